This design comes from an exercise in tuning for small area on the open sky130 flow, not from production work. Where RTL was checked, it was by simulation tests only, not by an equivalence proof against the original. Runs are listed by start time; runs that overlapped did not see each other's results, and the first one shown may already differ from the original design. Some runs may be left out. An edit can pass the tests and still lose a function that they never use. Function not checked in runs 1 to 4: the RTL went through the layout flow alone. The flow treats the clock pin as an ideal source, which a real chip does not have.

--- flow/config.mk ---
export PLATFORM = sky130hd
export DESIGN_NAME = processor
export DESIGN_NICKNAME = processor
export VERILOG_FILES = /design/flow/design.v
export SDC_FILE = /design/flow/constraint.sdc
export NUM_CORES = 8
export LEC_CHECK = 0
export CAP_MARGIN = 20
export CORE_MARGIN = 2
export CORE_UTILIZATION = 35
export SETUP_SLACK_MARGIN = 0.4
export SLEW_MARGIN = 20
--- flow/constraint.sdc ---
create_clock -name core_clock -period 12.0 [get_ports {clk}]
set_input_delay 2.4000 -clock core_clock [delete_from_list [all_inputs] [get_ports {clk}]]
set_output_delay 2.4000 -clock core_clock [all_outputs]
set_load 0.01 [all_outputs]
--- flow/design.v ---
module processor(
    input clk, reset,
    output [31:0] pc,
    input [31:0] instruction,
    output write_enable,
    output [31:0] address_to_mem, data_to_mem,
    input [31:0] data_from_mem
);
    wire branch_blt, branch_beq, branch_jal, branch_jalr, reg_write, mem_to_reg, mem_write, alu_src;
    wire [2:0] alu_control;
    wire [2:0] imm_control;
    wire [31:0] PCPLus4, ALUOut;
    wire BranchJalx = branch_jal | branch_jalr;
    wire [31:0] BranchTarget;
    wire lt, Zero;
    wire MuxPCSelect = (branch_blt & lt) | (branch_beq & Zero) | BranchJalx;
    wire [31:0] WD3;
    wire [31:0] PCNext;
    wire [31:0] SrcA, rd2;
    wire [31:0] ImmOp;
    wire [31:0] SrcB;
    control_unit ctrl(
        instruction, 
        branch_blt, branch_beq, branch_jal, branch_jalr, 
        reg_write, mem_to_reg, mem_write, alu_src, 
        alu_control, imm_control
    );
    ALU AlUModule(alu_control, SrcA, SrcB, lt, Zero, ALUOut);
    registers Regs(
        instruction[19:15], instruction[24:20], instruction[11:7],
        WD3, reg_write, reset, clk, SrcA, rd2
    );
    ImmDecoder immdec(instruction[31:7], imm_control, ImmOp);
    PC MyPC(PCNext, pc, clk, reset); 
    Plus4 alu4(pc, PCPLus4);
    assign SrcB = (alu_src) ? ImmOp : rd2;
    assign address_to_mem = ALUOut;
    assign data_to_mem = rd2;
    assign write_enable = mem_write;
    assign WD3 = (mem_to_reg) ? data_from_mem 
                            : (BranchJalx ? PCPLus4 : ALUOut);
    assign BranchTarget = (branch_jalr) ? ALUOut : (pc + ImmOp);
    assign PCNext = (MuxPCSelect) ? BranchTarget : reset ? 0 : PCPLus4;
endmodule
module Plus4(input [31:0] pcin, output [31:0] out);
    assign out = pcin + 4;
endmodule    
module control_unit(
        input [31:0] inst,
        output reg branch_blt, branch_beq, branch_jal, branch_jalr,
        output reg reg_write, mem_to_reg, mem_write, alu_src,
        output reg [2:0] alu_control,
        output reg [2:0] imm_control
    );
    localparam OPCODE_RTYPE   = 7'b0110011;
    localparam OPCODE_ITYPE   = 7'b0010011;
    localparam OPCODE_LOAD    = 7'b0000011;
    localparam OPCODE_STORE   = 7'b0100011;
    localparam OPCODE_BRANCH  = 7'b1100011;
    localparam OPCODE_LUI     = 7'b0110111;
    localparam OPCODE_JAL     = 7'b1101111;
    localparam OPCODE_JALR    = 7'b1100111;
    localparam OPCODE_EXP     = 7'b0001011; 
    localparam ALU_AND       = 3'b000;
    localparam ALU_SRL       = 3'b001;
    localparam ALU_ADD       = 3'b010;
    localparam ALU_SUB       = 3'b011;
    localparam ALU_EXPONENT  = 3'b100;
    localparam ALU_LUI       = 3'b101;
    localparam ALU_ETD       = 3'b111;
    always @(*) begin
        branch_blt   = 0;
        branch_beq   = 0;
        branch_jal   = 0;
        branch_jalr  = 0;
        reg_write    = 0;
        mem_to_reg   = 0;
        mem_write    = 0;
        alu_src      = 0;
        alu_control  = ALU_ADD;  
        imm_control  = 3'b000;   
        case (inst[6:0])
            OPCODE_RTYPE: begin  
                reg_write = 1;
                case ({inst[31:25], inst[14:12]})
                    {7'b0000000, 3'b000}: alu_control = ALU_ADD;  
                    {7'b0100000, 3'b000}: alu_control = ALU_SUB;  
                    {7'b0000000, 3'b111}: alu_control = ALU_AND;  
                    {7'b0000000, 3'b101}: alu_control = ALU_SRL;  
                    {7'b0000000, 3'b110}: alu_control = ALU_ETD;  
                endcase
            end
            OPCODE_ITYPE: begin  
                reg_write   = 1;
                alu_src     = 1;
                imm_control = 3'b001;  
                case (inst[14:12])
                    3'b000: alu_control = ALU_ADD;  
                endcase
            end
            OPCODE_LOAD: begin  
                if (inst[14:12] == 3'b010) begin  
                    reg_write   = 1;
                    mem_to_reg  = 1;
                    alu_src     = 1;
                    imm_control = 3'b001;  
                end
            end
            OPCODE_STORE: begin  
                if (inst[14:12] == 3'b010) begin  
                    mem_write   = 1;
                    alu_src     = 1;
                    imm_control = 3'b010;  
                end
            end
            OPCODE_BRANCH: begin  
                imm_control = 3'b011;  
                alu_control = ALU_SUB;  
                case (inst[14:12])
                    3'b000: branch_beq = 1;  
                    3'b100: branch_blt = 1;  
                    default: ;
                endcase
            end
            OPCODE_LUI: begin  
                reg_write   = 1;
                alu_src     = 1;
                imm_control = 3'b100;  
                alu_control = ALU_LUI;  
            end
            OPCODE_JAL: begin  
                branch_jal  = 1;
                reg_write   = 1;
                imm_control = 3'b101;  
            end
            OPCODE_JALR: begin  
                branch_jalr = 1;
                reg_write   = 1;
                alu_src     = 1;
                imm_control = 3'b001;  
            end
            OPCODE_EXP: begin  
                if (inst[14:12] == 3'b000 && inst[31:25] == 7'b0000000) begin
                    reg_write   = 1;
                    alu_control = ALU_EXPONENT;  
                end
            end
        endcase
    end
endmodule
module registers(
        input [4:0] a1, a2, a3,
        input [31:0] wd3,
        input we, reset, clk,
        output reg [31:0] rd1, rd2
    );
    integer i;
    reg [31:0] data [31:0];
    always @(*) begin
        rd1 = data[a1];
        rd2 = data[a2];
    end
    always @(posedge clk or posedge reset) begin
        if (reset) begin
            for(i = 0; i < 32; i = i + 1)
                data[i] <= 0;
        end else begin
            if (we == 1 && a3 != 0) begin
                data[a3] <= wd3;
            end
        end
    end
endmodule
module ALU (
        input [2:0] ALUControl,  
        input [31:0] SrcA, SrcB,
        output reg lt, Zero,
        output reg [31:0] ALUOut
    );
    integer i;
    always @(*) begin
        Zero = 0;
        lt = 0;
        case (ALUControl)
            3'b000: ALUOut = SrcA & SrcB;             
            3'b001: ALUOut = SrcA >> SrcB;            
            3'b010: ALUOut = SrcA + SrcB;             
            3'b011: ALUOut = SrcA - SrcB;             
            3'b100: ALUOut = $signed (SrcA[30:23]) - 127;
            default: ALUOut = SrcB;  
        endcase
        Zero = (ALUOut == 0);
        lt = ($signed(SrcA) < $signed(SrcB));
    end
endmodule
module ImmDecoder(
        input [31:7] inst,
        input [2:0] imm_control,
        output reg [31:0] ImmOp
    );
    always @(*) begin
        ImmOp = 0;
        case (imm_control)
            3'b000: ImmOp = 0; 
            3'b001: begin  
                ImmOp[11:0] = inst[31:20];
                ImmOp[31:12] = {20{inst[31]}};
            end
            3'b010: begin  
                ImmOp[11:5] = inst[31:25];
                ImmOp[4:0] = inst[11:7];
                ImmOp[31:12] = {20{inst[31]}};
            end
            3'b011: begin  
                ImmOp[31:13] = {19{inst[31]}};
                ImmOp[12]    = inst[31];
                ImmOp[11]    = inst[7];
                ImmOp[10:5]  = inst[30:25];
                ImmOp[4:1]   = inst[11:8];
                ImmOp[0]     = 0; 
            end
            3'b100: begin  
                ImmOp[31:12] = inst[31:12];
                ImmOp[11:0] = 12'b0;
            end
            3'b101: begin  
                ImmOp[31:21] = {11{inst[31]}};
                ImmOp[20]    = inst[31];
                ImmOp[19:12] = inst[19:12];
                ImmOp[11]    = inst[20];
                ImmOp[10:1]  = inst[30:21];
                ImmOp[0]     = 0; 
            end
            default: ImmOp = 0;
        endcase
    end
endmodule
module PC(input [31:0] PCnext, output [31:0] out, input clk, reset );
    reg [31:0] data;
    assign out = data;
    always @(posedge clk or posedge reset) begin
        if (reset)
            data <= 0;
        else
            data <= PCnext;
    end
endmodule
--- flow/run.sh ---
#!/bin/bash
# synth_recipe.tcl (not shown) runs the flow's synth.tcl, then flattens the netlist and writes it again
# the make line also repeats each setting of config.mk as NAME=value (left out here)
make -C /OpenROAD-flow-scripts/flow DESIGN_CONFIG=/design/flow/config.mk WORK_HOME=/design/flow/orfs CLKGATE_MAP_FILE= SYNTH_SCRIPT=/design/flow/synth_recipe.tcl finish
==> impl_metrics.toml, run 1 <==
[run]
drv_cap = 0

[place]
hpwl_um = 292000
io_buffer_count = 162
gp_congestion = 1.087

[floorplanning]
die_area_um2 = 185200
initial_core_util = 0.3520
core-area_um2 = 180700
ioPinCount = 163
die_height_um = 430.3
num_rows = 156
fp.dieW_um = 430.3

[global_routing]
antenna_found_initial = 44
grt_remaining_overflow = 0
grt_max_degree = 172
grt_pass1_vias = 65990
track_usage = 0.4381
grt_pass1_wl_um = 564000

[timing]
worst_slew_pin_slew_ns = 1.297
fin_crit_ns = 11.68
hold_viol_final = 0
clock_skew_ns = 0.09186
max_freq_mhz = 85.60
finalSetupTns_ns = 0
final_max_slew_viol_count = 0
setup_viol_count_final = 0
finalCritPeriodShare = 0.9735
grt_setup_unrepaired = "true"
slew-limit-headroom = 0.1350

[final_layout]
register_area_um2 = 26430
final_nets = 8064
filler_cell_count = 18130
multiInputGateArea_um2 = 34450
layout-drive-gt1-share = 0.1415
syn_to_final_growth_pct = 18.65

[logic_synthesis]
ys_top_cells_by_area = "dfrtp_1, o21ai_0, nand2_1"
post-synth-top-area-fraction = 0.4154
yosysWarnings = 6
synth_cell_types = 108
synth-seq-cells = 1056
yosysSeqAreaShare = 0.4154
ys.flop_type = "dfrtp_1"
synth-async-reset-ratio = 1.000
syn_area_um2 = 63620
synth_cells = 7740
synth_top_cell_by_area = "dfrtp_1"
avgSynthCellArea_um2 = 8.219
synth_commonest_cells = "nand2_1, o21ai_0, dfrtp_1"
synth_edf_count = 0
synthMostInstantiatedCell = "nand2_1"
synth_nets = 7906

[drt]
firstDrtPassIters = 9
dr.first_iter.drc_count = 12600
drc = 0
num_vias = 70990
wl_per_cell_um = 40.11
routed_wl_um = 417100
final_antenna_net_count = 0
via_per_inst = 6.826

[critical_path]
end_kind = "output port"
worst_path_max_delay_cell = "nor3_1"
crit_type = "in2out"
critPathMostFrequentCell = "buf_4"
cp_top_family = "compound AO/OA/AOI/OAI gates"
max_stage_delay_ns = 0.98
start_kind = "primary input"
crit_fanout = 19
critical_path_arrival_ns = 9.28
crit_buf_inv = 4
crit_required_ns = 9.60
path_cells = "buf_2, buf_4, nor3_1, o21ai_1, buf_4, nand4_1, or4_1, o32a_1, ha_1, or3_1, o211ai_1, o221ai_1, a31o_2, o2111ai_2, a31oi_2, or2_2, a31oi_1, nand3_1, a32oi_4, clkdlybuf4s50_1"

[clock_network]
clk_latency_ns = 0.85
root_buffer = "clkbuf_16"
clkSlewWorstSetupHoldPaths_ns = 0.07
htree_levels = 3
clock_path_buffers = 3
cts_tree = "built"
cts_buffers = 118
hold_buffers = 0
clock-sinks = 1056

[hold_path]
hold_class = "reg2reg"

[status]
outcome = "no timing/DRC/antenna violations"
## through the flow
step	instances	setup WS [ns]	cell area, µm²	hold slack, ns	utilization
2_1_floorplan	7740	-5.972	63620	0.4387	-
3_3_place_gp	10140	-0.05121	70760	0.3908	0.3915
3_5_place_dp	10140	-0.08421	70830	0.3890	0.3919
4_1_cts	10370	0.3265	75190	0.4044	0.4160
5_1_grt	10380	0.4007	75420	0.4135	0.4173
6_report	10400	0.3176	75480	0.4051	0.4176
## routing by layer
metal | part of all wire | vias to the layer above | global-route usage | routed length, µm
li1 | - | 28560 | - | -
met3 | 0.14 | 1899 | 0.1742 | 57920
met1 | 0.36 | 34350 | 0.5341 | 151700
met2 | 0.40 | 6156 | 0.6101 | 165100
met5 | 0.00041 | - | 0 | 173
met4 | 0.10 | 26 | 0.3499 | 42240
## sequential cells by signal, summed over array words and instances, names as in the netlist
signal	flops
Regs.data	1024
MyPC.data	32
## placed cells by master (no fill, tap or decap), types with 22 or more instances in the layout
cell	instances
clkdlybuf4s50_1	150
and3_1	345
nor3_1	67
buf_4	596
diode_2	31
and2_1	30
nor2_2	35
or4_1	27
nand2_1	1186
a21oi_1	137
a211oi_1	44
nor2_1	291
nand3_1	731
nor4_1	39
inv_1	93
mux2_4	26
a21o_1	43
o21ai_0	1113
xnor2_1	51
nor2b_1	33
a221o_1	22
o211ai_1	32
ha_1	97
nand2b_1	37
mux2i_1	67
or3_1	27
a221oi_1	31
xor2_1	44
and4_1	31
nand4_1	236
a22o_1	52
clkbuf_16	118
a22oi_1	310
a31oi_1	45
a2111oi_0	89
dfrtp_1	1056
a21oi_2	27
buf_12	32
## cells by family after synthesis
logic type / Yosys count / share of synthesized area
DFF: 1056 / 0.4154
buffers and inverters: 865 / 0.05772
AOI/OAI and AO/OA: 2222 / 0.2206
adders and majority gates: 100 / 0.02002
xor gates and xnor gates: 95 / 0.01308
muxes: 113 / 0.02038
and+or+nand+nor: 3289 / 0.2528
## worst reg2reg max path: cells and delay by family (launching register included)
kind            cells  cell delay, ns
flops               1            0.54
compound gates      9            2.09
fa+ha+maj           1            0.26
xor+xnor            1            0.09
simple gates       10            3.24
buf+inv             8            1.54
mux                 1            0.35
## what timing repair did
action | in CTS | in global routing
gates resized for setup | 12 | 48
pin swaps | 0 | 3
setup buffers | 3 | 1
setup endpoints to repair | 9 | 12
## final timing paths
path	slack, ns	endpoint	cells past startpoint	startpoint
worst max register to register	3.78	MyPC.data[2]$_DFF_PP0_	30	Regs.data[6][9]$_DFFE_PP0P_
worst max-delay path	0.32	address_to_mem[27]	20	instruction[15]
max in group asynchronous	7.04	Regs.data[1][10]$_DFFE_PP0P_	6	reset
worst min register to register	0.41	Regs.data[0][19]$_DFFE_PP0P_	0	Regs.data[0][19]$_DFFE_PP0P_
min in group asynchronous	2.17	Regs.data[29][24]$_DFFE_PP0P_	3	reset
worst min-delay path	0.41	Regs.data[0][19]$_DFFE_PP0P_	0	Regs.data[0][19]$_DFFE_PP0P_
## layout make-up
type                    instances  share of cell area
well taps                    2370             0.03928
inverters                     100            0.005022
flip-flops and latches       1056              0.3501
clock buffers                 155             0.04348
repair buffers                803             0.09135
multi-input cells            5819              0.4564
diodes                         31            0.001028
clock inverters                66             0.01333
Power of run 1 is not shown: the default activity estimate is doubtful for this run.
==> inputs of run 2 (changes only) <==
==> flow/design.v (replaced) <==
module processor(
    input clk, reset,
    output [31:0] pc,
    input [31:0] instruction,
    output write_enable,
    output [31:0] address_to_mem, data_to_mem,
    input [31:0] data_from_mem
);
    wire [31:0] I = instruction;
    integer i;
    genvar b, r;
    wire [6:0] op = I[6:0];
    wire [2:0] f3 = I[14:12];
    wire [6:0] f7 = I[31:25];
    wire [4:0] rd = I[11:7];
    wire [4:0] ra = I[19:15];
    wire [4:0] rb = I[24:20];
    wire is_r    = op == 7'b0110011;
    wire is_i    = op == 7'b0010011;
    wire is_ld   = op == 7'b0000011;
    wire is_st   = op == 7'b0100011;
    wire is_br   = op == 7'b1100011;
    wire is_lui  = op == 7'b0110111;
    wire is_jal  = op == 7'b1101111;
    wire is_jalr = op == 7'b1100111;
    wire is_cu   = op == 7'b0001011;
    wire lw    = is_ld & (f3 == 3'b010);
    wire sw    = is_st & (f3 == 3'b010);
    wire beq   = is_br & (f3 == 3'b000);
    wire blt   = is_br & (f3 == 3'b100);
    wire f7z   = f7 == 7'b0000000;
    wire expo  = is_cu & f7z & (f3 == 3'b000);
    wire r_sub = is_r & (f7 == 7'b0100000) & (f3 == 3'b000);
    wire r_and = is_r & f7z & (f3 == 3'b111);
    wire r_srl = is_r & f7z & (f3 == 3'b101);
    wire r_etd = is_r & f7z & (f3 == 3'b110);
    wire link  = is_jal | is_jalr;
    wire reg_write = is_r | is_i | lw | is_lui | link | expo;
    wire use_b = is_r | is_br;       
    wire sub   = r_sub | is_br;
    reg  [31:0] pc_r;
    reg  [31:0] rf [1:31];
    reg  [31:1] valid;               
    assign pc = pc_r;
    reg [31:0] sa, sb, wr, nwr;
    always @(*) begin
        sa = 32'd0; sb = 32'd0; wr = 32'd0; nwr = 32'd0;
        for (i = 1; i < 32; i = i + 1) begin
            sa[i]  = (ra == i) & valid[i] & ~r_etd;    
            sb[i]  = (rb == i) & valid[i];
            wr[i]  = reg_write & (rd == i);
            nwr[i] = ~(reg_write & (rd == i));
        end
    end
    wire [31:0] A, B;                
    generate for (b = 0; b < 32; b = b + 1) begin : rd_g
        wire [31:0] col;
        assign col[0] = 1'b0;
        for (r = 1; r < 32; r = r + 1) begin : c
            assign col[r] = rf[r][b];
        end
        rdmux ma(.s(sa), .d(col), .y(A[b]));
        rdmux mb(.s(sb), .d(col), .y(B[b]));
    end endgenerate
    wire [31:0] wd;
    reg  [31:0] nxt [1:31];
    generate for (r = 1; r < 32; r = r + 1) begin : wr_g
        for (b = 0; b < 32; b = b + 1) begin : c
            wire y;
            c_ao22 m(.a(wr[r]), .b(wd[b]), .c(nwr[r]), .d(rf[r][b]), .y(y));
            always @(*) nxt[r][b] = y;
        end
    end endgenerate
    reg [31:0] imm, k0, k1;
    always @(*) begin
        for (i = 0; i < 32; i = i + 1) begin
            if (i < 5)       imm[i] = is_st ? I[7 + i] : I[20 + i];
            else if (i < 11) imm[i] = I[20 + i];
            else             imm[i] = I[31];
            k0[i] = use_b ? sub : imm[i];
            k1[i] = use_b ? ~sub : imm[i];
        end
    end
    wire [31:0] xv;                  
    generate for (b = 0; b < 32; b = b + 1) begin : x_g
        if (b % 2 == 0) begin : e
            c_mux2i m(.s(B[b]), .a(~k0[b]), .b(~k1[b]), .y(xv[b]));
        end else begin : o
            c_mux2i m(.s(B[b]), .a(k0[b]), .b(k1[b]), .y(xv[b]));
        end
    end endgenerate
    localparam SPL = 18;
    wire [32:0] c1, cz, co;         
    wire [31:0] p1, S;
    assign c1[0] = sub;
    generate for (b = 0; b < 32; b = b + 1) begin : a1_g
        if (b % 2 == 0) begin : e
            c_xor2  x(.a(A[b]), .b(xv[b]), .y(p1[b]));
        end else begin : o
            c_xnor2 x(.a(A[b]), .b(xv[b]), .y(p1[b]));
        end
        if (b < SPL) begin : lo
            c_mux2i k(.s(p1[b]), .a(xv[b]), .b(c1[b]), .y(c1[b+1]));
        end else if (b == SPL) begin : first
            c_nand2 k0(.a(A[b]), .b(xv[b]), .y(cz[b+1]));
            c_nor2  k1(.a(A[b]), .b(xv[b]), .y(co[b+1]));
        end else if (b < 31) begin : hi
            c_mux2i k0(.s(p1[b]), .a(xv[b]), .b(cz[b]), .y(cz[b+1]));
            c_mux2i k1(.s(p1[b]), .a(xv[b]), .b(co[b]), .y(co[b+1]));
        end
        if (b <= SPL) begin : sl
            if (b % 2 == 0) begin : e
                c_xor2  s(.a(p1[b]), .b(c1[b]), .y(S[b]));
            end else begin : o
                c_xnor2 s(.a(p1[b]), .b(c1[b]), .y(S[b]));
            end
        end else begin : sh
            wire cs;
            c_mux2i m(.s(c1[SPL]), .a(cz[b]), .b(co[b]), .y(cs));
            if (b % 2 == 0) begin : e
                c_xnor2 s(.a(p1[b]), .b(cs), .y(S[b]));
            end else begin : o
                c_xor2  s(.a(p1[b]), .b(cs), .y(S[b]));
            end
        end
    end endgenerate
    wire eq = &p1;                                   
    wire lt = (A[31] ^ B[31]) ? A[31] : S[31];
    wire big = |B[31:5];
    wire [31:0] l0n, l1, l2n, l3;
    wire e0 = r_srl & ~big & ~B[4];
    wire e1 = r_srl & ~big & B[4];
    generate for (b = 0; b < 32; b = b + 1) begin : sh_g
        if (b < 31) begin : s0
            c_mux2i m(.s(B[0]), .a(A[b]), .b(A[b+1]), .y(l0n[b]));
        end else begin : z0
            c_nand2 m(.a(~B[0]), .b(A[b]), .y(l0n[b]));
        end
        if (b < 30) begin : s1
            c_mux2i m(.s(B[1]), .a(l0n[b]), .b(l0n[b+2]), .y(l1[b]));
        end else begin : z1
            c_nor2 m(.a(B[1]), .b(l0n[b]), .y(l1[b]));
        end
        if (b < 28) begin : s2
            c_mux2i m(.s(B[2]), .a(l1[b]), .b(l1[b+4]), .y(l2n[b]));
        end else begin : z2
            c_nand2 m(.a(~B[2]), .b(l1[b]), .y(l2n[b]));
        end
        if (b < 24) begin : s3
            c_mux2i m(.s(B[3]), .a(l2n[b]), .b(l2n[b+8]), .y(l3[b]));
        end else begin : z3
            c_nor2 m(.a(B[3]), .b(l2n[b]), .y(l3[b]));
        end
    end endgenerate
    wire [7:0] ex = A[30:23];
    wire [7:0] exr = (ex + 8'd1) ^ 8'h80;
    wire exhi = expo & (ex != 8'd127);       
    wire [31:0] pc4;
    wire [32:0] ci;
    assign pc4[1:0] = pc_r[1:0];
    assign pc4[2] = ~pc_r[2];
    assign ci[3] = pc_r[2];
    generate for (b = 3; b < 32; b = b + 1) begin : inc_g
        c_ha h(.a(pc_r[b]), .b(ci[b]), .s(pc4[b]), .c(ci[b+1]));
    end endgenerate
    reg [31:0] im2;
    always @(*) begin
        im2 = 32'd0;
        for (i = 1; i < 32; i = i + 1) begin
            if (i < 5)       im2[i] = is_jal ? I[20 + i] : I[7 + i];
            else if (i < 11) im2[i] = I[20 + i];
            else if (i == 11) im2[i] = is_jal ? I[20] : I[7];
            else if (i < 20) im2[i] = is_jal ? I[i] : I[31];
            else             im2[i] = I[31];
        end
    end
    wire [31:0] tgt;
    wire [32:0] c2;
    wire [31:0] p2;
    assign tgt[0] = pc_r[0];
    assign c2[2] = pc_r[1] & im2[1];
    assign tgt[1] = pc_r[1] ^ im2[1];
    generate for (b = 2; b < 32; b = b + 1) begin : a2_g
        if (b % 2 == 0) begin : e
            c_xor2  x(.a(pc_r[b]), .b(im2[b]), .y(p2[b]));
            c_mux2i k(.s(p2[b]), .a(im2[b]), .b(c2[b]), .y(c2[b+1]));
            c_xor2  s(.a(p2[b]), .b(c2[b]), .y(tgt[b]));
        end else begin : o
            c_xor2  x(.a(pc_r[b]), .b(im2[b]), .y(p2[b]));
            c_mux2i k(.s(p2[b]), .a(~im2[b]), .b(c2[b]), .y(c2[b+1]));
            c_xnor2 s(.a(p2[b]), .b(c2[b]), .y(tgt[b]));
        end
    end endgenerate
    wire taken = is_jal | (beq & eq) | (blt & lt);
    wire nS = ~reset & is_jalr;
    wire nT = ~reset & ~is_jalr & taken;
    wire n4 = ~reset & ~is_jalr & ~taken;
    wire [31:0] npcn;
    generate for (b = 0; b < 32; b = b + 1) begin : np_g
        c_aoi222 m(.a(nS), .b(S[b]), .c(nT), .d(tgt[b]), .e(n4), .f(pc4[b]), .y(npcn[b]));
    end endgenerate
    wire selM = lw;
    wire selL = link;
    wire selS = ~(lw | link | r_and | r_srl | expo | is_lui);
    generate for (b = 0; b < 32; b = b + 1) begin : wd_g
        wdbit #(.K(b < 8 ? 0 : b < 12 ? 1 : b < 16 ? 2 : 3)) m(
            .selS(selS), .S(S[b]), .selM(selM), .M(data_from_mem[b]), .selL(selL), .L(pc4[b]),
            .selA(r_and), .a(A[b]), .b(B[b]),
            .e0(e0), .e1(e1), .h0(l3[b]), .h1(b < 16 ? l3[(b + 16) % 32] : 1'b0),
            .selE(expo), .x(b < 8 ? exr[b % 8] : 1'b0), .selU(is_lui), .u(I[b]), .exhi(exhi),
            .y(wd[b]));
    end endgenerate
    wire [31:1] vnext = {31{~reset}} & (valid | wr[31:1]);
    always @(posedge clk) begin
        pc_r  <= ~npcn;
        valid <= vnext;
        for (i = 1; i < 32; i = i + 1)
            rf[i] <= nxt[i];
    end
    assign write_enable   = sw;
    assign address_to_mem = S;
    assign data_to_mem    = B;
endmodule
module rdmux(input [31:0] s, input [31:0] d, output y);
    wire [10:0] t;
    wire [2:0] u;
    genvar k;
    generate for (k = 0; k < 10; k = k + 1) begin : a
        c_aoi222 m(.a(s[3*k+1]), .b(d[3*k+1]), .c(s[3*k+2]), .d(d[3*k+2]),
                   .e(s[3*k+3]), .f(d[3*k+3]), .y(t[k]));
    end endgenerate
    c_nand2 m31(.a(s[31]), .b(d[31]), .y(t[10]));
    c_nand4 n0(.a(t[0]), .b(t[1]), .c(t[2]), .d(t[3]), .y(u[0]));
    c_nand4 n1(.a(t[4]), .b(t[5]), .c(t[6]), .d(t[7]), .y(u[1]));
    c_nand3 n2(.a(t[8]), .b(t[9]), .c(t[10]), .y(u[2]));
    c_or3   o(.a(u[0]), .b(u[1]), .c(u[2]), .y(y));
endmodule
module wdbit #(parameter K = 0) (
    input selS, S, selM, M, selL, L, selA, a, b, e0, e1, h0, h1,
    input selE, x, selU, u, exhi,
    output y
);
    wire t1 = ~((selS & S) | (selM & M) | (selL & L));
    wire t2 = ~(selA & a & b);
    wire t3 = K < 3 ? ~((e0 & h0) | (e1 & h1)) : ~(e0 & h0);
    wire t4 = K == 0 ? ~(selE & x) : K == 1 ? ~exhi : ~((selU & u) | exhi);
    assign y = ~(t1 & t2 & t3 & t4);
endmodule
module c_nand2(input a, b, output y); assign y = ~(a & b); endmodule
module c_nand3(input a, b, c, output y); assign y = ~(a & b & c); endmodule
module c_nand4(input a, b, c, d, output y); assign y = ~(a & b & c & d); endmodule
module c_nor2(input a, b, output y); assign y = ~(a | b); endmodule
module c_or3(input a, b, c, output y); assign y = a | b | c; endmodule
module c_xor2(input a, b, output y); assign y = a ^ b; endmodule
module c_xnor2(input a, b, output y); assign y = ~(a ^ b); endmodule
module c_ao22(input a, b, c, d, output y); assign y = (a & b) | (c & d); endmodule
module c_aoi21(input a, b, c, output y); assign y = ~((a & b) | c); endmodule
module c_aoi22(input a, b, c, d, output y); assign y = ~((a & b) | (c & d)); endmodule
module c_aoi222(input a, b, c, d, e, f, output y); assign y = ~((a & b) | (c & d) | (e & f)); endmodule
module c_mux2i(input s, a, b, output y); assign y = ~(s ? b : a); endmodule
module c_ha(input a, b, output s, c); assign s = a ^ b; assign c = a & b; endmodule
--- a/flow/config.mk
+++ b/flow/config.mk
@@ -7,6 +7,8 @@
 export LEC_CHECK = 0
 export CAP_MARGIN = 20
 export CORE_MARGIN = 2
-export CORE_UTILIZATION = 35
-export SETUP_SLACK_MARGIN = 0.4
+export CORE_UTILIZATION = 60
+export SETUP_SLACK_MARGIN = 0.1
 export SLEW_MARGIN = 20
+export SYNTH_HIERARCHICAL = 1
+export SYNTH_MINIMUM_KEEP_SIZE = 0
==> run 2 against run 1 <==
Final cell count fell by 42%. First-iteration DRC count rose by 27%. Global-route usage rose by 14 points. Synthesized area fell by 27%. The layout now fails its checks (setup timing). Worst setup slack got worse by 0.53 ns. Critical path type unchanged. Sequential share of layout area rose by 1.4 points.
==> impl_metrics.toml, run 2 <==
[drt]
final_antenna_net_count = 0
routed_wl_um = 238100
wl_per_cell_um = 39.43
num_vias = 51940
via_per_inst = 8.603
dr.first_iter.drc_count = 15950
firstDrtPassIters = 23
drc = 0

[global_routing]
grt_remaining_overflow = 0
grt_pass1_wl_um = 337000
grt_pass1_vias = 48360
track_usage = 0.5772
antenna_found_initial = 19
grt_max_degree = 39

[clock_network]
clock-sinks = 1055
clk_latency_ns = 0.73
clkSlewWorstSetupHoldPaths_ns = 0.07
htree_levels = 3
root_buffer = "clkbuf_16"
cts_buffers = 103
clock_path_buffers = 3
cts_tree = "built"

[logic_synthesis]
synth_nets = 4229
synth_cells = 4132
avgSynthCellArea_um2 = 11.17
yosysWarnings = 11
syn_area_um2 = 46160

[critical_path]
worst_path_max_delay_cell = "nand4_1"
r2r_end = "pc_r[20]$_DFF_P_"
crit_required_ns = 9.60
max_stage_delay_ns = 0.76
critPathMostFrequentCell = "mux2i_1"
crit_fanout = 17
r2r_slack_ns = 3.56
critical_path_arrival_ns = 9.81
crit_type = "in2out"
end_kind = "output port"
r2r_cells = 34
r2r-start = "valid[10]$_DFF_P_"
start_kind = "primary input"

[timing]
grt_setup_unrepaired = "true"
final_max_slew_viol_count = 0
fin_crit_ns = 12.21
finalCritPeriodShare = 1.018
setup_ws_ns = -0.2142
slew-limit-headroom = 0.1401
clock_skew_ns = 0.06691
setup_viol_count_final = 13
fin_hold_ws_ns = 0.4994
hold_viol_final = 0
worst_slew_pin_slew_ns = 1.287
max_freq_mhz = 81.87

[hold_path]
hold_class = "reg2reg"
worstHoldPathCells = 1
holdPathEnd = "rf[17][26]$_DFF_P_"
hp-start = "rf[17][26]$_DFF_P_"

[final_layout]
layout-drive-gt1-share = 0.1843
regMostFlops = "rf"
reg_top3 = "rf: 992 flops, pc_r: 32 flops, valid: 31 flops"
syn_to_final_growth_pct = 25.81
largest_reg_flops = 992
final_cell_mix = "dfxtp_1, a22o_1, a222oi_1, buf_4, mux2i_1"
final_nets = 5011
final_common_cell = "dfxtp_1"
filler_cell_count = 5117

[floorplanning]
initial_core_util = 0.6067
die_height_um = 281.4
fp.dieW_um = 281.4
core-area_um2 = 76080
die_area_um2 = 79160
num_rows = 101
ioPinCount = 163

[status]
failed_checks = "setup timing"
outcome = "failed layout checks"

[place]
hpwl_um = 152400
io_buffer_count = 162
gp_congestion = 1.091

[run]
drv_cap = 0
run 2: metal layers:
metal / up-vias / GRT usage / share of wire
li1: 20000 / - / -
met5: - / 0.02015 / 0.0020
met3: 1761 / 0.2790 / 0.18
met4: 26 / 0.4742 / 0.11
met2: 5934 / 0.7899 / 0.38
met1: 24210 / 0.6778 / 0.32
run 2: what timing repair did:
item | CTS | global route
setup buffers | 45 | 16
gates resized for setup | 118 | 42
setup endpoints to repair | 18 | 19
hold buffers | 0 | 0
pin swaps | 24 | 32
gates cloned | 3 | 0
run 2: per-stage QoR:
step           setup WS (ns)  setup TNS (ns)  cells    util  instance area [µm²]
5_1_grt              -0.3609          -4.039   6028  0.7631                58050
3_5_place_dp          -1.018          -14.71   5771  0.7023                53430
6_report             -0.2142          -1.418   6037  0.7633                58070
2_1_floorplan         0.2289               0   4132       -                46470
4_1_cts              0.01873               0   6007  0.7577                57650
3_3_place_gp         -0.8046          -11.36   5770  0.7020                53410
run 2: worst max path at each step:
stage,start,to,slack (ns),cells past startpoint
after floorplan,instruction[26],address_to_mem[31],0.23,30
final,instruction[20],address_to_mem[31],-0.21,27
after global routing,instruction[25],address_to_mem[27],-0.36,38
after detailed placement,instruction[26],address_to_mem[29],-1.02,34
after CTS,instruction[28],address_to_mem[19],0.02,38
after global placement,instruction[26],address_to_mem[29],-0.80,35
run 2: layout make-up:
type                            instances  area (µm²)  area share
Clock inverter                         46       684.4     0.01179
Timing Repair Buffer                  711        6017      0.1036
Tap cell                             1030        1289     0.02219
Clock buffer                          142        2935     0.05055
Multi-Input combinational cell       2964       25700      0.4426
Inverter                               79       296.5    0.005106
Sequential cell                      1055       21120      0.3637
Antenna cell                           10       25.02   0.0004309
run 2: worst max-delay path, delay by kind of cell:
kind / cells / cell delay (ns)
buf+inv: 8 / 1.78
simple gates: 5 / 2.05
xor+xnor: 2 / 0.38
compound gates: 1 / 0.35
mux: 11 / 2.82
Power of run 2 is not shown: the default activity estimate is doubtful for this run.
==> inputs of run 3 (changes only) <==
--- a/flow/design.v
+++ b/flow/design.v
@@ -40,16 +40,15 @@
     wire sub   = r_sub | is_br;
     reg  [31:0] pc_r;
     reg  [31:0] rf [1:31];
-    reg  [31:1] valid;               
     assign pc = pc_r;
     reg [31:0] sa, sb, wr, nwr;
     always @(*) begin
         sa = 32'd0; sb = 32'd0; wr = 32'd0; nwr = 32'd0;
         for (i = 1; i < 32; i = i + 1) begin
-            sa[i]  = (ra == i) & valid[i] & ~r_etd;    
-            sb[i]  = (rb == i) & valid[i];
-            wr[i]  = reg_write & (rd == i);
-            nwr[i] = ~(reg_write & (rd == i));
+            sa[i]  = (ra == i);
+            sb[i]  = (rb == i);
+            wr[i]  = reset | (reg_write & (rd == i));
+            nwr[i] = ~(reset | (reg_write & (rd == i)));
         end
     end
     wire [31:0] A, B;                
@@ -89,9 +88,10 @@
             c_mux2i m(.s(B[b]), .a(k0[b]), .b(k1[b]), .y(xv[b]));
         end
     end endgenerate
-    localparam SPL = 18;
+    localparam B1 = 10, B2 = 22;
     wire [32:0] c1, cz, co;         
     wire [31:0] p1, S;
+    wire c22n;                      
     assign c1[0] = sub;
     generate for (b = 0; b < 32; b = b + 1) begin : a1_g
         if (b % 2 == 0) begin : e
@@ -99,37 +99,48 @@
         end else begin : o
             c_xnor2 x(.a(A[b]), .b(xv[b]), .y(p1[b]));
         end
-        if (b < SPL) begin : lo
+        if (b < B1) begin : lo
             c_mux2i k(.s(p1[b]), .a(xv[b]), .b(c1[b]), .y(c1[b+1]));
-        end else if (b == SPL) begin : first
+        end else if (b == B1 || b == B2) begin : first
             c_nand2 k0(.a(A[b]), .b(xv[b]), .y(cz[b+1]));
             c_nor2  k1(.a(A[b]), .b(xv[b]), .y(co[b+1]));
         end else if (b < 31) begin : hi
             c_mux2i k0(.s(p1[b]), .a(xv[b]), .b(cz[b]), .y(cz[b+1]));
             c_mux2i k1(.s(p1[b]), .a(xv[b]), .b(co[b]), .y(co[b+1]));
         end
-        if (b <= SPL) begin : sl
+        if (b <= B1) begin : s0
             if (b % 2 == 0) begin : e
                 c_xor2  s(.a(p1[b]), .b(c1[b]), .y(S[b]));
             end else begin : o
                 c_xnor2 s(.a(p1[b]), .b(c1[b]), .y(S[b]));
             end
-        end else begin : sh
+        end else if (b < B2) begin : s1
             wire cs;
-            c_mux2i m(.s(c1[SPL]), .a(cz[b]), .b(co[b]), .y(cs));
+            c_mux2i m(.s(c1[B1]), .a(cz[b]), .b(co[b]), .y(cs));
             if (b % 2 == 0) begin : e
                 c_xnor2 s(.a(p1[b]), .b(cs), .y(S[b]));
             end else begin : o
                 c_xor2  s(.a(p1[b]), .b(cs), .y(S[b]));
             end
+        end else if (b == B2) begin : s2
+            c_mux2i m(.s(c1[B1]), .a(cz[b]), .b(co[b]), .y(c22n));
+            c_xnor2 s(.a(p1[b]), .b(c22n), .y(S[b]));
+        end else begin : s3
+            wire cs;
+            c_mux2i m(.s(c22n), .a(co[b]), .b(cz[b]), .y(cs));
+            if (b % 2 == 0) begin : e
+                c_xnor2 s(.a(p1[b]), .b(cs), .y(S[b]));
+            end else begin : o
+                c_xor2  s(.a(p1[b]), .b(cs), .y(S[b]));
+            end
         end
     end endgenerate
     wire eq = &p1;                                   
     wire lt = (A[31] ^ B[31]) ? A[31] : S[31];
     wire big = |B[31:5];
     wire [31:0] l0n, l1, l2n, l3;
-    wire e0 = r_srl & ~big & ~B[4];
-    wire e1 = r_srl & ~big & B[4];
+    wire e0 = ~reset & r_srl & ~big & ~B[4];
+    wire e1 = ~reset & r_srl & ~big & B[4];
     generate for (b = 0; b < 32; b = b + 1) begin : sh_g
         if (b < 31) begin : s0
             c_mux2i m(.s(B[0]), .a(A[b]), .b(A[b+1]), .y(l0n[b]));
@@ -154,7 +165,7 @@
     end endgenerate
     wire [7:0] ex = A[30:23];
     wire [7:0] exr = (ex + 8'd1) ^ 8'h80;
-    wire exhi = expo & (ex != 8'd127);       
+    wire exhi = ~reset & expo & (ex != 8'd127);       
     wire [31:0] pc4;
     wire [32:0] ci;
     assign pc4[1:0] = pc_r[1:0];
@@ -199,21 +210,24 @@
     generate for (b = 0; b < 32; b = b + 1) begin : np_g
         c_aoi222 m(.a(nS), .b(S[b]), .c(nT), .d(tgt[b]), .e(n4), .f(pc4[b]), .y(npcn[b]));
     end endgenerate
-    wire selM = lw;
-    wire selL = link;
-    wire selS = ~(lw | link | r_and | r_srl | expo | is_lui);
+    wire nrst = ~reset;
+    wire selM = nrst & lw;
+    wire selL = nrst & link;
+    wire selS = nrst & ~(lw | link | r_and | r_srl | expo | is_lui | r_etd);
+    wire selB = nrst & r_etd;
+    wire selA = nrst & r_and;
+    wire selE = nrst & expo;
+    wire selU = nrst & is_lui;
     generate for (b = 0; b < 32; b = b + 1) begin : wd_g
         wdbit #(.K(b < 8 ? 0 : b < 12 ? 1 : b < 16 ? 2 : 3)) m(
             .selS(selS), .S(S[b]), .selM(selM), .M(data_from_mem[b]), .selL(selL), .L(pc4[b]),
-            .selA(r_and), .a(A[b]), .b(B[b]),
+            .selA(selA), .a(A[b]), .selB(selB), .b(B[b]),
             .e0(e0), .e1(e1), .h0(l3[b]), .h1(b < 16 ? l3[(b + 16) % 32] : 1'b0),
-            .selE(expo), .x(b < 8 ? exr[b % 8] : 1'b0), .selU(is_lui), .u(I[b]), .exhi(exhi),
+            .selE(selE), .x(b < 8 ? exr[b % 8] : 1'b0), .selU(selU), .u(I[b]), .exhi(exhi),
             .y(wd[b]));
     end endgenerate
-    wire [31:1] vnext = {31{~reset}} & (valid | wr[31:1]);
     always @(posedge clk) begin
         pc_r  <= ~npcn;
-        valid <= vnext;
         for (i = 1; i < 32; i = i + 1)
             rf[i] <= nxt[i];
     end
@@ -236,12 +250,12 @@
     c_or3   o(.a(u[0]), .b(u[1]), .c(u[2]), .y(y));
 endmodule
 module wdbit #(parameter K = 0) (
-    input selS, S, selM, M, selL, L, selA, a, b, e0, e1, h0, h1,
+    input selS, S, selM, M, selL, L, selA, a, selB, b, e0, e1, h0, h1,
     input selE, x, selU, u, exhi,
     output y
 );
     wire t1 = ~((selS & S) | (selM & M) | (selL & L));
-    wire t2 = ~(selA & a & b);
+    wire t2 = ~(b & (selB | (selA & a)));
     wire t3 = K < 3 ? ~((e0 & h0) | (e1 & h1)) : ~(e0 & h0);
     wire t4 = K == 0 ? ~(selE & x) : K == 1 ? ~exhi : ~((selU & u) | exhi);
     assign y = ~(t1 & t2 & t3 & t4);
==> flow/flow/run.sh (new file) <==
#!/bin/bash
# Layout flow: the standard ORFS steps, with buf_1 port buffers and a
# clock tree built from small clock buffers without dummy loads.
# Each tool's output goes to a log in this folder.
set -e
export BUFFER_PORTS_ARGS="-buffer_cell sky130_fd_sc_hd__buf_1"
export CTS_ARGS="-sink_clustering_enable -repair_clock_nets -dont_use_dummy_load -buf_list {sky130_fd_sc_hd__clkbuf_4 sky130_fd_sc_hd__clkbuf_8}"
bash standard.sh > standard.log 2>&1
==> flow/standard.sh (new file) <==
#!/bin/bash
# synth_recipe.tcl (not shown) runs the flow's synth.tcl, then flattens the netlist and writes it again
# the make line also repeats each setting of config.mk as NAME=value (left out here)
make -C /OpenROAD-flow-scripts/flow DESIGN_CONFIG=/design/flow/config.mk WORK_HOME=/design/flow/orfs CLKGATE_MAP_FILE= SYNTH_SCRIPT=/design/flow/synth_recipe.tcl "${@:-finish}"
--- a/flow/config.mk
+++ b/flow/config.mk
@@ -7,8 +7,8 @@
 export LEC_CHECK = 0
 export CAP_MARGIN = 20
 export CORE_MARGIN = 2
-export CORE_UTILIZATION = 60
-export SETUP_SLACK_MARGIN = 0.1
+export CORE_UTILIZATION = 45
+export SETUP_SLACK_MARGIN = 0.3
 export SLEW_MARGIN = 20
 export SYNTH_HIERARCHICAL = 1
 export SYNTH_MINIMUM_KEEP_SIZE = 0
removed: flow/run.sh
==> run 3 against run 2 <==
Fmax grew 4.7%. Sequential cell count shrank 31. Synthesized area shrank 1.8%. Critical endpoint is now address_to_mem[25]. Utilization fell by 23 points. Wire length rose by 1.3%. Register-to-register slack improved by 0.25 ns. Non-clock buffer count shrank 313. Now clean on timing, DRC and antenna. Synthesized cell count is 2.0% lower.
==> impl_metrics.toml, run 3 <==
[drt]
dr.first_iter.drc_count = 13460
drc = 0
routed_wl_um = 241000
firstDrtPassIters = 16
final_antenna_net_count = 0
num_vias = 48490
via_per_inst = 8.245
wl_per_cell_um = 40.99

[logic_synthesis]
yosysWarnings = 11
synth_nets = 4145
syn_area_um2 = 45340
synth_cells = 4048
avgSynthCellArea_um2 = 11.20

[critical_path]
critPathMostFrequentCell = "mux2i_1"
r2r_cells = 33
r2r_end = "pc_r[31]$_DFF_P_"
crit_type = "in2out"
max_stage_delay_ns = 1.09
path_cells = "buf_1, nand2b_1, nor2_4, buf_4, a222oi_1, nand4_1, or3_1, xor2_1, mux2i_1, mux2i_1, mux2i_1, mux2i_2, mux2i_2, buf_4, mux2i_1, xor2_1, buf_1"
crit_fanout = 18
r2r-start = "pc_r[2]$_DFF_P_"
start_kind = "primary input"
crit_required_ns = 9.60
worst_path_max_delay_cell = "nand4_1"
critical_path_arrival_ns = 9.27
r2r_slack_ns = 3.81
end_kind = "output port"

[final_layout]
layout-drive-gt1-share = 0.1278
regMostFlops = "rf"
largest_reg_flops = 992
reg_top3 = "rf: 992 flops, pc_r: 32 flops"
final_nets = 4667
final_common_cell = "dfxtp_1"
final_cell_mix = "dfxtp_1, a22o_1, a222oi_1, mux2i_1, buf_4"
syn_to_final_growth_pct = 16.86

[clock_network]
clkSlewWorstSetupHoldPaths_ns = 0.05
clk_latency_ns = 0.88
htree_levels = 4
cts_buffers = 171
clock-sinks = 1024
cts_tree = "built"
clock_path_buffers = 3
root_buffer = "clkbuf_8"
hold_buffers = 0

[global_routing]
grt_pass1_vias = 43420
grt_remaining_overflow = 0
grt_max_degree = 49
antenna_found_initial = 35
grt_pass1_wl_um = 334900
track_usage = 0.4448

[timing]
worst_slew_pin_slew_ns = 1.262
setup_viol_count_final = 0
max_freq_mhz = 85.71
clock_skew_ns = 0.09114
fin_crit_ns = 11.67
finalCritPeriodShare = 0.9722
finalSetupTns_ns = 0
hold_viol_final = 0
grt_setup_unrepaired = "false"
final_max_slew_viol_count = 0
slew-limit-headroom = 0.1562

[hold_path]
hold_class = "reg2reg"
hp-start = "rf[27][9]$_DFF_P_"
worstHoldPathCells = 1
holdPathEnd = "rf[27][9]$_DFF_P_"

[floorplanning]
ioPinCount = 163
fp.dieW_um = 321.4
core-area_um2 = 100000
num_rows = 116
die_height_um = 321.4
die_area_um2 = 103300
initial_core_util = 0.4534

[status]
outcome = "no timing/DRC/antenna violations"

[run]
drv_cap = 0

[place]
io_buffer_count = 162
hpwl_um = 154800
gp_congestion = 1.125
[run 3: worst max-delay path by stage]
stage	startpoint	endpoint	slack (ns)
6_report	instruction[18]	address_to_mem[25]	0.33
3_3_place_gp	instruction[21]	address_to_mem[25]	0.39
3_5_place_dp	instruction[21]	address_to_mem[25]	0.32
5_1_grt	instruction[22]	address_to_mem[25]	0.29
2_1_floorplan	instruction[20]	address_to_mem[31]	0.44
4_1_cts	instruction[21]	address_to_mem[25]	0.34
[run 3: layer usage]
metal,global-route usage,share of wire,vias to the layer above
li1,-,-,19170
met1,0.5585,0.36,23470
met2,0.6182,0.40,4755
met3,0.1884,0.16,1068
met4,0.2916,0.084,28
met5,0.0004728,0.00071,-
[run 3: worst max-delay path, delay by kind of cell]
| family | cells | cell delay (ns) |
|---|---|---|
| AOI/OAI and AO/OA | 1 | 0.50 |
| xor gates and xnor gates | 2 | 0.73 |
| buffers and inverters | 4 | 1.22 |
| muxes | 6 | 1.42 |
| and+or+nand+nor | 4 | 2.93 |
[run 3: what timing repair did]
| action | CTS | global route |
|---|---|---|
| gates resized for setup | 0 | 9 |
| cloned | 0 | 5 |
| endpoints found under the setup margin | 1 | 22 |
| pin swaps | 1 | 9 |
| buffers inserted | 0 | 10 |
[run 3: cell type report]
| class | count | area, µm² |
|---|---|---|
| inverters | 68 | 255.2 |
| well taps | 1298 | 1624 |
| repair buffers | 398 | 2572 |
| fillers | 8861 | 47010 |
| clock buffers | 171 | 2354 |
| multi-input cells | 2907 | 25650 |
| flip-flops and latches | 1024 | 20500 |
| diodes | 15 | 37.54 |
[run 3: stage by stage]
step	instances	hold slack, ns	worst slack, ns	utilization	area, µm²
final	5881	0.4987	0.3333	0.5299	52990
after global routing	5870	0.5028	0.2909	0.5296	52960
after CTS	5844	0.4945	0.3358	0.5264	52640
after detailed placement	5673	0.4766	0.3237	0.5028	50280
after global placement	5668	0.4728	0.3941	0.5018	50180
after floorplan	4048	0.4599	0.4351	-	45420
Power of run 3 is not shown: the default activity estimate is doubtful for this run.
==> inputs of run 4 (changes only) <==
--- a/flow/config.mk
+++ b/flow/config.mk
@@ -7,7 +7,7 @@
 export LEC_CHECK = 0
 export CAP_MARGIN = 20
 export CORE_MARGIN = 2
-export CORE_UTILIZATION = 45
+export CORE_UTILIZATION = 55
 export SETUP_SLACK_MARGIN = 0.3
 export SLEW_MARGIN = 20
 export SYNTH_HIERARCHICAL = 1
==> run 4 against run 3 <==
Still clean on timing, DRC and antenna. Critical path depth up 2. First-iteration DRC count up 3.7%. Synthesized area unchanged. Sequential cell count unchanged. Via count down 0.31%. Utilization up 11 points. Final cell count down 4.1%. Global-route usage up 6.8 points.
==> impl_metrics.toml, run 4 <==
[status]
outcome = "no timing/DRC/antenna violations"

[timing]
finalSetupTns_ns = 0
max_freq_mhz = 87.45
slew-limit-headroom = 0.1709
clock_skew_ns = 0.07969
hold_viol_final = 0
grt_setup_unrepaired = "false"
fin_crit_ns = 11.43
worst_slew_pin_slew_ns = 1.241
setup_viol_count_final = 0
final_max_slew_viol_count = 0
finalCritPeriodShare = 0.9529

[final_layout]
multiInputGateArea_um2 = 25630
register_area_um2 = 20500
filler_cell_count = 6725
final_nets = 4658
final_cell_mix = "dfxtp_1, a22o_1, a222oi_1, mux2i_1, buf_4"
syn_to_final_growth_pct = 15.77
layout-drive-gt1-share = 0.1244
largest_reg_flops = 992
regMostFlops = "rf"
final_common_cell = "dfxtp_1"
reg_top3 = "rf: 992 flops, pc_r: 32 flops"

[critical_path]
critical_path_arrival_ns = 9.03
crit_start = "instruction[21]"
start_kind = "primary input"
cp_top_family = "simple AND/OR/NAND/NOR gates"
crit_buf_inv = 3
cp.depth = 19
crit_required_ns = 9.60
crit_type = "in2out"
crit_fanout = 22
r2r-start = "pc_r[2]$_DFF_P_"
end_kind = "output port"
r2r_cells = 33
worst_path_max_delay_cell = "a222oi_1"
path_cells = "buf_1, nand2b_2, nor2_4, buf_4, a222oi_1, nand4_1, or3_1, mux2i_1, xnor2_1, mux2i_1, mux2i_1, mux2i_1, mux2i_1, mux2i_1, mux2i_1, mux2i_1, mux2i_1, xnor2_1, buf_1"
critPathMostFrequentCell = "mux2i_1"
r2r_slack_ns = 4.12
endpoint = "address_to_mem[30]"
max_stage_delay_ns = 1.00
r2r_end = "pc_r[31]$_DFF_P_"

[global_routing]
grt_max_degree = 50
track_usage = 0.5123
antenna_found_initial = 16
grt_pass1_vias = 43750
grt_remaining_overflow = 0
grt_pass1_wl_um = 320900

[floorplanning]
core-area_um2 = 81850
initial_core_util = 0.5540
ioPinCount = 163
die_area_um2 = 84760
die_height_um = 291.1
num_rows = 105
fp.dieW_um = 291.1

[place]
io_buffer_count = 162
gp_congestion = 1.113
hpwl_um = 149600

[clock_network]
root_buffer = "clkbuf_8"
htree_levels = 4
clk_latency_ns = 0.87
cts_tree = "built"
cts_buffers = 166
hold_buffers = 0
clkSlewWorstSetupHoldPaths_ns = 0.05
clock_path_buffers = 3
clock-sinks = 1024

[logic_synthesis]
syn_area_um2 = 45340
yosysWarnings = 11
synth_nets = 4145
avgSynthCellArea_um2 = 11.20
synth_cells = 4048

[drt]
m1WireLength_um = 81380
firstDrtPassIters = 17
dr.first_iter.drc_count = 13960
drc = 0
num_vias = 48340
routed_wl_um = 229100
final_antenna_net_count = 0
met3WireLength_um = 40250
topRoutingLayerUsed = "met5"
routed-wl-met2_um = 88300
via_per_inst = 8.571
wl_per_cell_um = 40.62

[run]
drv_cap = 0

[hold_path]
hold_class = "reg2reg"
-- run 4: worst min-delay path by stage --
stage / startpoint / end / cells after the start
CTS: rf[29][18]$_DFF_P_ / rf[29][18]$_DFF_P_ / 1
detailed placement: rf[31][19]$_DFF_P_ / rf[31][19]$_DFF_P_ / 1
global placement: rf[25][31]$_DFF_P_ / rf[25][31]$_DFF_P_ / 1
floorplan: rf[10][0]$_DFF_P_ / rf[10][0]$_DFF_P_ / 1
finish: rf[2][24]$_DFF_P_ / rf[2][24]$_DFF_P_ / 1
global route: rf[22][20]$_DFF_P_ / rf[22][20]$_DFF_P_ / 1
-- run 4: layout make-up --
class / instances / share of cell area
Sequential cell: 1024 / 0.3905
Antenna cell: 11 / 0.0005243
Timing Repair Buffer: 399 / 0.04693
Clock buffer: 166 / 0.04352
Tap cell: 1070 / 0.02550
Inverter: 68 / 0.004862
Multi-Input combinational cell: 2902 / 0.4882
-- run 4: timing repair --
action                                  in CTS  in global routing
endpoints found under the setup margin       0                 10
setup buffers                                0                  3
resized for setup                            0                  6
-- run 4: per-stage QoR --
stage	area (µm²)	hold slack (ns)	util	instances	worst slack, ns
after detailed placement	50130	0.4755	0.6125	5460	0.4212
after global placement	50060	0.4731	0.6116	5457	0.4718
after floorplan	45420	0.4599	-	4048	0.4351
after CTS	52410	0.4942	0.6404	5626	0.3960
after global routing	52480	0.5053	0.6412	5632	0.4141
final	52500	0.4973	0.6414	5640	0.5655
-- run 4: layer usage --
layer,vias up,global-route usage
met5,-,0
met4,12,0.3485
met3,1011,0.2175
met2,4962,0.6905
met1,23220,0.6581
li1,19140,-
Power of run 4 is not shown: the default activity estimate is doubtful for this run.
==> inputs of run 5 (changes only) <==
--- a/flow/design.v
+++ b/flow/design.v
@@ -41,16 +41,36 @@
     reg  [31:0] pc_r;
     reg  [31:0] rf [1:31];
     assign pc = pc_r;
-    reg [31:0] sa, sb, wr, nwr;
-    always @(*) begin
-        sa = 32'd0; sb = 32'd0; wr = 32'd0; nwr = 32'd0;
-        for (i = 1; i < 32; i = i + 1) begin
-            sa[i]  = (ra == i);
-            sb[i]  = (rb == i);
-            wr[i]  = reset | (reg_write & (rd == i));
-            nwr[i] = ~(reset | (reg_write & (rd == i)));
-        end
-    end
+    wire [3:0] ahi, bhi, whi;
+    wire [7:0] alo, blo, wlo;
+    genvar h;
+    generate for (h = 0; h < 4; h = h + 1) begin : pdh
+        assign ahi[h] = ra[4:3] == h;
+        assign bhi[h] = rb[4:3] == h;
+        assign whi[h] = reset | (reg_write & (rd[4:3] == h));    
+    end endgenerate
+    generate for (h = 0; h < 8; h = h + 1) begin : pdl
+        assign alo[h] = ra[2:0] == h;
+        assign blo[h] = rb[2:0] == h;
+        assign wlo[h] = reset | (rd[2:0] == h);
+    end endgenerate
+    wire [31:0] sa [0:1];
+    wire [31:0] sb [0:1];
+    wire [31:0] wr, nwr;
+    assign wr[0] = 1'b0;
+    assign nwr[0] = 1'b1;
+    generate for (r = 1; r < 32; r = r + 1) begin : dw
+        c_and2  uw(.a(whi[r/8]), .b(wlo[r%8]), .y(wr[r]));
+        c_nand2 un(.a(whi[r/8]), .b(wlo[r%8]), .y(nwr[r]));
+    end endgenerate
+    generate for (h = 0; h < 2; h = h + 1) begin : dec
+        assign sa[h][0] = 1'b0;
+        assign sb[h][0] = 1'b0;
+        for (r = 1; r < 32; r = r + 1) begin : d
+            c_and2 ua(.a(ahi[r/8]), .b(alo[r%8]), .y(sa[h][r]));
+            c_and2 ub(.a(bhi[r/8]), .b(blo[r%8]), .y(sb[h][r]));
+        end
+    end endgenerate
     wire [31:0] A, B;                
     generate for (b = 0; b < 32; b = b + 1) begin : rd_g
         wire [31:0] col;
@@ -58,8 +78,8 @@
         for (r = 1; r < 32; r = r + 1) begin : c
             assign col[r] = rf[r][b];
         end
-        rdmux ma(.s(sa), .d(col), .y(A[b]));
-        rdmux mb(.s(sb), .d(col), .y(B[b]));
+        rdmux ma(.s(sa[b/16]), .d(col), .y(A[b]));
+        rdmux mb(.s(sb[b/16]), .d(col), .y(B[b]));
     end endgenerate
     wire [31:0] wd;
     reg  [31:0] nxt [1:31];
@@ -260,6 +280,7 @@
     wire t4 = K == 0 ? ~(selE & x) : K == 1 ? ~exhi : ~((selU & u) | exhi);
     assign y = ~(t1 & t2 & t3 & t4);
 endmodule
+module c_and2(input a, b, output y); assign y = a & b; endmodule
 module c_nand2(input a, b, output y); assign y = ~(a & b); endmodule
 module c_nand3(input a, b, c, output y); assign y = ~(a & b & c); endmodule
 module c_nand4(input a, b, c, d, output y); assign y = ~(a & b & c & d); endmodule
==> flow/flow/run.sh (replaced) <==
#!/bin/bash
# Layout flow: the standard ORFS steps (standard.sh) with
#  - buf_1 port buffers,
#  - a clock tree of clkbuf_4 cells without dummy loads,
#  - high-fanout drivers upsized before placement-time repair (pre_gpl.tcl),
#  - slack-based downsizing after clock tree synthesis (post_cts.tcl).
# Each tool's output goes to a log file in this folder.
set -e
here=$(pwd)
export BUFFER_PORTS_ARGS="-buffer_cell sky130_fd_sc_hd__buf_1"
export CTS_ARGS="-sink_clustering_enable -dont_use_dummy_load -buf_list {sky130_fd_sc_hd__clkbuf_4} -sink_clustering_size 8 -sink_clustering_max_diameter 50"
export PRE_GLOBAL_PLACE_TCL=$here/flow/pre_gpl.tcl
export POST_CTS_TCL=$here/flow/post_cts.tcl
bash standard.sh > standard.log 2>&1
==> flow/flow/post_cts.tcl (new file) <==
# After clock tree synthesis: downsize gates whose paths have slack to spare.
estimate_parasitics -placement
puts "post_cts: area before recovery [rsz::design_area]"
repair_timing -recover_power 100 -setup_margin 0.15 -verbose
puts "post_cts: area after recovery [rsz::design_area]"
==> flow/flow/pre_gpl.tcl (new file) <==
# Before placement-time repair: give each gate that drives 12 or more pins the
# next drive strength, so one stronger gate replaces a buffer tree.
set n_up 0
foreach inst [[ord::get_db_block] getInsts] {
  set m [[$inst getMaster] getName]
  if {![regexp {^(sky130_fd_sc_hd__[a-z0-9]+)_1$} $m -> base]} continue
  if {[string match "*df*" $m]} continue
  foreach it [$inst getITerms] {
    if {![$it isOutputSignal]} continue
    set net [$it getNet]
    if {$net == "NULL" || $net == ""} continue
    set fo [expr {[llength [$net getITerms]] - 1}]
    if {$fo >= 12} {
      set new "${base}_2"
      if {[[ord::get_db] findMaster $new] != "NULL"} {
        replace_cell [$inst getName] $new
        incr n_up
      }
    }
  }
}
puts "pre_gpl: upsized $n_up high-fanout drivers"
--- a/flow/config.mk
+++ b/flow/config.mk
@@ -8,7 +8,7 @@
 export CAP_MARGIN = 20
 export CORE_MARGIN = 2
 export CORE_UTILIZATION = 55
-export SETUP_SLACK_MARGIN = 0.3
+export SETUP_SLACK_MARGIN = 0.1
 export SLEW_MARGIN = 20
 export SYNTH_HIERARCHICAL = 1
 export SYNTH_MINIMUM_KEEP_SIZE = 0
==> run 5 against run 4 <==
Still clean on timing, DRC and antenna. Utilization is 2.9 points lower. Final cell count shrank 1.3%. Count of clock-buffer cells in the layout down 16. Clock skew grew 0.0025 ns. Final area shrank 4.3%. Largest cell class unchanged. Highest routed layer unchanged. Critical path depth grew 6. Critical endpoint is now address_to_mem[23]. First-iteration DRC count is 2.3% lower.
==> impl_metrics.toml, run 5 <==
[status]
outcome = "no timing/DRC/antenna violations"

[drt]
final_antenna_net_count = 0
dr.first_iter.drc_count = 13640
via_per_inst = 8.516
drc = 0
routed_wl_um = 221000
num_vias = 47380
wl_per_cell_um = 39.72
firstDrtPassIters = 22

[logic_synthesis]
syn_area_um2 = 45590
synth_cells = 4068
yosysWarnings = 11
avgSynthCellArea_um2 = 11.21
synth_nets = 4165

[timing]
setup_ws_ns = 0.2717
setup_viol_count_final = 0
slew-limit-headroom = 0.1701
fin_hold_ws_ns = 0.5055
finalSetupTns_ns = 0
hold_viol_final = 0
final_max_slew_viol_count = 0
clock_skew_ns = 0.08215
fin_crit_ns = 11.73
finalCritPeriodShare = 0.9774
max_freq_mhz = 85.26
grt_setup_unrepaired = "false"
worst_slew_pin_slew_ns = 1.245

[floorplanning]
core-area_um2 = 82110
ioPinCount = 163
num_rows = 105
die_area_um2 = 85210
initial_core_util = 0.5553
die_height_um = 291.9
fp.dieW_um = 291.9

[place]
hpwl_um = 140500
gp_congestion = 1.055
place_ws_ns = 0.5652
io_buffer_count = 162

[critical_path]
crit_type = "in2out"
max_stage_delay_ns = 0.60
crit_fanout = 12
crit_required_ns = 9.60
critical_path_arrival_ns = 9.33
worst_path_max_delay_cell = "or3_1"
critPathMostFrequentCell = "mux2i_1"
crit_buf_inv = 4
cp_top_family = "multiplexers"
end_kind = "output port"
start_kind = "primary input"

[hold_path]
hold_class = "reg2reg"

[clock_network]
cts_tree = "built"
clk_latency_ns = 1.19
clock-sinks = 1024
clkSlewWorstSetupHoldPaths_ns = 0.09

[final_layout]
filler_cell_count = 6967
layout-drive-gt1-share = 0.1165
reg_top3 = "rf: 992 flops, pc_r: 32 flops"
final_nets = 4573
syn_to_final_growth_pct = 10.23
regMostFlops = "rf"
multiInputGateArea_um2 = 25340
final_common_cell = "dfxtp_1"
largest_reg_flops = 992
final_cell_mix = "dfxtp_1, a22o_1, a222oi_1, mux2i_1, and2_2"
register_area_um2 = 20500

[global_routing]
track_usage = 0.4911
grt_remaining_overflow = 0
antenna_found_initial = 11
grt_pass1_wl_um = 307800
grt_max_degree = 35
grt_pass1_vias = 42360

[run]
drv_cap = 0
==> run 5: stage by stage <==
stage | utilization | instances | area, µm²
6_report | 0.6121 | 5564 | 50260
5_1_grt | 0.6117 | 5551 | 50230
3_5_place_dp | 0.5937 | 5363 | 48750
3_3_place_gp | 0.5933 | 5362 | 48710
2_1_floorplan | - | 4068 | 45610
==> run 5: worst reg2reg max path: cells and delay by family, from the launching register on <==
| family | cells | cell delay, ns |
|---|---|---|
| and+or+nand+nor | 3 | 1.12 |
| AOI/OAI and AO/OA | 5 | 2.04 |
| xor gates and xnor gates | 2 | 0.66 |
| DFF | 1 | 0.34 |
| buffers and inverters | 4 | 1.04 |
| muxes | 14 | 2.92 |
==> run 5: final timing paths <==
check / from / end / slack (ns) / cells past startpoint
worst min-delay path: rf[17][9]$_DFF_P_ / rf[17][9]$_DFF_P_ / 0.51 / 1
worst max-delay path: instruction[22] / address_to_mem[23] / 0.27 / 25
worst max register to register: rf[16][11]$_DFF_P_ / pc_r[9]$_DFF_P_ / 3.78 / 28
worst min register to register: rf[17][9]$_DFF_P_ / rf[17][9]$_DFF_P_ / 0.51 / 1
==> run 5: final cells by class <==
type,count,area share
multi-input combinational,2955,0.5042
timing repair buffer,274,0.03254
tap,1070,0.02664
inverter,71,0.005303
antenna,20,0.0009958
sequential,1024,0.4079
clock buffer,150,0.02241
==> run 5: layer usage <==
metal,up-vias,track usage,share of wire
met4,6,0.3347,0.086
met5,-,0.003971,0.00018
met2,4928,0.6711,0.39
met3,972,0.1684,0.16
met1,22550,0.6483,0.36
li1,18930,-,-
Power of run 5 is not shown: the default activity estimate is doubtful for this run.
==> inputs of run 6 (changes only) <==
--- a/flow/design.v
+++ b/flow/design.v
@@ -108,50 +108,59 @@
             c_mux2i m(.s(B[b]), .a(k0[b]), .b(k1[b]), .y(xv[b]));
         end
     end endgenerate
-    localparam B1 = 10, B2 = 22;
     wire [32:0] c1, cz, co;         
     wire [31:0] p1, S;
-    wire c22n;                      
+    wire [3:1] bsel;                
     assign c1[0] = sub;
+    assign bsel[1] = c1[8];
     generate for (b = 0; b < 32; b = b + 1) begin : a1_g
         if (b % 2 == 0) begin : e
             c_xor2  x(.a(A[b]), .b(xv[b]), .y(p1[b]));
         end else begin : o
             c_xnor2 x(.a(A[b]), .b(xv[b]), .y(p1[b]));
         end
-        if (b < B1) begin : lo
+        if (b < 8) begin : rip
             c_mux2i k(.s(p1[b]), .a(xv[b]), .b(c1[b]), .y(c1[b+1]));
-        end else if (b == B1 || b == B2) begin : first
-            c_nand2 k0(.a(A[b]), .b(xv[b]), .y(cz[b+1]));
-            c_nor2  k1(.a(A[b]), .b(xv[b]), .y(co[b+1]));
-        end else if (b < 31) begin : hi
-            c_mux2i k0(.s(p1[b]), .a(xv[b]), .b(cz[b]), .y(cz[b+1]));
-            c_mux2i k1(.s(p1[b]), .a(xv[b]), .b(co[b]), .y(co[b+1]));
-        end
-        if (b <= B1) begin : s0
             if (b % 2 == 0) begin : e
                 c_xor2  s(.a(p1[b]), .b(c1[b]), .y(S[b]));
             end else begin : o
                 c_xnor2 s(.a(p1[b]), .b(c1[b]), .y(S[b]));
             end
-        end else if (b < B2) begin : s1
-            wire cs;
-            c_mux2i m(.s(c1[B1]), .a(cz[b]), .b(co[b]), .y(cs));
-            if (b % 2 == 0) begin : e
-                c_xnor2 s(.a(p1[b]), .b(cs), .y(S[b]));
-            end else begin : o
-                c_xor2  s(.a(p1[b]), .b(cs), .y(S[b]));
+        end else begin : blk
+            localparam K = b / 8;           
+            localparam POS = (K == 1);      
+            if (b % 8 == 0) begin : first
+                c_nand2 k0(.a(A[b]), .b(xv[b]), .y(cz[b+1]));
+                c_nor2  k1(.a(A[b]), .b(xv[b]), .y(co[b+1]));
+            end else if (b < 31) begin : chain
+                c_mux2i k0(.s(p1[b]), .a(xv[b]), .b(cz[b]), .y(cz[b+1]));
+                c_mux2i k1(.s(p1[b]), .a(xv[b]), .b(co[b]), .y(co[b+1]));
             end
-        end else if (b == B2) begin : s2
-            c_mux2i m(.s(c1[B1]), .a(cz[b]), .b(co[b]), .y(c22n));
-            c_xnor2 s(.a(p1[b]), .b(c22n), .y(S[b]));
-        end else begin : s3
-            wire cs;
-            c_mux2i m(.s(c22n), .a(co[b]), .b(cz[b]), .y(cs));
-            if (b % 2 == 0) begin : e
-                c_xnor2 s(.a(p1[b]), .b(cs), .y(S[b]));
-            end else begin : o
-                c_xor2  s(.a(p1[b]), .b(cs), .y(S[b]));
+            if (b % 8 == 0) begin : s0
+                if (POS) begin : p
+                    c_xor2  s(.a(p1[b]), .b(bsel[K]), .y(S[b]));
+                end else begin : n
+                    c_xnor2 s(.a(p1[b]), .b(bsel[K]), .y(S[b]));
+                end
+            end else begin : sn
+                wire cs;
+                if (POS) begin : p
+                    c_mux2i m(.s(bsel[K]), .a(cz[b]), .b(co[b]), .y(cs));
+                end else begin : n
+                    c_mux2i m(.s(bsel[K]), .a(co[b]), .b(cz[b]), .y(cs));
+                end
+                if (b % 2 == 0) begin : e
+                    c_xnor2 s(.a(p1[b]), .b(cs), .y(S[b]));
+                end else begin : o
+                    c_xor2  s(.a(p1[b]), .b(cs), .y(S[b]));
+                end
+            end
+            if (b % 8 == 7 && K < 3) begin : cout
+                if (POS) begin : p
+                    c_mux2i m(.s(bsel[K]), .a(cz[b+1]), .b(co[b+1]), .y(bsel[K+1]));
+                end else begin : n
+                    c_mux2i m(.s(bsel[K]), .a(co[b+1]), .b(cz[b+1]), .y(bsel[K+1]));
+                end
             end
         end
     end endgenerate
==> flow/flow/run.sh (replaced) <==
#!/bin/bash
# Layout flow: the standard ORFS steps (standard.sh) with
#  - buf_1 port buffers,
#  - a clock tree of clkbuf_4 cells without dummy loads,
#  - high-fanout drivers upsized before placement-time repair (pre_gpl.tcl).
# Each tool's output goes to a log file in this folder.
set -e
here=$(pwd)
export BUFFER_PORTS_ARGS="-buffer_cell sky130_fd_sc_hd__buf_1"
export CTS_ARGS="-sink_clustering_enable -dont_use_dummy_load -buf_list {sky130_fd_sc_hd__clkbuf_4} -sink_clustering_size 8 -sink_clustering_max_diameter 50"
export PRE_GLOBAL_PLACE_TCL=$here/flow/pre_gpl.tcl
bash standard.sh > standard.log 2>&1
--- a/flow/config.mk
+++ b/flow/config.mk
@@ -7,8 +7,8 @@
 export LEC_CHECK = 0
 export CAP_MARGIN = 20
 export CORE_MARGIN = 2
-export CORE_UTILIZATION = 55
-export SETUP_SLACK_MARGIN = 0.1
+export CORE_UTILIZATION = 58
+export SETUP_SLACK_MARGIN = 0.2
 export SLEW_MARGIN = 20
 export SYNTH_HIERARCHICAL = 1
 export SYNTH_MINIMUM_KEEP_SIZE = 0
removed: flow/flow/post_cts.tcl
==> run 6 against run 5 <==
Register-to-register slack improved by 0.09 ns. Synthesized cell count barely moved. Final area fell by 0.40%. Clock skew increased by 0.050 ns. Global-route usage increased by 2.7 points. Still clean on timing, DRC and antenna. Non-clock buffer count decreased by 26. Count of clock-buffer cells in the layout stayed put. Highest routed layer unchanged. Wire length rose by 0.52%. Critical endpoint is now address_to_mem[31]. Hold slack got worse by 0.0033 ns. Via count up 1.9%. Largest cell class unchanged. Utilization is 3.2 points higher.
==> impl_metrics.toml, run 6 <==
[status]
outcome = "no timing/DRC/antenna violations"

[final_layout]
multiInputGateArea_um2 = 25440
reg_top3 = "rf: 992 flops, pc_r: 32 flops"
register_area_um2 = 20500
layout-drive-gt1-share = 0.1166
final_cell_mix = "dfxtp_1, a22o_1, a222oi_1, mux2i_1, buf_1"
final_common_cell = "dfxtp_1"
filler_cell_count = 6437
syn_to_final_growth_pct = 9.723
largest_reg_flops = 992
regMostFlops = "rf"
final_nets = 4551

[critical_path]
worst_path_max_delay_cell = "or3_1"
start_kind = "primary input"
crit_buf_inv = 6
crit_fanout = 16
max_stage_delay_ns = 0.55
path_cells = "buf_1, and3b_1, and2_2, a222oi_1, nand4_1, or3_1, xor2_1, mux2i_1, mux2i_1, mux2i_1, mux2i_1, mux2i_1, mux2i_1, mux2i_1, mux2i_1, buf_4, mux2i_1, buf_4, mux2i_1, buf_4, mux2i_1, xor2_1, buf_4, buf_1"
cp_top_family = "multiplexers"
critical_path_arrival_ns = 9.16
crit_required_ns = 9.60
critPathMostFrequentCell = "mux2i_1"
crit_type = "in2out"
end_kind = "output port"

[timing]
final_max_slew_viol_count = 0
max_freq_mhz = 86.48
setup_ws_ns = 0.4368
finalCritPeriodShare = 0.9636
slew-limit-headroom = 0.09140
grt_setup_unrepaired = "false"
setup_viol_count_final = 0
clock_skew_ns = 0.1321
fin_crit_ns = 11.56
finalSetupTns_ns = 0
hold_viol_final = 0
worst_slew_pin_slew_ns = 1.363

[place]
hpwl_um = 141500
io_buffer_count = 162
place_ws_ns = 0.6549
gp_congestion = 1.102

[global_routing]
grt_pass1_wl_um = 310200
track_usage = 0.5181
grt_max_degree = 35
grt_remaining_overflow = 0
antenna_found_initial = 21
grt_pass1_vias = 43440

[logic_synthesis]
synth_cells = 4072
syn_area_um2 = 45620
synth_nets = 4169
yosysWarnings = 11
avgSynthCellArea_um2 = 11.20

[drt]
firstDrtPassIters = 22
drc = 0
via_per_inst = 8.765
dr.first_iter.drc_count = 14910
routed_wl_um = 222200
num_vias = 48280
final_antenna_net_count = 0
wl_per_cell_um = 40.34

[floorplanning]
die_height_um = 284.5
num_rows = 102
core-area_um2 = 77720
fp.dieW_um = 284.5
ioPinCount = 163
die_area_um2 = 80910
initial_core_util = 0.5870

[hold_path]
hold_class = "reg2reg"

[clock_network]
cts_buffers = 150
cts_setup_buffers = 0
clkSlewWorstSetupHoldPaths_ns = 0.08
root_buffer = "clkbuf_4"
clk_latency_ns = 1.10
htree_levels = 4
clock-sinks = 1024
cts_tree = "built"
clock_path_buffers = 3

[run]
drv_cap = 0
## run 6: worst reg2reg max path: cells and delay by family, from the launching register on
family	cells	cell delay, ns
buf+inv	6	1.32
xor+xnor	2	0.55
mux	12	2.65
simple gates	4	1.21
compound gates	4	1.86
flops	1	0.35
## run 6: per-stage QoR
stage | area (µm²) | cells | hold WS, ns | util
after floorplan | 45630 | 4072 | 0.4599 | -
final | 50060 | 5508 | 0.5022 | 0.6440
after CTS | 49880 | 5488 | 0.5022 | 0.6417
after global routing | 50030 | 5497 | 0.5179 | 0.6437
after detailed placement | 48750 | 5338 | 0.4766 | 0.6273
after global placement | 48700 | 5336 | 0.4723 | 0.6265
## run 6: cell type report
| cell class | count | area share |
|---|---|---|
| antenna | 16 | 0.0007999 |
| timing repair buffer | 248 | 0.02755 |
| inverter | 71 | 0.005324 |
| sequential | 1024 | 0.4095 |
| multi-input combinational | 2959 | 0.5083 |
| tap | 1040 | 0.02600 |
| clock buffer | 150 | 0.02250 |
## run 6: repair_timing
item | in CTS | in global routing
endpoints found under the setup margin | 0 | 7
hold buffers | 0 | 0
resized for setup | 0 | 6
## run 6: worst paths after layout
kind / start / endpoint / slack (ns) / depth (start not counted)
hold / removal: rf[17][15]$_DFF_P_ / rf[17][15]$_DFF_P_ / 0.50 / 1
setup reg to reg: rf[13][0]$_DFF_P_ / pc_r[4]$_DFF_P_ / 3.87 / 28
hold reg to reg: rf[17][15]$_DFF_P_ / rf[17][15]$_DFF_P_ / 0.50 / 1
setup / recovery: instruction[15] / address_to_mem[31] / 0.44 / 24
## run 6: per-layer routing
metal	up-vias	track usage	routed length [µm]
li1	18890	-	-
met1	22650	0.6747	78350
met2	5470	0.6940	84900
met3	1253	0.2044	39130
met4	12	0.3580	19600
met5	-	0.02262	184
Power of run 6 is not shown: the default activity estimate is doubtful for this run.
==> inputs of run 7 (changes only) <==
--- a/flow/config.mk
+++ b/flow/config.mk
@@ -5,10 +5,10 @@
 export SDC_FILE = /design/flow/constraint.sdc
 export NUM_CORES = 8
 export LEC_CHECK = 0
-export CAP_MARGIN = 20
+export CAP_MARGIN = 5
 export CORE_MARGIN = 2
 export CORE_UTILIZATION = 58
 export SETUP_SLACK_MARGIN = 0.2
-export SLEW_MARGIN = 20
+export SLEW_MARGIN = 5
 export SYNTH_HIERARCHICAL = 1
 export SYNTH_MINIMUM_KEEP_SIZE = 0
==> run 7 against run 6 <==
Highest routed layer unchanged. Critical path depth stayed put. Still clean. Global-route usage is 0.24 points higher. Die area stayed put. Critical path type unchanged.
==> impl_metrics.toml, run 7 <==
[final_layout]
final_cell_mix = "dfxtp_1, a22o_1, a222oi_1, mux2i_1, and2_2"
filler_cell_count = 6444
utilization = 0.6418
regMostFlops = "rf"
reg_top3 = "rf: 992 flops, pc_r: 32 flops"
largest_reg_flops = 992
final_nets = 4545
fin_cells = 5506
layout-drive-gt1-share = 0.1156
syn_to_final_growth_pct = 9.342
final_common_cell = "dfxtp_1"

[clock_network]
root_buffer = "clkbuf_4"
clock_path_buffers = 3
clock-sinks = 1024
clk_latency_ns = 1.12
htree_levels = 4
cts_buffers = 150
cts_tree = "built"
cts_setup_buffers = 0
clkSlewWorstSetupHoldPaths_ns = 0.09

[logic_synthesis]
syn_area_um2 = 45620
yosysWarnings = 11
synth_cells = 4072
synth_nets = 4169
avgSynthCellArea_um2 = 11.20

[global_routing]
grt.busiest_layer = "met2"
grt_util_met3 = 0.2376
grt_remaining_overflow = 0
track_usage = 0.5205
grt_pass1_vias = 43480
grt_pass1_wl_um = 311400
use_met1 = 0.6647
antenna_found_initial = 27
grt_use_met2 = 0.6916
grt_max_degree = 35

[timing]
hold_viol_final = 0
max_freq_mhz = 87.87
finalCritPeriodShare = 0.9484
final_max_slew_viol_count = 0
clock_skew_ns = 0.1188
worst_slew_pin_slew_ns = 1.421
finalSetupTns_ns = 0
grt_setup_unrepaired = "false"
slew-limit-headroom = 0.05278
setup_viol_count_final = 0
fin_crit_ns = 11.38

[floorplanning]
num_rows = 102
ioPinCount = 163
die_area_um2 = 80910
core-area_um2 = 77720
fp.dieW_um = 284.5
die_height_um = 284.5
initial_core_util = 0.5870

[status]
outcome = "no timing/DRC/antenna violations"

[critical_path]
crit_buf_inv = 5
cp_top_family = "multiplexers"
end_kind = "output port"
max_stage_delay_ns = 0.78
critPathMostFrequentCell = "mux2i_1"
crit_type = "in2out"
start_kind = "primary input"
worst_path_max_delay_cell = "nor2_1"
path_cells = "buf_1, nand2_1, nor2_1, and2_2, a222oi_1, nand4_1, or3_1, xor2_1, mux2i_1, mux2i_1, mux2i_1, mux2i_1, mux2i_1, mux2i_1, mux2i_1, mux2i_1, buf_4, mux2i_1, buf_4, mux2i_1, buf_4, mux2i_1, xor2_1, buf_1"
critical_path_arrival_ns = 8.98
crit_required_ns = 9.60
crit_fanout = 16

[drt]
final_antenna_net_count = 0
routed_wl_um = 222200
num_vias = 47960
dr.first_iter.drc_count = 14660
firstDrtPassIters = 17
wl_per_cell_um = 40.35
drc = 0
via_per_inst = 8.711

[place]
gp_congestion = 1.102
io_buffer_count = 162
hpwl_um = 141600
dp_cells = 5336

[hold_path]
hold_class = "reg2reg"

[run]
drv_cap = 0
run 7: routing by layer:
metal	vias to the layer above	wire length [µm]	share of wire
met4	24	19970	0.090
li1	18910	-	-
met2	5168	84400	0.38
met1	22630	77590	0.35
met5	-	370	0.0017
met3	1229	39850	0.18
run 7: path summary, 6_finish.rpt:
check	from	slack, ns	to	cells after the start
hold reg to reg	rf[26][1]$_DFF_P_	0.50	rf[26][1]$_DFF_P_	1
hold / removal	rf[26][1]$_DFF_P_	0.50	rf[26][1]$_DFF_P_	1
setup reg to reg	rf[22][0]$_DFF_P_	4.10	pc_r[9]$_DFF_P_	28
setup / recovery	instruction[17]	0.62	address_to_mem[25]	24
run 7: cell type report:
class | count | area (µm²) | share of cell area
diodes | 20 | 50.05 | 0.001003
clock buffers | 150 | 1126 | 0.02258
inverters | 71 | 266.5 | 0.005343
multi-input cells | 2959 | 25420 | 0.5097
flip-flops and latches | 1024 | 20500 | 0.4110
well taps | 1040 | 1301 | 0.02609
repair buffers | 242 | 1215 | 0.02436
run 7: timing repair:
action | CTS | global route
resized for setup | 0 | 7
endpoints found under the setup margin | 0 | 7
endpoints found under the hold margin | 0 | 0
hold buffers | 0 | 0
run 7: stage by stage:
step                      hold slack [ns]  setup WS (ns)  instance area, µm²
after floorplan                    0.4599         0.3113               45630
final                              0.5036         0.6193               49880
after global routing               0.5180         0.3246               49870
after detailed placement           0.4755         0.6254               48700
after global placement             0.4723         0.8179               48700
after CTS                          0.5012         0.6020               49820
run 7: worst register-to-register path: cells and delay by family (launching register included):
family          cells  cell delay, ns
mux                12            2.67
compound gates      4            1.81
buf+inv             6            1.24
simple gates        4            1.14
xor+xnor            2            0.50
flops               1            0.34
Power of run 7 is not shown: the default activity estimate is doubtful for this run.
==> inputs of run 8 (changes only) <==
==> flow/flow/run.sh (replaced) <==
#!/bin/bash
# Layout flow: the standard ORFS steps (standard.sh) with
#  - buf_1 port buffers,
#  - a clock tree of clkbuf_4 cells without dummy loads,
#  - high-fanout drivers upsized before placement-time repair (pre_gpl.tcl),
#  - clock buffers with slow flip-flop clock edges upsized after CTS (post_cts.tcl).
# Each tool's output goes to a log file in this folder.
set -e
here=$(pwd)
export BUFFER_PORTS_ARGS="-buffer_cell sky130_fd_sc_hd__buf_1"
export CTS_ARGS="-sink_clustering_enable -dont_use_dummy_load -buf_list {sky130_fd_sc_hd__clkbuf_4} -sink_clustering_size 8 -sink_clustering_max_diameter 50"
export PRE_GLOBAL_PLACE_TCL=$here/flow/pre_gpl.tcl
export POST_CTS_TCL=$here/flow/post_cts.tcl
bash standard.sh > standard.log 2>&1
==> flow/flow/post_cts.tcl (new file) <==
# After clock tree synthesis: give a clkbuf_8 to every clock buffer whose
# flip-flop clock pins see a slow edge, then re-legalize placement.
estimate_parasitics -placement
set limit 0.100
set fixed 0
foreach inst [[ord::get_db_block] getInsts] {
  set m [[$inst getMaster] getName]
  if {$m ne "sky130_fd_sc_hd__clkbuf_4"} continue
  set worst 0
  foreach it [$inst getITerms] {
    if {![$it isOutputSignal]} continue
    set net [$it getNet]
    foreach s [$net getITerms] {
      if {[$s isOutputSignal]} continue
      set pin [get_pins [$s getName]]
      set sl [get_property $pin slew_max]
      if {$sl > $worst} { set worst $sl }
    }
  }
  if {$worst > $limit} {
    replace_cell [$inst getName] sky130_fd_sc_hd__clkbuf_8
    incr fixed
  }
}
puts "post_cts_clk: upsized $fixed clock buffers"
if {$fixed > 0} {
  detailed_placement
  check_placement -verbose
  estimate_parasitics -placement
}
set mx 0
foreach pin [get_pins -hierarchical */CLK] {
  set s [get_property $pin slew_max]
  if {$s > $mx} { set mx $s }
}
puts "post_cts_clk: worst clock pin slew $mx"
--- a/flow/config.mk
+++ b/flow/config.mk
@@ -5,10 +5,10 @@
 export SDC_FILE = /design/flow/constraint.sdc
 export NUM_CORES = 8
 export LEC_CHECK = 0
-export CAP_MARGIN = 5
+export CAP_MARGIN = 10
 export CORE_MARGIN = 2
 export CORE_UTILIZATION = 58
 export SETUP_SLACK_MARGIN = 0.2
-export SLEW_MARGIN = 5
+export SLEW_MARGIN = 10
 export SYNTH_HIERARCHICAL = 1
 export SYNTH_MINIMUM_KEEP_SIZE = 0
==> run 8 against run 7 <==
Register-to-register slack worse by 0.22 ns. Non-clock buffer count unchanged. Worst setup slack worse by 0.22 ns. Sequential cell count unchanged. Utilization up 0.11 points. Clock skew up 0.072 ns. Largest cell class unchanged.
==> impl_metrics.toml, run 8 <==
[timing]
grt_setup_unrepaired = "false"
setup_viol_count_final = 0
fin_crit_ns = 11.60
finalSetupTns_ns = 0
hold_viol_final = 0
finalCritPeriodShare = 0.9668
fin_hold_ws_ns = 0.5029
final_max_slew_viol_count = 0
clock_skew_ns = 0.1907
slew-limit-headroom = 0.05569
worst_slew_pin_slew_ns = 1.416
max_freq_mhz = 86.19

[critical_path]
path_cells = "clkbuf_2, and3b_1, and2_2, a222oi_1, nand4_1, or3_2, mux2i_1, xor2_1, mux2i_1, mux2i_1, mux2i_1, mux2i_1, mux2i_1, mux2i_1, mux2i_1, mux2i_1, buf_4, mux2i_1, buf_4, mux2i_1, buf_4, mux2i_1, xor2_1, buf_1"
r2r_slack_ns = 3.88
crit_type = "in2out"
worst_path_max_delay_cell = "or3_2"
critical_path_arrival_ns = 9.20
r2r_end = "pc_r[9]$_DFF_P_"
crit_start = "instruction[20]"
crit_required_ns = 9.60
start_kind = "primary input"
max_stage_delay_ns = 0.60
endpoint = "address_to_mem[25]"
r2r_cells = 28
critPathMostFrequentCell = "mux2i_1"
end_kind = "output port"
r2r-start = "rf[13][0]$_DFF_P_"
crit_fanout = 16

[final_layout]
filler_cell_count = 6426
regMostFlops = "rf"
layout-drive-gt1-share = 0.1149
final_nets = 4545
largest_reg_flops = 992
final_common_cell = "dfxtp_1"
final_cell_mix = "dfxtp_1, a22o_1, a222oi_1, mux2i_1"
reg_top3 = "rf: 992 flops, pc_r: 32 flops"
syn_to_final_growth_pct = 9.523

[floorplanning]
initial_core_util = 0.5870
die_area_um2 = 80910
ioPinCount = 163
fp.dieW_um = 284.5
die_height_um = 284.5
num_rows = 102
core-area_um2 = 77720

[drt]
num_vias = 48120
drc = 0
firstDrtPassIters = 17
routed_wl_um = 222600
via_per_inst = 8.753
dr.first_iter.drc_count = 15050
final_antenna_net_count = 0
wl_per_cell_um = 40.48

[logic_synthesis]
synth_cells = 4072
syn_area_um2 = 45620
yosysWarnings = 11
avgSynthCellArea_um2 = 11.20
synth_nets = 4169

[global_routing]
grt_pass1_vias = 43480
grt_max_degree = 35
track_usage = 0.5209
antenna_found_initial = 20
grt_pass1_wl_um = 311700
grt_remaining_overflow = 0

[clock_network]
clock-sinks = 1024
clk_latency_ns = 0.94
clkSlewWorstSetupHoldPaths_ns = 0.08
cts_tree = "built"

[place]
gp_congestion = 1.102
hpwl_um = 141600
io_buffer_count = 162

[hold_path]
hold_class = "reg2reg"

[run]
drv_cap = 0

[status]
outcome = "no timing/DRC/antenna violations"
-- run 8: worst max-delay path, delay by kind of cell --
| family | cells | cell delay [ns] |
|---|---|---|
| multiplexers | 12 | 2.68 |
| AO/OA/AOI/OAI | 1 | 0.40 |
| XOR/XNOR | 2 | 0.70 |
| AND/OR/NAND/NOR | 4 | 1.81 |
| buffers and inverters | 5 | 1.18 |
-- run 8: through the flow --
stage	utilization	setup WS, ns	std cells	cell area, µm²
final	0.6429	0.3984	5498	49960
after global routing	0.6427	0.2152	5493	49950
after detailed placement	0.6265	0.6254	5336	48700
after global placement	0.6265	0.8179	5336	48700
after floorplan	-	0.3113	4072	45630
-- run 8: worst min-delay path by stage --
stage	endpoint	depth (start not counted)	slack (ns)	from
floorplan	rf[10][0]$_DFF_P_	1	0.46	rf[10][0]$_DFF_P_
global placement	rf[16][8]$_DFF_P_	1	0.47	rf[16][8]$_DFF_P_
detailed placement	rf[31][9]$_DFF_P_	1	0.48	rf[31][9]$_DFF_P_
global route	rf[11][21]$_DFF_P_	1	0.52	rf[11][21]$_DFF_P_
finish	rf[4][27]$_DFF_P_	1	0.50	rf[4][27]$_DFF_P_
-- run 8: cell type report --
type / instances / area (µm²) / share of cell area
Clock buffer: 150 / 1232 / 0.02467
Multi-Input combinational cell: 2959 / 25420 / 0.5088
Antenna cell: 12 / 30.03 / 0.0006010
Tap cell: 1040 / 1301 / 0.02604
Timing Repair Buffer: 242 / 1214 / 0.02429
Inverter: 71 / 266.5 / 0.005334
Sequential cell: 1024 / 20500 / 0.4103
-- run 8: layer usage --
metal / vias up / track usage / routed length (µm)
met5: - / 0.005952 / 156
li1: 18880 / - / -
met1: 22650 / 0.6714 / 77840
met3: 1216 / 0.2334 / 40230
met2: 5365 / 0.6937 / 84990
met4: 16 / 0.3453 / 19340
Power of run 8 is not shown: the default activity estimate is doubtful for this run.

## separate check: timing with driven ports
Ports are ideal in the flow. The routed layouts listed here were re-timed in OpenROAD. Step 1, drivers: a clkbuf_16 drives clk and a buf_2 each remaining input, both assumed. Step 2 times the ports against the registers' clock, not the clock port: input delays grow and output delays shrink by t, the midpoint of the rising clock arrivals with the driver on. Three values: no drivers, after step 1, after step 2; two values: the first two.
| run | shift t [ns] | setup slack, ns | hold slack, ns | worst data-port slew with drivers (ns) |
|---|---|---|---|---|
| run 1 | 0.888 | 0.318 / 0.238 / 0.238 | 0.405 / 0.405 / 0.405 | 0.13 |
| run 2 | 0.770 | -0.214 / -0.247 / -0.247 | 0.499 / 0.499 / 0.499 | 0.22 |
| run 3 | 0.901 | 0.333 / 0.308 / 0.113 | 0.499 / 0.499 / 0.499 | 0.10 |
| run 4 | 0.899 | 0.565 / 0.493 / 0.493 | 0.497 / 0.497 / 0.497 | 0.15 |
| run 5 | 1.213 | 0.272 / 0.247 / 0.247 | 0.506 / 0.506 / 0.506 | 0.14 |
| run 6 | 1.101 | 0.437 / 0.407 / 0.407 | 0.502 / 0.502 / 0.502 | 0.16 |
| run 7 | 1.131 | 0.619 / 0.594 / 0.594 | 0.504 / 0.504 / 0.504 | 0.14 |
| run 8 | 0.919 | 0.398 / 0.376 / 0.376 | 0.503 / 0.503 / 0.503 | 0.14 |
The setup slack of run 3, which loses most, moves by -0.025 ns with the drivers and by -0.220 ns with both steps.
